Background: an optimization exercise with open tools, aiming at small area. Do not read the settings as production practice.
Only simulation tests tie the RTL to the original design; equivalence was not proved.
Order is by start time. A run may have started before the one above it ended, and the first run may already hold edits.
Not every run is shown, and edits may drop behaviour that the tests do not exercise.
The flow treats the clock pin as an ideal source, which a real chip does not have.

`flow/design.v`:
```
module quantizer #(
    parameter Q_BITS = 3         
) (
    input logic [7:0] noisy_in,   
    output logic [Q_BITS-1:0] q_out   
);
    always_comb begin
        if (noisy_in[7]) begin   
            if (noisy_in < 8'hA0)       q_out = 3'd0;   
            else if (noisy_in < 8'hC0)  q_out = 3'd1;   
            else if (noisy_in < 8'hE0)  q_out = 3'd2;   
            else                        q_out = 3'd3;   
        end else begin           
            if (noisy_in < 8'h20)       q_out = 3'd4;   
            else if (noisy_in < 8'h40)  q_out = 3'd5;   
            else if (noisy_in < 8'h60)  q_out = 3'd6;   
            else                        q_out = 3'd7;   
        end
    end
endmodule
module bmc #(
    parameter Q_BITS = 3,        
    parameter BM_WIDTH = 4       
) (
    input logic [Q_BITS-1:0] q0,   
    input logic [Q_BITS-1:0] q1,   
    output logic [8*BM_WIDTH-1:0] bm   
);
    logic [BM_WIDTH-1:0] metric_0_q0, metric_1_q0, metric_0_q1, metric_1_q1;
    assign metric_0_q0 = {1'b0, q0};
    assign metric_1_q0 = 4'd7 - {1'b0, q0};
    assign metric_0_q1 = {1'b0, q1};
    assign metric_1_q1 = 4'd7 - {1'b0, q1};
    assign bm[BM_WIDTH*0 +: BM_WIDTH] = metric_0_q0 + metric_0_q1;   
    assign bm[BM_WIDTH*1 +: BM_WIDTH] = metric_1_q0 + metric_1_q1;   
    assign bm[BM_WIDTH*2 +: BM_WIDTH] = metric_1_q0 + metric_1_q1;   
    assign bm[BM_WIDTH*3 +: BM_WIDTH] = metric_0_q0 + metric_0_q1;   
    assign bm[BM_WIDTH*4 +: BM_WIDTH] = metric_1_q0 + metric_0_q1;   
    assign bm[BM_WIDTH*5 +: BM_WIDTH] = metric_0_q0 + metric_1_q1;   
    assign bm[BM_WIDTH*6 +: BM_WIDTH] = metric_0_q0 + metric_1_q1;   
    assign bm[BM_WIDTH*7 +: BM_WIDTH] = metric_1_q0 + metric_0_q1;   
endmodule
module acs #(
    parameter BM_WIDTH = 4,      
    parameter PM_WIDTH = 10      
) (
    input logic [4*PM_WIDTH-1:0] pm,       
    input logic [8*BM_WIDTH-1:0] bm,       
    output logic [4*PM_WIDTH-1:0] new_pm,  
    output logic [7:0] decisions           
);
    logic [PM_WIDTH-1:0] pm0, pm1, pm2, pm3;
    logic [PM_WIDTH-1:0] bm0, bm1, bm2, bm3, bm4, bm5, bm6, bm7;
    assign pm0 = pm[PM_WIDTH*0 +: PM_WIDTH];
    assign pm1 = pm[PM_WIDTH*1 +: PM_WIDTH];
    assign pm2 = pm[PM_WIDTH*2 +: PM_WIDTH];
    assign pm3 = pm[PM_WIDTH*3 +: PM_WIDTH];
    assign bm0 = {{(PM_WIDTH-BM_WIDTH){1'b0}}, bm[BM_WIDTH*0 +: BM_WIDTH]};
    assign bm1 = {{(PM_WIDTH-BM_WIDTH){1'b0}}, bm[BM_WIDTH*1 +: BM_WIDTH]};
    assign bm2 = {{(PM_WIDTH-BM_WIDTH){1'b0}}, bm[BM_WIDTH*2 +: BM_WIDTH]};
    assign bm3 = {{(PM_WIDTH-BM_WIDTH){1'b0}}, bm[BM_WIDTH*3 +: BM_WIDTH]};
    assign bm4 = {{(PM_WIDTH-BM_WIDTH){1'b0}}, bm[BM_WIDTH*4 +: BM_WIDTH]};
    assign bm5 = {{(PM_WIDTH-BM_WIDTH){1'b0}}, bm[BM_WIDTH*5 +: BM_WIDTH]};
    assign bm6 = {{(PM_WIDTH-BM_WIDTH){1'b0}}, bm[BM_WIDTH*6 +: BM_WIDTH]};
    assign bm7 = {{(PM_WIDTH-BM_WIDTH){1'b0}}, bm[BM_WIDTH*7 +: BM_WIDTH]};
    logic [PM_WIDTH-1:0] pm_00_to_00, pm_01_to_00;
    assign pm_00_to_00 = pm0 + bm0;
    assign pm_01_to_00 = pm1 + bm1;
    assign new_pm[PM_WIDTH*0 +: PM_WIDTH] = (pm_00_to_00 < pm_01_to_00) ? pm_00_to_00 : pm_01_to_00;
    assign decisions[1:0] = (pm_00_to_00 < pm_01_to_00) ? 2'd0 : 2'd1;
    logic [PM_WIDTH-1:0] pm_00_to_10, pm_01_to_10;
    assign pm_00_to_10 = pm0 + bm2;
    assign pm_01_to_10 = pm1 + bm3;
    assign new_pm[PM_WIDTH*2 +: PM_WIDTH] = (pm_00_to_10 < pm_01_to_10) ? pm_00_to_10 : pm_01_to_10;
    assign decisions[5:4] = (pm_00_to_10 < pm_01_to_10) ? 2'd0 : 2'd1;
    logic [PM_WIDTH-1:0] pm_10_to_01, pm_11_to_01;
    assign pm_10_to_01 = pm2 + bm4;
    assign pm_11_to_01 = pm3 + bm5;
    assign new_pm[PM_WIDTH*1 +: PM_WIDTH] = (pm_10_to_01 < pm_11_to_01) ? pm_10_to_01 : pm_11_to_01;
    assign decisions[3:2] = (pm_10_to_01 < pm_11_to_01) ? 2'd2 : 2'd3;
    logic [PM_WIDTH-1:0] pm_10_to_11, pm_11_to_11;
    assign pm_10_to_11 = pm2 + bm6;
    assign pm_11_to_11 = pm3 + bm7;
    assign new_pm[PM_WIDTH*3 +: PM_WIDTH] = (pm_10_to_11 < pm_11_to_11) ? pm_10_to_11 : pm_11_to_11;
    assign decisions[7:6] = (pm_10_to_11 < pm_11_to_11) ? 2'd2 : 2'd3;
endmodule
module viterbi_decoder #(
    parameter STATES = 4,
    parameter N = 32,            
    parameter PM_WIDTH = 10      
) (
    input logic clk,
    input logic rst,
    input logic enable,
    output logic done,
    input logic [2*STATES-1:0] decisions,           
    input logic [STATES*PM_WIDTH-1:0] new_pm,
    output logic [STATES*N-1:0] survivor_paths,     
    output logic [STATES*PM_WIDTH-1:0] path_metrics,
    output logic [$clog2(N)-1:0] t
);
	 always_ff @(posedge clk or posedge rst) begin
		 if (rst) begin
			  for (int s = 0; s < STATES; s++) begin
					survivor_paths[N*s +: N] <= 0;
					path_metrics[PM_WIDTH*s +: PM_WIDTH] <= (s == 0) ? 0 : 255;   
			  end
			  t <= 0;
			  done <= 0;
		 end else if (enable && t < N) begin
			  path_metrics <= new_pm;
			  for (int s = 0; s < STATES; s++) begin
					logic bit_to_append;
					logic [1:0] d;
					bit_to_append = (s >= 2) ? 1'b1 : 1'b0;
					d = decisions[2*s +: 2];
					survivor_paths[N*s +: N] <= {survivor_paths[N*d +: N-1], bit_to_append};
			  end
			  t <= t + 1;
			  if (t == N-1) done <= 1;
			  else done <= 0;
		 end else begin
			  done <= (t >= N);
		 end
	end
endmodule
module viterbi_top (
    input  logic        clk,
    input  logic        rst,         
    input  logic        in_valid,    
    input  logic [7:0]  in0,         
    input  logic [7:0]  in1,         
    output logic        out_valid,   
    output logic [31:0] out_bits     
);
    localparam N = 32;
    localparam STATES = 4;
    localparam Q_BITS = 3;
    localparam BM_WIDTH = 4;
    localparam PM_WIDTH = 10;
    logic [Q_BITS-1:0] q0, q1;
    logic [8*BM_WIDTH-1:0] bm;
    logic [STATES*PM_WIDTH-1:0] pm_in, new_pm, path_metrics;
    logic [2*STATES-1:0] decisions;
    logic [STATES*N-1:0] survivor_paths;
    logic [$clog2(N)-1:0] t;
    quantizer #(.Q_BITS(Q_BITS)) quant0 (.noisy_in(in0), .q_out(q0));
    quantizer #(.Q_BITS(Q_BITS)) quant1 (.noisy_in(in1), .q_out(q1));
    bmc #(.Q_BITS(Q_BITS), .BM_WIDTH(BM_WIDTH)) bmc_inst (.q0(q0), .q1(q1), .bm(bm));
    assign pm_in = (t == 0) ? {10'd255, 10'd255, 10'd255, 10'd0} : path_metrics;
    acs #(.BM_WIDTH(BM_WIDTH), .PM_WIDTH(PM_WIDTH)) acs_inst (
        .pm(pm_in), .bm(bm), .new_pm(new_pm), .decisions(decisions)
    );
    viterbi_decoder #(.STATES(STATES), .N(N), .PM_WIDTH(PM_WIDTH)) dec (
        .clk(clk), .rst(rst), .enable(in_valid), .done(out_valid),
        .decisions(decisions), .new_pm(new_pm),
        .survivor_paths(survivor_paths), .path_metrics(path_metrics), .t(t)
    );
    always_comb begin
        logic [1:0] min_state;
        logic [PM_WIDTH-1:0] min_pm;
        min_state = 2'd0;
        min_pm = path_metrics[0 +: PM_WIDTH];
        for (int s = 1; s < STATES; s++) begin
            if (path_metrics[PM_WIDTH*s +: PM_WIDTH] < min_pm) begin
                min_pm = path_metrics[PM_WIDTH*s +: PM_WIDTH];
                min_state = s[1:0];
            end
        end
        out_bits = survivor_paths[N*min_state +: N];
    end
endmodule
```
`flow/run.sh`:
```
#!/bin/bash
# synth_recipe.tcl (not shown) runs the flow's synth.tcl, then flattens the netlist and writes it again
# the make line also repeats each setting of config.mk as NAME=value (left out here)
make -C /OpenROAD-flow-scripts/flow DESIGN_CONFIG=/design/flow/config.mk WORK_HOME=/design/flow/orfs CLKGATE_MAP_FILE= SYNTH_SCRIPT=/design/flow/synth_recipe.tcl finish
```
`flow/config.mk`:
```
export PLATFORM = sky130hd
export DESIGN_NAME = viterbi_top
export DESIGN_NICKNAME = viterbi_top
export VERILOG_FILES = /design/flow/design.v
export SDC_FILE = /design/flow/constraint.sdc
export NUM_CORES = 4
export LEC_CHECK = 0
export CAP_MARGIN = 20
export CORE_MARGIN = 2
export CORE_UTILIZATION = 40
export SLEW_MARGIN = 20
```
`flow/constraint.sdc`:
```
create_clock -name core_clock -period 10.0 [get_ports {clk}]
set_input_delay 2.0000 -clock core_clock [delete_from_list [all_inputs] [get_ports {clk}]]
set_output_delay 2.0000 -clock core_clock [all_outputs]
set_load 0.01 [all_outputs]
```
==> results of run 1 <==
==> worst max-delay path, stage by stage, from the launching register on <==
cell and delay (ns):
dfrtp_1 0.48, inv_1 0.10, ha_1 0.32, a21oi_1 0.12, o21ai_0 0.14, a31o_2 0.27
nor2_4 0.26, buf_4 0.59, mux2i_1 0.33, ha_1 0.29, and2_1 0.20, a211oi_1 0.20
a21bo_2 0.29, buf_4 0.33, nand3_1 0.18, o21ai_1 0.08, ha_1 0.31, nand4_1 0.10
or3_1 0.40, nor2b_1 0.20, a311oi_4 0.14, and2_4 0.33, o31ai_1 0.55, clkdlybuf4s50_1 0.64
==> cells in the mapped netlist, types with 10 or more instances <==
| library cell | count | area, um2 |
|---|---|---|
| a21o_1 | 33 | 248 |
| a21oi_1 | 206 | 1030 |
| a31oi_1 | 17 | 106 |
| and3_1 | 31 | 194 |
| buf_2 | 21 | 105 |
| buf_6 | 11 | 124 |
| clkbuf_1 | 62 | 233 |
| dfrtp_1 | 144 | 3600 |
| dfstp_2 | 24 | 631 |
| fa_1 | 12 | 240 |
| ha_1 | 106 | 1330 |
| inv_1 | 57 | 214 |
| mux2i_1 | 168 | 1680 |
| nand2_1 | 45 | 169 |
| nand2b_1 | 25 | 156 |
| nand3_1 | 53 | 265 |
| nand4_1 | 12 | 75.1 |
| nor2_1 | 188 | 706 |
| o21a_1 | 11 | 82.6 |
| o21ai_0 | 17 | 85.1 |
| o21ai_1 | 21 | 105 |
| o22ai_1 | 14 | 87.6 |
| o31ai_1 | 39 | 293 |
| xnor2_1 | 35 | 307 |
| xor2_1 | 10 | 87.6 |
==> per-layer routing <==
layer / vias to the layer above / GRT usage [%] / share of wire (%)
li1: 5182 / - / -
met1: 5022 / 27.2 / 48
met2: 175 / 33.4 / 47
met3: 32 / 2.43 / 3.2
met4: 0 / 4.96 / 1.4
met5: - / 0 / 0
==> registers in the layout (all words and copies together), names as in the netlist <==
register	cells
dec.done	1
dec.path_metrics	40
dec.survivor_paths	122
dec.t	5
==> per-stage QoR <==
step                area [um2]  setup WS (ns)  cells  utilization, %  hold slack (ns)
finish                   14200          0.674   1894            44.1            0.497
floorplan                13000           2.79   1466               -            0.448
CTS                      14200          0.739   1894            44.1            0.490
detailed placement       13600           1.22   1862            42.2            0.473
global placement         13600           1.28   1862            42.2            0.468
global route             14200          0.316   1894            44.1            0.514
==> worst paths after layout <==
path                                               end  cells after the start                    from  slack [ns]
worst max-delay path                      out_bits[28]                     23     dec.path_metrics[7]        0.67
worst min-delay path            dec.survivor_paths[96]                      1  dec.survivor_paths[96]        0.50
worst max register to register  dec.survivor_paths[99]                     19                dec.t[0]        4.20
worst min register to register  dec.survivor_paths[96]                      1  dec.survivor_paths[96]        0.50
max in group asynchronous         dec.path_metrics[19]                      3                     rst        6.36
min in group asynchronous       dec.survivor_paths[25]                      2                     rst        2.13
==> logic make-up after synthesis <==
kind of cell | count (synthesis) | synth area share, %
muxes | 177 | 13.7
adders and majority gates | 118 | 12.0
DFF | 168 | 32.5
AOI/OAI and AO/OA | 392 | 18.3
buffers and inverters | 159 | 5.57
xor gates and xnor gates | 45 | 3.03
and+or+nand+nor | 407 | 14.8
==> layout make-up <==
class / count / area, um2 / share of cell area [%]
repair buffers: 56 / 528 / 3.71
clock buffers: 18 / 439 / 3.08
flip-flops and latches: 168 / 4230 / 29.7
well taps: 442 / 553 / 3.88
clock inverters: 14 / 175 / 1.23
multi-input cells: 1139 / 8100 / 56.8
inverters: 57 / 219 / 1.54
==> placed cells by master, fill, tap and decap left out, types with 7 or more instances in the layout <==
cell             instances
o22ai_1                 14
nand3_1                 53
buf_4                   15
o21ai_0                 17
and3_1                  31
o31ai_1                 39
dfstp_2                 24
clkbuf_16               17
xor2_1                  10
a31oi_1                 17
mux2i_1                168
a21o_1                  32
ha_1                   106
and2_1                   9
nand2b_1                25
o21a_1                  11
o21ai_1                 19
inv_1                   56
xnor2_1                 35
nor2_1                 188
or2_1                    7
dfrtp_1                144
clkdlybuf4s50_1         40
nand2_1                 45
fa_1                    12
nand4_1                 12
a21oi_1                206
==> flow_summary_export.csv, run 1 <==
group,metric,value,unit
status,status,"finished clean",
floorplanning,rows,66,
timing,hold_viol,0,
floorplanning,die-area,34000,um2
timing,clock_skew,0.0180,ns
synthesis,synth_cell_type_count,64,
clock_network,cts_made_buffers,17,
synthesis,syn-num-nets,1603,
timing,period_share,93.3,%
drt,drtIter0Drc,673,
floorplanning,io_pins,52,
final_layout,layout-drive-gt1-share,6.82,%
drt,routed_wl,32400,um
global_routing,grt_antenna_before_repair,0,
worst_setup_path,cp.required,8.00,ns
drt,firstDrtPassIters,5,
worst_setup_path,cp-end-kind,"output port",
synthesis,synth-edff-count,0,
clock_network,cts_setup_buffers,0,
floorplanning,die_h,184,um
drt,routedWlPerCell,17.1,um
global_routing,grt_pass1_wl,54500,um
synthesis,netlist_area,13000,um2
timing,worst_pin_slew,1.02,ns
final_layout,n_antenna_cell,0,
synthesis,ys_ff_latch,168,
timing,fmax,107,MHz
synthesis,async_flop_share,100,%
synthesis,syn_inst,1466,
place,dp_hpwl,21600,um
floorplanning,floorplan.initialDensity,40.3,%
global_routing,overflow,0,
synthesis,ys.flop_type,"dfrtp_1",
floorplanning,core,32300,um2
drt,vias,10411,
clock_network,htreeDepth,4,
drt,via_per_inst,5.50,
clock_network,cts_root_buf,"clkbuf_16",
final_layout,fill_cells,3196,
final_layout,syn_to_final_growth,9.48,%
worst_setup_path,crit_fanout,65,
worst_setup_path,arrival,7.33,ns
drt,drt.antenna.violating_nets,0,
global_routing,first_global_vias,10489,
clock_network,clk_pin_slew_worst_paths,0.08,ns
timing,rsz0062_at_grt,"no",
synthesis,avgSynthCellArea,8.88,um2
place,gp_congestion,0.857,
timing,slew_headroom,32.3,%
timing,drv_slew,0,
timing,tns,0,ns
final_layout,nNetsFinal,1576,
global_routing,grt_usage,19.9,%
timing,min_period,9.33,ns
clock_network,cts_tree,"done",
synthesis,yosysSeqAreaShare,32.5,%
clock_network,clock_latency,0.44,ns
clock_network,cts_sinks,168,
clock_network,cts_resized,0,
worst_setup_path,timing_worst_setup_path_type,"register to output port",
place,port_buffers,41,
clock_network,hold_buffers,0,
global_routing,grt_max_degree,184,
floorplanning,die_w,184,um
drt,drc,0,
clock_network,clk_path_buf_depth,2,
min_path,hold_class,"register to register",
timing,setup_viol,0,
flow_run,drv_cap,0,
worst_setup_path,startpoint_type,"register",
synthesis,yosysWarnings,3,
Power of run 1 is not shown: default switching activity piles up to over one toggle a cycle in this logic, so the estimate is an artifact.
==> inputs of run 2 (changes only) <==
==> flow/design.v (replaced) <==
module sel2_row #(
    parameter W = 29
) (
    input  logic         clk,
    input  logic         sa,
    input  logic         sb,
    input  logic         hold,
    input  logic [W-1:0] a,
    input  logic [W-1:0] b,
    output logic [W-1:0] q
);
    always_ff @(posedge clk)
        q <= ({W{sa}} & a) | ({W{sb}} & b) | ({W{hold}} & q);
endmodule
module sel4_row #(
    parameter W = 29
) (
    input  logic         clk,
    input  logic [3:0]   s,
    input  logic         hold,
    input  logic [W-1:0] a0,
    input  logic [W-1:0] a1,
    input  logic [W-1:0] a2,
    input  logic [W-1:0] a3,
    output logic [W-1:0] q
);
    always_ff @(posedge clk)
        q <= ({W{s[0]}} & a0) | ({W{s[1]}} & a1) | ({W{s[2]}} & a2) | ({W{s[3]}} & a3)
           | ({W{hold}} & q);
endmodule
module viterbi_top (
    input  logic        clk,
    input  logic        rst,         
    input  logic        in_valid,    
    input  logic [7:0]  in0,         
    input  logic [7:0]  in1,         
    output logic        out_valid,   
    output logic [31:0] out_bits     
);
    logic [4:0]  t;                  
    logic [5:0]  pm [4];             
    logic [28:0] sv [4];             
    logic [3:0]  sd;                 
    logic [1:0]  best_r;
    function automatic logic [5:0] add6(input logic [5:0] x, input logic [5:0] y,
                                        input logic ci);
        logic c;
        c = ci;
        for (int i = 0; i < 6; i++) begin
            add6[i] = x[i] ^ y[i] ^ c;
            c = (x[i] & y[i]) | (x[i] & c) | (y[i] & c);
        end
    endfunction
    function automatic logic lt6(input logic [5:0] x, input logic [5:0] y);
        logic c;
        c = 1'b1;
        for (int i = 0; i < 5; i++)
            c = (x[i] & ~y[i]) | (x[i] & c) | (~y[i] & c);
        lt6 = x[5] ^ ~y[5] ^ c;
    endfunction
    logic [2:0] p0, p1;
    assign p0 = ~in0[7:5];
    assign p1 = ~in1[7:5];
    logic [5:0] pp, k, r0, r1;
    assign pp = add6({{3{p0[2]}}, p0}, {{3{p1[2]}}, p1}, 1'b1);     
    assign k  = {pp[4:0], 1'b0};
    assign r0 = {{2{p0[2]}}, p0, 1'b1};
    assign r1 = {{2{p1[2]}}, p1, 1'b1};
    logic [5:0] d01, d23, h01, h23, npp, dq, ndq;
    assign d01 = add6(pm[0], ~pm[1], 1'b1);
    assign d23 = add6(pm[2], ~pm[3], 1'b1);
    assign h01 = {d01[5], d01[5:1]};
    assign h23 = {d23[5], d23[5:1]};
    assign npp = add6(~pp, 6'd0, 1'b1);
    assign dq  = add6({{3{p1[2]}}, p1}, ~{{3{p0[2]}}, p0}, 1'b1);
    assign ndq = add6({{3{p0[2]}}, p0}, ~{{3{p1[2]}}, p1}, 1'b1);
    logic init;
    logic [3:0] dec;
    assign init = (t[4:1] == 4'd0);
    assign dec[0] = !init && !lt6(h01, pp);
    assign dec[2] = !init && !lt6(h01, npp);
    assign dec[1] = !init && !lt6(h23, dq);
    assign dec[3] = !init && !lt6(h23, ndq);
    logic [5:0] npm [4];
    assign npm[0] = dec[0] ? add6(pm[1], k, 1'b0) : pm[0];
    assign npm[2] = dec[2] ? pm[1] : add6(pm[0], k, 1'b0);
    assign npm[1] = dec[1] ? add6(pm[3], r1, 1'b0) : add6(pm[2], r0, 1'b0);
    assign npm[3] = dec[3] ? add6(pm[3], r0, 1'b0) : add6(pm[2], r1, 1'b0);
    logic c10, c32, cx;
    logic [5:0] m01, m23;
    logic [1:0] best;
    assign c10 = lt6(npm[1], npm[0]);
    assign c32 = lt6(npm[3], npm[2]);
    assign m01 = c10 ? npm[1] : npm[0];
    assign m23 = c32 ? npm[3] : npm[2];
    assign cx  = lt6(m23, m01);
    assign best = cx ? {1'b1, c32} : {1'b0, c10};
    logic last, fin, hold;
    assign last = (t == 5'd31);
    assign fin  = in_valid && last;
    assign hold = !in_valid;
    logic dbest;
    logic [1:0] bpred;
    logic [3:0] sa, sb, s0;
    assign dbest = dec[best];
    assign bpred = {best[0], dbest};
    for (genvar i = 0; i < 4; i++) begin : g_sel
        assign sa[i] = in_valid && !dec[i];
        assign sb[i] = in_valid &&  dec[i];
    end
    assign s0[0] = fin ? (bpred == 2'd0) : sa[0];
    assign s0[1] = fin ? (bpred == 2'd1) : sb[0];
    assign s0[2] = fin && (bpred == 2'd2);
    assign s0[3] = fin && (bpred == 2'd3);
    sel4_row #(.W(29)) u_sv0 (.clk(clk), .s(s0), .hold(hold),
        .a0({sv[0][27:0], sd[0]}), .a1({sv[1][27:0], sd[1]}),
        .a2({sv[2][27:0], sd[2]}), .a3({sv[3][27:0], sd[3]}), .q(sv[0]));
    sel2_row #(.W(29)) u_sv2 (.clk(clk), .sa(sa[2]), .sb(sb[2]), .hold(hold),
        .a({sv[0][27:0], sd[0]}), .b({sv[1][27:0], sd[1]}), .q(sv[2]));
    sel2_row #(.W(29)) u_sv1 (.clk(clk), .sa(sa[1]), .sb(sb[1]), .hold(hold),
        .a({sv[2][27:0], sd[2]}), .b({sv[3][27:0], sd[3]}), .q(sv[1]));
    sel2_row #(.W(29)) u_sv3 (.clk(clk), .sa(sa[3]), .sb(sb[3]), .hold(hold),
        .a({sv[2][27:0], sd[2]}), .b({sv[3][27:0], sd[3]}), .q(sv[3]));
    always_ff @(posedge clk) begin
        if (in_valid) begin
            for (int i = 0; i < 4; i++) pm[i] <= npm[i];
            sd[0] <= last ? dbest : dec[0];
            for (int i = 1; i < 4; i++) sd[i] <= dec[i];
            if (last) best_r <= best;
        end
    end
    always_ff @(posedge clk or posedge rst) begin
        if (rst) begin
            t <= 5'd0;
            out_valid <= 1'b0;
        end else begin
            if (in_valid) t <= add6({1'b0, t}, 6'd0, 1'b1);
            out_valid <= fin;
        end
    end
    assign out_bits = {sv[0], sd[0], best_r[0], best_r[1]};
endmodule
--- a/flow/config.mk
+++ b/flow/config.mk
@@ -9,3 +9,4 @@
 export CORE_MARGIN = 2
 export CORE_UTILIZATION = 40
 export SLEW_MARGIN = 20
+export SYNTH_HIERARCHICAL = 1
==> run 2 against run 1 <==
Net effect:
- still clean on timing, DRC and antenna
- final cell count decreased by 40%
- fmax increased by 1.5%
- worst hold slack got worse by 0.017 ns
- clock skew decreased by 0.0087 ns
- synthesized cell count decreased by 44%
- count of clock-buffer cells in the layout decreased by 1
- critical path type is now primary input to register
==> flow_summary_export.csv, run 2 <==
group,metric,value,unit
clock_network,clk_path_buf_depth,2,
timing,hold_viol,0,
place,gp_congestion,0.822,
floorplanning,core,21000,um2
global_routing,grt_max_degree,116,
drt,via_per_inst,5.82,
final_layout,max_flop_register,"u_sv0.q",
worst_setup_path,startpoint_type,"primary input",
final_layout,syn_to_final_growth,14.5,%
clock_network,cts_root_buf,"clkbuf_16",
global_routing,grt_pass1_wl,34400,um
floorplanning,die_h,150,um
worst_setup_path,arrival,9.55,ns
worst_setup_path,critPathTopFamily,"adder cells",
clock_network,cts_tree,"done",
worst_setup_path,max_stage_delay,0.66,ns
global_routing,overflow,0,
worst_setup_path,cp.required,10.36,ns
timing,clock_skew,0.00931,ns
synthesis,syn-num-nets,900,
worst_setup_path,crit_top_cell,"fa_1",
final_layout,final_cell_mix,"inv_1 (136), a222oi_1 (113), dfxtp_1 (113)",
final_layout,n_antenna_cell,0,
drt,drt.antenna.violating_nets,0,
synthesis,yosysWarnings,14,
timing,rsz0062_at_grt,"no",
global_routing,grt_usage,19.6,%
global_routing,first_global_vias,6423,
place,dp_hpwl,13800,um
floorplanning,die_w,150,um
drt,drtIter0Drc,1076,
synthesis,avgSynthCellArea,10.4,um2
final_layout,ff_latch_area,3310,um2
final_layout,largest_register_ffs,29,
drt,firstDrtPassIters,12,
synthesis,netlist_area,8510,um2
worst_setup_path,cp-end-kind,"register",
flow_run,drv_cap,0,
drt,routed_wl,21200,um
place,port_buffers,41,
clock_network,cts_made_buffers,17,
clock_network,cts_resized,0,
final_layout,nNetsFinal,935,
clock_network,htreeDepth,4,
timing,drv_slew,0,
global_routing,grt_antenna_before_repair,0,
worst_setup_path,r2r_slack,2.49,ns
final_layout,layout-drive-gt1-share,11.3,%
floorplanning,floorplan.initialDensity,40.6,%
timing,slew_headroom,42.8,%
synthesis,syn_inst,820,
timing,setup_viol,0,
min_path,hold_class,"register to register",
timing,min_period,9.19,ns
status,status,"finished clean",
clock_network,clock_latency,0.43,ns
clock_network,hold_buffers,0,
worst_setup_path,cp_num_buf_inv,4,
worst_setup_path,crit_fanout,17,
clock_network,cts_sinks,149,
floorplanning,rows,53,
timing,fmax,109,MHz
clock_network,clk_pin_slew_worst_paths,0.06,ns
drt,routedWlPerCell,18.5,um
timing,period_share,91.9,%
floorplanning,io_pins,52,
worst_setup_path,timing_worst_setup_path_type,"primary input to register",
drt,vias,6655,
final_layout,fill_cells,1969,
final_layout,multi_input_area,4350,um2
final_layout,final_common_cell,"inv_1",
drt,drc,0,
timing,worst_pin_slew,0.859,ns
clock_network,cts_setup_buffers,0,
floorplanning,die-area,22500,um2
timing,tns,0,ns
worst_setup_path,slowest_stage,"clkdlybuf4s50_1",
==> run 2: stage by stage <==
stage	instance area, um2	instances	hold slack (ns)	utilization (%)	setup WS [ns]
final	9750	1143	0.480	46.5	0.812
after global routing	9750	1143	0.505	46.5	0.310
after CTS	9740	1143	0.488	46.5	0.737
after detailed placement	9110	1111	0.478	43.5	0.317
after global placement	9110	1111	0.471	43.5	0.411
after floorplan	8510	820	0.442	-	1.73
==> run 2: layout make-up <==
type,instances,area share (%)
Sequential cell,149,34.0
Clock buffer,17,4.37
Inverter,139,5.37
Multi-Input combinational cell,484,44.6
Tap cell,275,3.53
Clock inverter,15,2.14
Timing Repair Buffer,64,5.97
==> run 2: final timing paths <==
kind,depth (start not counted),end,start
worst min register to register,2,u_sv0.q[28],u_sv0.q[28]
max in group asynchronous,2,t[0],rst
worst max register to register,26,u_sv0.q[15],pm[3][0]
worst min-delay path,2,u_sv0.q[28],u_sv0.q[28]
worst max-delay path,27,u_sv0.q[15],in1[5]
min in group asynchronous,2,out_valid,rst
==> run 2: per-layer routing <==
layer	up-vias	track usage, %	wire length [um]
li1	3125	-	-
met1	3280	28.3	9830
met2	234	29.9	9720
met3	16	4.30	1430
met4	0	4.58	185
met5	-	0	0
==> run 2: tightest hold or removal path: stages, from the launching register on <==
cell and delay, ns:
dfxtp_1 0.32, a222oi_1 0.07, nand2_1 0.06
Power of run 2 is left out for the same reason.
==> inputs of run 3 (changes only) <==
==> flow/design.v (replaced) <==
module sel2_row #(
    parameter W = 29
) (
    input  logic         clk,
    input  logic         sa,
    input  logic         sb,
    input  logic         hold,
    input  logic [W-1:0] a,
    input  logic [W-1:0] b,
    output logic [W-1:0] q
);
    always_ff @(posedge clk)
        q <= ({W{sa}} & a) | ({W{sb}} & b) | ({W{hold}} & q);
endmodule
module pick4 #(
    parameter W = 29
) (
    input  logic [3:0]   s,
    input  logic [W-1:0] a0,
    input  logic [W-1:0] a1,
    input  logic [W-1:0] a2,
    input  logic [W-1:0] a3,
    output logic [W-1:0] y
);
    assign y = ({W{s[0]}} & a0) | ({W{s[1]}} & a1) | ({W{s[2]}} & a2) | ({W{s[3]}} & a3);
endmodule
module viterbi_top (
    input  logic        clk,
    input  logic        rst,         
    input  logic        in_valid,    
    input  logic [7:0]  in0,         
    input  logic [7:0]  in1,         
    output logic        out_valid,   
    output logic [31:0] out_bits     
);
    logic [4:0]  t;                  
    logic [5:0]  pm [4];             
    logic [28:0] sv [4];             
    logic [3:0]  sd;                 
    function automatic logic [5:0] add6(input logic [5:0] x, input logic [5:0] y,
                                        input logic ci);
        logic c;
        c = ci;
        for (int i = 0; i < 6; i++) begin
            add6[i] = x[i] ^ y[i] ^ c;
            c = (x[i] & y[i]) | (x[i] & c) | (y[i] & c);
        end
    endfunction
    function automatic logic lt6(input logic [5:0] x, input logic [5:0] y);
        logic c;
        c = 1'b1;
        for (int i = 0; i < 5; i++)
            c = (x[i] & ~y[i]) | (x[i] & c) | (~y[i] & c);
        lt6 = x[5] ^ ~y[5] ^ c;
    endfunction
    logic [2:0] p0, p1;
    assign p0 = ~in0[7:5];
    assign p1 = ~in1[7:5];
    logic [5:0] pp, k, r0, r1;
    assign pp = add6({{3{p0[2]}}, p0}, {{3{p1[2]}}, p1}, 1'b1);     
    assign k  = {pp[4:0], 1'b0};
    assign r0 = {{2{p0[2]}}, p0, 1'b1};
    assign r1 = {{2{p1[2]}}, p1, 1'b1};
    logic [5:0] d01, d23, h01, h23, npp, dq, ndq;
    assign d01 = add6(pm[0], ~pm[1], 1'b1);
    assign d23 = add6(pm[2], ~pm[3], 1'b1);
    assign h01 = {d01[5], d01[5:1]};
    assign h23 = {d23[5], d23[5:1]};
    assign npp = add6(~pp, 6'd0, 1'b1);
    assign dq  = add6({{3{p1[2]}}, p1}, ~{{3{p0[2]}}, p0}, 1'b1);
    assign ndq = add6({{3{p0[2]}}, p0}, ~{{3{p1[2]}}, p1}, 1'b1);
    logic init;
    logic [3:0] dec;
    assign init = (t[4:1] == 4'd0);
    assign dec[0] = !init && !lt6(h01, pp);
    assign dec[2] = !init && !lt6(h01, npp);
    assign dec[1] = !init && !lt6(h23, dq);
    assign dec[3] = !init && !lt6(h23, ndq);
    logic [5:0] c0b, c2a, c1a, c1b, c3a, c3b;      
    assign c0b = add6(pm[1], k, 1'b0);
    assign c2a = add6(pm[0], k, 1'b0);
    assign c1a = add6(pm[2], r0, 1'b0);
    assign c1b = add6(pm[3], r1, 1'b0);
    assign c3a = add6(pm[2], r1, 1'b0);
    assign c3b = add6(pm[3], r0, 1'b0);
    logic last, fin, hold;
    logic [3:0] sa, sb;
    assign last = (t == 5'd31);
    assign fin  = in_valid && last;
    assign hold = !in_valid;
    for (genvar i = 0; i < 4; i++) begin : g_sel
        assign sa[i] = in_valid && !dec[i];
        assign sb[i] = in_valid &&  dec[i];
    end
    sel2_row #(.W(29)) u_sv0 (.clk(clk), .sa(sa[0]), .sb(sb[0]), .hold(hold),
        .a({sv[0][27:0], sd[0]}), .b({sv[1][27:0], sd[1]}), .q(sv[0]));
    sel2_row #(.W(29)) u_sv2 (.clk(clk), .sa(sa[2]), .sb(sb[2]), .hold(hold),
        .a({sv[0][27:0], sd[0]}), .b({sv[1][27:0], sd[1]}), .q(sv[2]));
    sel2_row #(.W(29)) u_sv1 (.clk(clk), .sa(sa[1]), .sb(sb[1]), .hold(hold),
        .a({sv[2][27:0], sd[2]}), .b({sv[3][27:0], sd[3]}), .q(sv[1]));
    sel2_row #(.W(29)) u_sv3 (.clk(clk), .sa(sa[3]), .sb(sb[3]), .hold(hold),
        .a({sv[2][27:0], sd[2]}), .b({sv[3][27:0], sd[3]}), .q(sv[3]));
    sel2_row #(.W(6)) u_pm2 (.clk(clk), .sa(sa[2]), .sb(sb[2]), .hold(hold),
        .a(c2a), .b(pm[1]), .q(pm[2]));
    sel2_row #(.W(6)) u_pm1 (.clk(clk), .sa(sa[1]), .sb(sb[1]), .hold(hold),
        .a(c1a), .b(c1b), .q(pm[1]));
    sel2_row #(.W(6)) u_pm3 (.clk(clk), .sa(sa[3]), .sb(sb[3]), .hold(hold),
        .a(c3a), .b(c3b), .q(pm[3]));
    always_ff @(posedge clk) begin
        if (sb[0]) pm[0] <= c0b;
        if (in_valid) sd <= dec;
    end
    always_ff @(posedge clk or posedge rst) begin
        if (rst) begin
            t <= 5'd0;
            out_valid <= 1'b0;
        end else begin
            if (in_valid) t <= add6({1'b0, t}, 6'd0, 1'b1);
            out_valid <= fin;
        end
    end
    logic c10, c32, cx;
    logic [5:0] m01, m23;
    logic [1:0] best;
    logic [3:0] bsel;
    assign c10 = !d01[5] && (d01 != 6'd0);       
    assign c32 = !d23[5] && (d23 != 6'd0);       
    assign m01 = c10 ? pm[1] : pm[0];
    assign m23 = c32 ? pm[3] : pm[2];
    assign cx  = lt6(m23, m01);
    assign best = cx ? {1'b1, c32} : {1'b0, c10};
    for (genvar i = 0; i < 4; i++) begin : g_bsel
        assign bsel[i] = (best == i);
    end
    logic [28:0] bsv;
    pick4 #(.W(29)) u_out (.s(bsel), .a0(sv[0]), .a1(sv[1]), .a2(sv[2]), .a3(sv[3]), .y(bsv));
    assign out_bits = {bsv, sd[best], best[0], best[1]};
endmodule
--- a/flow/config.mk
+++ b/flow/config.mk
@@ -7,6 +7,6 @@
 export LEC_CHECK = 0
 export CAP_MARGIN = 20
 export CORE_MARGIN = 2
-export CORE_UTILIZATION = 40
+export CORE_UTILIZATION = 30
 export SLEW_MARGIN = 20
 export SYNTH_HIERARCHICAL = 1
==> run 3 against run 2 <==
Net effect:
- still clean
- clock skew grew 0.0018 ns
- register-to-register slack gained 2.7 ns
- fmax grew 5.8%
- global-route usage shrank 4.9 points
- die area grew 31%
- sequential share of layout area shrank 1.7 points
- first-iteration DRC count grew 16%
- critical path depth shrank 8
- utilization shrank 12 points
- count of clock-buffer cells in the layout grew 5
- critical path type is now register to output port
- largest cell class unchanged
==> flow_summary_export.csv, run 3 <==
group,metric,value,unit
clock_network,clock_latency,0.42,ns
final_layout,nNetsFinal,919,
synthesis,synth_top_area_cell,"dfxtp_1",
final_layout,fin_util,35.0,%
clock_network,cts_root_buf,"clkbuf_16",
drt,drt.antenna.violating_nets,0,
worst_setup_path,reg2regPathDepth,15,
clock_network,cts_setup_buffers,0,
clock_network,clk_pin_slew_worst_paths,0.06,ns
final_layout,fill_cells,2789,
drt,drc,0,
drt,via_per_inst,5.31,
global_routing,grt_antenna_before_repair,0,
timing,drv_slew,0,
global_routing,first_global_vias,6434,
timing,fmax,115,MHz
clock_network,cts_tree,"done",
worst_setup_path,timing_worst_setup_path_type,"register to output port",
final_layout,final_cell_mix,"inv_1 (200), a222oi_1 (134), dfxtp_1 (134)",
synthesis,synth_common_cells,"inv_1 (200), a222oi_1 (134), dfxtp_1 (134)",
status,status,"finished clean",
timing,period_share,86.8,%
drt,firstDrtPassIters,9,
synthesis,avgSynthCellArea,10.4,um2
synthesis,yosysMostFrequentCell,"inv_1",
floorplanning,io_pins,52,
drt,drtIter0Drc,1249,
min_path,hold_class,"register to register",
floorplanning,floorplan.initialDensity,30.4,%
synthesis,async_flop_share,4.00,%
worst_setup_path,r2r_slack,5.22,ns
timing,worst_slack,1.32,ns
timing,tns,0,ns
worst_setup_path,arrival,6.68,ns
synthesis,yosysSeqAreaShare,37.2,%
timing,hold_viol,0,
global_routing,grt_pass1_wl,34300,um
clock_network,cts_resized,0,
drt,routedWlPerCell,17.2,um
clock_network,clk_path_buf_depth,2,
final_layout,final_common_cell,"inv_1",
flow_run,drv_cap,0,
synthesis,syn_inst,812,
clock_network,htreeDepth,4,
synthesis,yosysWarnings,15,
timing,rsz0062_at_grt,"no",
clock_network,hold_buffers,0,
global_routing,grt_max_degree,92,
clock_network,cts_made_buffers,17,
synthesis,netlist_top_cells_area,"dfxtp_1 (32%), a222oi_1 (16%), fa_1 (12%), inv_1 (8.9%), a22oi_2 (4.6%)",
timing,min_period,8.68,ns
drt,routed_wl,21100,um
synthesis,ys_ff_latch,150,
clock_network,cts_sinks,150,
timing,fin_hold_ws,0.470,ns
floorplanning,rows,61,
place,dp_slack,1.78,ns
final_layout,n_antenna_cell,0,
worst_setup_path,startpoint_type,"register",
timing,slew_headroom,27.2,%
synthesis,ys.flop_type,"dfxtp_1",
synthesis,synth_cell_type_count,44,
worst_setup_path,cp.required,8.00,ns
worst_setup_path,crit_path_end,"out_bits[27]",
worst_setup_path,crit_fanout,18,
global_routing,grt_usage,14.6,%
timing,clock_skew,0.0111,ns
timing,worst_pin_slew,1.09,ns
worst_setup_path,r2r_end,"u_sv3.q[0]",
final_layout,syn_to_final_growth,14.9,%
worst_setup_path,startpoint,"pm[0][0]",
floorplanning,die-area,29500,um2
place,gp_congestion,0.808,
worst_setup_path,regToRegStartpoint,"u_pm3.q[0]",
synthesis,syn-num-nets,894,
place,dp_hpwl,13400,um
worst_setup_path,cp-end-kind,"output port",
final_layout,layout-drive-gt1-share,12.4,%
drt,vias,6516,
floorplanning,die_w,172,um
global_routing,overflow,0,
synthesis,post-synth-top-area-fraction,31.8,%
timing,setup_viol,0,
synthesis,synth-edff-count,10,
place,port_buffers,41,
synthesis,netlist_area,8430,um2
floorplanning,core,27700,um2
floorplanning,die_h,172,um
[run 3: metal layers]
layer	wire length [um]	track usage (%)	part of all wire, %	up-vias
met5	0	0	0	-
met4	217	4.09	1.0	0
met3	1130	2.25	5.4	16
met2	10100	24.3	48	227
met1	9560	19.7	45	3260
li1	-	-	-	3013
[run 3: cell type report]
class	count	area (um2)	share of cell area, %
multi-input cells	409	4160	42.9
flip-flops and latches	150	3130	32.3
inverters	201	757	7.81
repair buffers	58	533	5.50
clock buffers	22	497	5.13
well taps	378	473	4.88
clock inverters	9	138	1.42
[run 3: worst min-delay path by stage]
stage	from	end	slack [ns]	cells after the start
after floorplan	u_pm3.q[3]	u_pm3.q[3]	0.43	2
after detailed placement	u_pm3.q[3]	u_pm3.q[3]	0.46	2
final	t[0]	t[0]	0.47	1
after global routing	t[0]	t[0]	0.50	1
after CTS	t[0]	t[0]	0.47	1
after global placement	u_sv0.q[28]	u_sv0.q[28]	0.45	2
[run 3: critical path, stage by stage (launching register included)]
cell and delay, ns:
edfxtp_1 0.43, inv_1 0.08, ha_1 0.14, inv_1 0.05
fa_1 0.37, fa_1 0.39, fa_1 0.52, or3_1 0.39
o21bai_4 0.35, mux2_2 0.40, a22oi_2 0.15, o31ai_1 0.12
maj3_2 0.37, o21ai_4 0.20, xor2_1 0.38, and2_1 0.86
buf_4 0.31, a22oi_2 0.09, nand2_1 0.12, clkdlybuf4s50_1 0.55
[run 3: kinds of logic (layout without fill, tap and decap cells)]
kind of cell             Yosys count  after routing  synth area share [%]
multiplexers                      17             17                  2.17
AND/OR/NAND/NOR                   82             82                  4.02
XOR/XNOR                          25             25                  2.97
flip-flops                       150            150                  37.2
buffers and inverters            253            290                  14.1
adder cells (fa/ha/maj)           72             72                  14.8
AO/OA/AOI/OAI                    213            213                  24.7
[run 3: stage by stage]
step	area, um2	cells
after floorplan	8430	812
after global placement	9050	1196
after detailed placement	9050	1196
after CTS	9690	1227
after global routing	9690	1227
final	9690	1227
Power of run 3 is left out for the same reason.
==> inputs of run 4 (changes only) <==
--- a/flow/design.v
+++ b/flow/design.v
@@ -12,17 +12,33 @@
     always_ff @(posedge clk)
         q <= ({W{sa}} & a) | ({W{sb}} & b) | ({W{hold}} & q);
 endmodule
+module sel2_row_n #(
+    parameter W = 29
+) (
+    input  logic         clk,
+    input  logic         sa,
+    input  logic         sb,
+    input  logic         hold,
+    input  logic [W-1:0] a,
+    input  logic [W-1:0] b,
+    output logic [W-1:0] q
+);
+    always_ff @(posedge clk)
+        q <= ~(({W{sa}} & a) | ({W{sb}} & b) | ({W{hold}} & q));
+endmodule
 module pick4 #(
     parameter W = 29
 ) (
     input  logic [3:0]   s,
+    input  logic         inv,
     input  logic [W-1:0] a0,
     input  logic [W-1:0] a1,
     input  logic [W-1:0] a2,
     input  logic [W-1:0] a3,
     output logic [W-1:0] y
 );
-    assign y = ({W{s[0]}} & a0) | ({W{s[1]}} & a1) | ({W{s[2]}} & a2) | ({W{s[3]}} & a3);
+    assign y = (({W{s[0]}} & a0) | ({W{s[1]}} & a1) | ({W{s[2]}} & a2) | ({W{s[3]}} & a3))
+             ^ {W{inv}};
 endmodule
 module viterbi_top (
     input  logic        clk,
@@ -37,6 +53,7 @@
     logic [5:0]  pm [4];             
     logic [28:0] sv [4];             
     logic [3:0]  sd;                 
+    logic        ph;                 
     function automatic logic [5:0] add6(input logic [5:0] x, input logic [5:0] y,
                                         input logic ci);
         logic c;
@@ -92,13 +109,13 @@
         assign sa[i] = in_valid && !dec[i];
         assign sb[i] = in_valid &&  dec[i];
     end
-    sel2_row #(.W(29)) u_sv0 (.clk(clk), .sa(sa[0]), .sb(sb[0]), .hold(hold),
+    sel2_row_n #(.W(29)) u_sv0 (.clk(clk), .sa(sa[0]), .sb(sb[0]), .hold(hold),
         .a({sv[0][27:0], sd[0]}), .b({sv[1][27:0], sd[1]}), .q(sv[0]));
-    sel2_row #(.W(29)) u_sv2 (.clk(clk), .sa(sa[2]), .sb(sb[2]), .hold(hold),
+    sel2_row_n #(.W(29)) u_sv2 (.clk(clk), .sa(sa[2]), .sb(sb[2]), .hold(hold),
         .a({sv[0][27:0], sd[0]}), .b({sv[1][27:0], sd[1]}), .q(sv[2]));
-    sel2_row #(.W(29)) u_sv1 (.clk(clk), .sa(sa[1]), .sb(sb[1]), .hold(hold),
+    sel2_row_n #(.W(29)) u_sv1 (.clk(clk), .sa(sa[1]), .sb(sb[1]), .hold(hold),
         .a({sv[2][27:0], sd[2]}), .b({sv[3][27:0], sd[3]}), .q(sv[1]));
-    sel2_row #(.W(29)) u_sv3 (.clk(clk), .sa(sa[3]), .sb(sb[3]), .hold(hold),
+    sel2_row_n #(.W(29)) u_sv3 (.clk(clk), .sa(sa[3]), .sb(sb[3]), .hold(hold),
         .a({sv[2][27:0], sd[2]}), .b({sv[3][27:0], sd[3]}), .q(sv[3]));
     sel2_row #(.W(6)) u_pm2 (.clk(clk), .sa(sa[2]), .sb(sb[2]), .hold(hold),
         .a(c2a), .b(pm[1]), .q(pm[2]));
@@ -108,15 +125,17 @@
         .a(c3a), .b(c3b), .q(pm[3]));
     always_ff @(posedge clk) begin
         if (sb[0]) pm[0] <= c0b;
-        if (in_valid) sd <= dec;
+        sd <= ~(in_valid ? dec ^ {4{ph}} : sd);
     end
     always_ff @(posedge clk or posedge rst) begin
         if (rst) begin
             t <= 5'd0;
             out_valid <= 1'b0;
+            ph <= 1'b0;
         end else begin
             if (in_valid) t <= add6({1'b0, t}, 6'd0, 1'b1);
             out_valid <= fin;
+            ph <= ~ph;
         end
     end
     logic c10, c32, cx;
@@ -133,6 +152,6 @@
         assign bsel[i] = (best == i);
     end
     logic [28:0] bsv;
-    pick4 #(.W(29)) u_out (.s(bsel), .a0(sv[0]), .a1(sv[1]), .a2(sv[2]), .a3(sv[3]), .y(bsv));
-    assign out_bits = {bsv, sd[best], best[0], best[1]};
+    pick4 #(.W(29)) u_out (.s(bsel), .inv(ph), .a0(sv[0]), .a1(sv[1]), .a2(sv[2]), .a3(sv[3]), .y(bsv));
+    assign out_bits = {bsv, sd[best] ^ ph, best[0], best[1]};
 endmodule
--- a/flow/config.mk
+++ b/flow/config.mk
@@ -6,7 +6,9 @@
 export NUM_CORES = 4
 export LEC_CHECK = 0
 export CAP_MARGIN = 20
+export CELL_PAD_IN_SITES_DETAIL_PLACEMENT = 1
 export CORE_MARGIN = 2
 export CORE_UTILIZATION = 30
+export PLACE_DENSITY = 0.5
 export SLEW_MARGIN = 20
 export SYNTH_HIERARCHICAL = 1
==> run 4 against run 3 <==
Net effect:
- still clean
- critical path depth rose by 1
- cell area fell by 1.4%
- routed wire length rose by 6.3%
- global-route usage rose by 1.2 points
- non-clock buffer count fell by 2
- highest routed layer unchanged
==> flow_summary_export.csv, run 4 <==
group,metric,value,unit
clock_network,clk_pin_slew_worst_paths,0.06,ns
drt,routed_wl,22400,um
synthesis,ys_ff_latch,151,
synthesis,netlist_top_cells_area,"dfxtp_1 (33%), a222oi_1 (16%), fa_1 (12%), xnor2_1 (5.3%), a221oi_2 (5.2%)",
final_layout,final_cell_mix,"dfxtp_1 (138), a222oi_1 (134), inv_1 (84)",
clock_network,cts_resized,0,
clock_network,clock_latency,0.42,ns
clock_network,cts_tree,"done",
flow_run,drv_cap,0,
synthesis,synth-edff-count,6,
timing,period_share,91.4,%
synthesis,synth_top_area_cell,"dfxtp_1",
clock_network,hold_buffers,0,
timing,min_period,9.14,ns
clock_network,htreeDepth,4,
timing,tns,0,ns
clock_network,cts_root_buf,"clkbuf_16",
timing,fmax,109,MHz
timing,setup_viol,0,
place,dp_hpwl,14100,um
global_routing,first_global_vias,6409,
place,gp_congestion,0.796,
floorplanning,die-area,29300,um2
synthesis,syn-num-nets,792,
final_layout,nNetsFinal,813,
floorplanning,die_w,171,um
synthesis,ys.flop_type,"dfxtp_1",
drt,drt.antenna.violating_nets,0,
drt,drc,0,
status,status,"finished clean",
drt,drtIter0Drc,1052,
worst_setup_path,cp-end-kind,"output port",
worst_setup_path,timing.critical_path.cells,"inv_1 -> ha_1 -> inv_1 -> fa_1 -> fa_1 -> fa_1 -> inv_1 -> fa_1 -> nor2b_1 -> a21oi_4 -> mux2i_1 -> nand2b_1 -> a2111oi_4 -> o221ai_1 -> or4_1 -> nor2b_4 -> buf_4 -> a221oi_2 -> xnor2_1 -> clkdlybuf4s50_1",
drt,firstDrtPassIters,9,
global_routing,grt_usage,15.9,%
timing,slew_headroom,28.1,%
final_layout,final_common_cell,"dfxtp_1",
global_routing,grt_antenna_before_repair,0,
synthesis,yosysMostFrequentCell,"dfxtp_1",
synthesis,yosysSeqAreaShare,37.2,%
worst_setup_path,critPathTopFamily,"adder cells",
worst_setup_path,cp_num_buf_inv,5,
floorplanning,floorplan.initialDensity,30.3,%
worst_setup_path,cp.required,8.00,ns
global_routing,overflow,0,
clock_network,cts_setup_buffers,0,
drt,via_per_inst,5.58,
worst_setup_path,crit_fanout,18,
min_path,hold_class,"register to register",
drt,vias,6257,
timing,rsz0062_at_grt,"no",
clock_network,cts_made_buffers,17,
synthesis,avgSynthCellArea,11.8,um2
synthesis,post-synth-top-area-fraction,33.0,%
floorplanning,die_h,171,um
synthesis,syn_inst,710,
final_layout,n_antenna_cell,0,
synthesis,yosysWarnings,15,
timing,worst_pin_slew,1.08,ns
global_routing,grt_pass1_wl,36600,um
timing,drv_slew,0,
floorplanning,rows,61,
synthesis,netlist_area,8370,um2
floorplanning,io_pins,52,
timing,clock_skew,0.0109,ns
final_layout,syn_to_final_growth,14.1,%
worst_setup_path,startpoint_type,"register",
final_layout,fill_cells,3025,
worst_setup_path,arrival,7.14,ns
global_routing,grt_max_degree,103,
synthesis,async_flop_share,4.64,%
clock_network,cts_sinks,151,
timing,hold_viol,0,
worst_setup_path,timing_worst_setup_path_type,"register to output port",
floorplanning,core,27600,um2
final_layout,layout-drive-gt1-share,13.4,%
clock_network,clk_path_buf_depth,2,
drt,routedWlPerCell,19.9,um
synthesis,synth_cell_type_count,47,
worst_setup_path,slowest_stage,"nor2b_4",
place,port_buffers,41,
worst_setup_path,max_stage_delay,0.72,ns
synthesis,synth_common_cells,"dfxtp_1 (138), a222oi_1 (134), inv_1 (85)",
worst_setup_path,crit_top_cell,"fa_1",
==> run 4: cell count changes after synthesis, moves of 5 or more <==
cell	delta
a22oi_1	-28
buf_6	-8
nand2_1	-32
a22o_1	+29
inv_1	-115
o21ai_0	-5
mux2i_1	+12
nor2b_1	+6
a221oi_2	+29
a22oi_2	-31
xnor2_1	+33
nor3_1	-6
==> run 4: logic make-up after synthesis <==
kind of cell | count (synthesis) | share of synthesized area [%]
flip-flops | 151 | 37.2
AND/OR/NAND/NOR | 57 | 3.36
buffers and inverters | 140 | 9.01
adder cells (fa/ha/maj) | 72 | 14.9
multiplexers | 26 | 3.17
AO/OA/AOI/OAI | 207 | 26.0
XOR/XNOR | 57 | 6.33
==> run 4: area by class of cell <==
type	count	area (um2)	share of cell area, %
well taps	378	473	4.95
clock buffers	18	439	4.60
multi-input cells	419	4540	47.6
clock inverters	14	130	1.36
repair buffers	56	523	5.47
flip-flops and latches	151	3120	32.6
inverters	86	325	3.40
==> run 4: through the flow <==
stage / instance area [um2] / hold WS (ns) / worst slack, ns / cells / util (%)
floorplan: 8370 / 0.418 / 2.81 / 710 / -
global placement: 8980 / 0.430 / 1.32 / 1090 / 32.5
detailed placement: 8980 / 0.440 / 1.24 / 1090 / 32.5
CTS: 9550 / 0.449 / 0.773 / 1122 / 34.6
global route: 9550 / 0.478 / 0.461 / 1122 / 34.6
finish: 9550 / 0.445 / 0.857 / 1122 / 34.6
==> run 4: metal layers <==
layer | up-vias | global-route usage (%) | wire [um]
met5 | - | 0 | 0
met4 | 0 | 4.27 | 214
met3 | 14 | 2.06 | 944
met2 | 167 | 26.0 | 10600
met1 | 3244 | 22.0 | 10600
li1 | 2832 | - | -
==> run 4: final timing paths <==
| path | cells past startpoint | to | from | slack (ns) |
|---|---|---|---|---|
| worst max-delay path | 20 | out_bits[10] | u_pm2.q[0] | 0.86 |
| worst min-delay path | 1 | u_sv3.q[28] | u_sv3.q[28] | 0.45 |
| worst max register to register | 15 | u_sv3.q[26] | u_pm2.q[0] | 4.96 |
| worst min register to register | 1 | u_sv3.q[28] | u_sv3.q[28] | 0.45 |
| max in group asynchronous | 2 | ph | rst | 7.94 |
| min in group asynchronous | 2 | out_valid | rst | 1.82 |
Power of run 4 is left out for the same reason.
==> inputs of run 5 (changes only) <==
--- a/flow/design.v
+++ b/flow/design.v
@@ -70,6 +70,13 @@
             c = (x[i] & ~y[i]) | (x[i] & c) | (~y[i] & c);
         lt6 = x[5] ^ ~y[5] ^ c;
     endfunction
+    function automatic logic neg6(input logic [5:0] x, input logic [5:0] y);
+        logic c;
+        c = 1'b0;
+        for (int i = 0; i < 5; i++)
+            c = (x[i] & y[i]) | (x[i] & c) | (y[i] & c);
+        neg6 = x[5] ^ y[5] ^ c;
+    endfunction
     logic [2:0] p0, p1;
     assign p0 = ~in0[7:5];
     assign p1 = ~in1[7:5];
@@ -78,21 +85,19 @@
     assign k  = {pp[4:0], 1'b0};
     assign r0 = {{2{p0[2]}}, p0, 1'b1};
     assign r1 = {{2{p1[2]}}, p1, 1'b1};
-    logic [5:0] d01, d23, h01, h23, npp, dq, ndq;
+    logic [5:0] d01, d23, h01, h23, dq;
     assign d01 = add6(pm[0], ~pm[1], 1'b1);
     assign d23 = add6(pm[2], ~pm[3], 1'b1);
     assign h01 = {d01[5], d01[5:1]};
     assign h23 = {d23[5], d23[5:1]};
-    assign npp = add6(~pp, 6'd0, 1'b1);
     assign dq  = add6({{3{p1[2]}}, p1}, ~{{3{p0[2]}}, p0}, 1'b1);
-    assign ndq = add6({{3{p0[2]}}, p0}, ~{{3{p1[2]}}, p1}, 1'b1);
     logic init;
     logic [3:0] dec;
     assign init = (t[4:1] == 4'd0);
     assign dec[0] = !init && !lt6(h01, pp);
-    assign dec[2] = !init && !lt6(h01, npp);
+    assign dec[2] = !init && !neg6(h01, pp);
     assign dec[1] = !init && !lt6(h23, dq);
-    assign dec[3] = !init && !lt6(h23, ndq);
+    assign dec[3] = !init && !neg6(h23, dq);
     logic [5:0] c0b, c2a, c1a, c1b, c3a, c3b;      
     assign c0b = add6(pm[1], k, 1'b0);
     assign c2a = add6(pm[0], k, 1'b0);
==> flow/flow/run.sh (new file) <==
#!/bin/bash
# The standard layout (standard.sh, standard synthesis unchanged) with
# three changes that only affect buffering and sizing:
#  - every port gets a buffer, the smallest one (buf_1);
#  - the clock tree is built from clkbuf_8 cells, without dummy loads;
#  - after global routing, cells on paths with positive slack are sized down.
# The make output goes to standard.log; ORFS's per-step logs stay under orfs/logs.
set -euo pipefail
export BUFFER_PORTS_ARGS="-buffer_cell sky130_fd_sc_hd__buf_1"
export CTS_ARGS="-sink_clustering_enable -repair_clock_nets -buf_list sky130_fd_sc_hd__clkbuf_8 -dont_use_dummy_load"
export RECOVER_POWER=100
bash standard.sh finish > standard.log 2>&1
==> flow/standard.sh (new file) <==
#!/bin/bash
# synth_recipe.tcl (not shown) runs the flow's synth.tcl, then flattens the netlist and writes it again
# the make line also repeats each setting of config.mk as NAME=value (left out here)
make -C /OpenROAD-flow-scripts/flow DESIGN_CONFIG=/design/flow/config.mk WORK_HOME=/design/flow/orfs CLKGATE_MAP_FILE= SYNTH_SCRIPT=/design/flow/synth_recipe.tcl "${@:-finish}"
removed: flow/run.sh
==> run 5 against run 4 <==
Net effect:
- utilization shrank 2.7 points
- non-clock buffer count grew 4
- global-route usage is essentially flat
- now fails the layout checks on max-capacitance violations, max-slew violations
- register-to-register slack lost 0.64 ns
- sequential share of layout area grew 3.8 points
- synthesized cell count shrank 1.8%
- flip-flop and latch count is the same
- routed wire length shrank 0.38%
- worst hold slack gained 0.0016 ns
==> flow_summary_export.csv, run 5 <==
group,metric,value,unit
status,status,"finished with violations",
status,check.faults,"max-capacitance violations, max-slew violations",
timing,setup_viol,0,
place,port_buffers,41,
final_layout,fin_area,8570,um2
clock_network,clk_path_buf_depth,2,
floorplanning,die-area,28600,um2
timing,min_period,9.30,ns
synthesis,netlist_area,8180,um2
global_routing,overflow,0,
worst_setup_path,regToRegStartpoint,"u_pm3.q[0]",
final_layout,n_antenna_cell,0,
global_routing,grt_pass1_wl,35900,um
synthesis,syn_inst,697,
clock_network,cts_resized,0,
drt,routed_wl,22300,um
worst_setup_path,timing_worst_setup_path_type,"register to output port",
floorplanning,floorplan.initialDensity,30.4,%
drt,drc,0,
final_layout,nNetsFinal,790,
synthesis,muxShareOfSynthArea,3.41,%
min_path,hold_start,"u_sv3.q[28]",
drt,drt.antenna.violating_nets,0,
timing,worst_pin_slew,2.74,ns
global_routing,grt_max_degree,103,
place,placed_area,8510,um2
clock_network,clk_pin_slew_worst_paths,0.08,ns
floorplanning,core,26900,um2
place,dp_hpwl,13900,um
timing,period_share,93.0,%
floorplanning,io_pins,52,
floorplanning,die_h,169,um
clock_network,cts_tree,"done",
synthesis,synth_top_area_cell,"dfxtp_1",
worst_setup_path,cp.required,8.00,ns
synthesis,synth_common_cells,"dfxtp_1 (138), a222oi_1 (134), inv_1 (81)",
synthesis,post-synth-top-area-fraction,33.8,%
clock_network,htreeDepth,4,
final_layout,fill_cells,3039,
timing,slew_headroom,-82.7,%
min_path,min_delay_worst_endpoint,"u_sv3.q[28]",
clock_network,cts_setup_buffers,0,
global_routing,first_global_vias,6308,
clock_network,cts_root_buf,"clkbuf_8",
synthesis,netlist_top_cells_area,"dfxtp_1 (34%), a222oi_1 (16%), fa_1 (10%), a221oi_2 (5.3%), xnor2_1 (5.2%)",
synthesis,synth_top_family_by_area,"compound AO/OA/AOI/OAI gates",
synthesis,async_flop_share,4.64,%
timing,tns,0,ns
synthesis,avgSynthCellArea,11.7,um2
timing,fmax,108,MHz
clock_network,clock_latency,0.47,ns
min_path,hold_depth,1,
worst_setup_path,arrival,7.30,ns
synthesis,synth-compound-area-share,26.2,%
timing,rsz0062_at_grt,"no",
drt,vias,6126,
synthesis,ys.flop_type,"dfxtp_1",
place,gp_congestion,0.762,
worst_setup_path,cp-end-kind,"output port",
place,dpl.cell_count,1042,
worst_setup_path,startpoint_type,"register",
worst_setup_path,crit_fanout,17,
final_layout,final_cell_mix,"dfxtp_1 (138), a222oi_1 (134), inv_1 (80)",
worst_setup_path,reg2regPathDepth,13,
synthesis,synth_cell_type_count,48,
drt,drtIter0Drc,934,
global_routing,grt_antenna_before_repair,0,
global_routing,grt_usage,15.9,%
synthesis,syn-num-nets,767,
final_layout,syn_to_final_growth,4.74,%
worst_setup_path,r2r_end,"u_sv3.q[7]",
final_layout,final_cells,1059,
synthesis,yosysSeqAreaShare,38.1,%
timing,hold_viol,0,
worst_setup_path,r2r_slack,4.32,ns
synthesis,ys_ff_latch,151,
clock_network,cts_made_buffers,17,
synthesis,synth-xor-area-share,6.46,%
synthesis,synth-simple-area-share,3.53,%
floorplanning,die_w,169,um
synthesis,synthAdderAreaFrac,13.2,%
final_layout,final_common_cell,"dfxtp_1",
synthesis,synth-edff-count,6,
synthesis,yosysMostFrequentCell,"dfxtp_1",
clock_network,hold_buffers,0,
final_layout,layout-drive-gt1-share,7.80,%
drt,via_per_inst,5.78,
floorplanning,rows,60,
synthesis,yosysWarnings,15,
drt,firstDrtPassIters,10,
flow_run,drv_cap,4,
timing,drv_slew,139,
clock_network,cts_sinks,151,
min_path,hold_class,"register to register",
timing,clock_skew,0.0392,ns
drt,routedWlPerCell,21.0,um
==> run 5: changes by cell type after synthesis, sizes merged, moves of 3 or more <==
cell   delta
nor2      -8
fa        -7
nor2b     +6
ha        -5
inv       -5
mux2      +5
mux2i     -5
and2      -3
maj3      +3
nand2     +3
==> run 5: cell families (layout without fill, tap and decap cells) <==
kind of cell             count (synthesis)  after routing
flip-flops                             151            151
buffers and inverters                  137            158
multiplexers                            26             26
XOR/XNOR                                55             55
AO/OA/AOI/OAI                          208            208
adder cells (fa/ha/maj)                 63             63
AND/OR/NAND/NOR                         57             57
==> run 5: stage by stage <==
stage / hold slack, ns / util (%) / setup slack (ns)
after floorplan: 0.418 / - / 2.97
after global placement: 0.435 / 31.7 / 1.50
after detailed placement: 0.436 / 31.7 / 1.46
after CTS: 0.447 / 32.5 / 0.942
after global routing: 0.480 / 31.9 / 0.255
final: 0.447 / 31.9 / 0.704
==> run 5: critical path, cell delays in order (launching register included) <==
cell	delay [ns]
dfxtp_1	0.49
ha_1	0.21
inv_1	0.05
fa_1	0.37
fa_1	0.39
fa_1	0.38
inv_1	0.08
fa_1	0.42
nor4b_1	0.19
a21boi_2	0.62
mux2i_1	0.24
a32oi_1	0.25
a31oi_1	0.11
maj3_1	0.36
maj3_1	0.54
xnor2_4	0.37
nor2b_2	0.83
buf_4	0.30
a22o_1	0.14
a221oi_1	0.07
xnor2_1	0.19
buf_1	0.22
==> run 5: worst max-delay path by stage <==
stage / from / endpoint / slack [ns] / cells after the start
2_1_floorplan: pm[0][0] / out_bits[30] / 2.97 / 22
3_3_place_gp: u_pm3.q[0] / out_bits[3] / 1.50 / 21
3_5_place_dp: u_pm3.q[0] / out_bits[3] / 1.46 / 21
4_1_cts: u_pm3.q[0] / out_bits[3] / 0.94 / 21
5_1_grt: u_pm3.q[0] / out_bits[3] / 0.26 / 21
6_report: u_pm3.q[0] / out_bits[3] / 0.70 / 21
==> run 5: per-layer routing <==
metal  vias up  GRT usage (%)  part of all wire, %
met3        15           2.64                  4.1
met1      3160           21.5                   47
met2       166           26.6                   48
met5         -              0                    0
met4         0           3.94                 0.93
li1       2785              -                    -
==> run 5: final cells by class <==
| type | instances | area, um2 | share of cell area, % |
|---|---|---|---|
| clock buffers | 17 | 234 | 2.73 |
| well taps | 341 | 427 | 4.98 |
| flip-flops and latches | 151 | 3120 | 36.4 |
| repair buffers | 60 | 274 | 3.20 |
| multi-input cells | 409 | 4210 | 49.1 |
| inverters | 81 | 307 | 3.58 |
Power of run 5 is left out for the same reason.
==> inputs of run 6 (changes only) <==
==> flow/flow/run.sh (replaced) <==
#!/bin/bash
# The standard layout (standard.sh, standard synthesis unchanged) with
# three changes that only affect buffering and sizing:
#  - every port gets a buffer, the smallest one (buf_1);
#  - the clock tree is built from clkbuf_8 cells, without dummy loads;
#  - before the placement-stage repair, cells on paths with positive slack
#    are sized down (flow/pre_resize.tcl).
# The make output goes to standard.log; ORFS's per-step logs stay under orfs/logs.
set -euo pipefail
export BUFFER_PORTS_ARGS="-buffer_cell sky130_fd_sc_hd__buf_1"
export CTS_ARGS="-sink_clustering_enable -repair_clock_nets -buf_list sky130_fd_sc_hd__clkbuf_8 -dont_use_dummy_load"
export PRE_RESIZE_TCL="$(pwd)/flow/pre_resize.tcl"
bash standard.sh finish > standard.log 2>&1
==> flow/flow/pre_resize.tcl (new file) <==
# Before the placement-stage repair_design: size down cells on paths with
# positive slack. repair_design, which follows, then fixes any slew or
# capacitance limit this breaks.
estimate_parasitics -placement
repair_timing -recover_power 100 -verbose
==> run 6 against run 5 <==
Net effect:
- the run now finishes clean
- register-to-register slack improved by 0.51 ns
- synthesized cell count did not move
- first-iteration DRC count fell by 6.6%
- utilization rose by 0.30 points
- synthesized area did not move
- final cell count rose by 0.38%
- routed wire length fell by 0.85%
- largest cell class unchanged
==> flow_summary_export.csv, run 6 <==
group,metric,value,unit
worst_setup_path,r2r_end,"u_sv3.q[26]",
final_layout,nNetsFinal,793,
worst_setup_path,startpoint_type,"register",
clock_network,cts_made_buffers,17,
worst_setup_path,r2r_slack,4.83,ns
clock_network,hold_buffers,0,
final_layout,layout-drive-gt1-share,8.88,%
clock_network,cts_sinks,151,
clock_network,cts_setup_buffers,0,
synthesis,ys_ff_latch,151,
synthesis,yosysMostFrequentCell,"dfxtp_1",
drt,drtIter0Drc,872,
synthesis,synth_common_cells,"dfxtp_1 (138), a222oi_1 (134), inv_1 (81)",
timing,fmax,106,MHz
synthesis,netlist_area,8180,um2
worst_setup_path,timing_worst_setup_path_type,"register to output port",
worst_setup_path,timing.critical_path.cells,"ha_1 -> inv_1 -> fa_1 -> fa_1 -> fa_1 -> inv_1 -> fa_1 -> nor4b_1 -> a21boi_2 -> mux2i_1 -> a32oi_1 -> a31oi_1 -> maj3_1 -> maj3_1 -> xnor2_1 -> and2_2 -> clkbuf_1 -> a22o_1 -> a221oi_1 -> xnor2_1 -> buf_1",
global_routing,grt_max_degree,103,
min_path,hold_start,"u_sv0.q[28]",
min_path,hold_class,"register to register",
timing,worst_pin_slew,1.08,ns
synthesis,yosysSeqAreaShare,38.1,%
worst_setup_path,crit_top_cell,"fa_1",
worst_setup_path,crit_fanout,18,
timing,slew_headroom,28.2,%
drt,routed_wl,22100,um
global_routing,grt_pass1_wl,36100,um
floorplanning,die_w,169,um
final_layout,syn_to_final_growth,5.74,%
synthesis,syn_inst,697,
status,status,"finished clean",
floorplanning,rows,60,
synthesis,synth_top_family_by_area,"compound AO/OA/AOI/OAI gates",
worst_setup_path,cp.required,8.00,ns
floorplanning,die-area,28600,um2
min_path,min_delay_worst_endpoint,"u_sv0.q[28]",
worst_setup_path,max_stage_delay,0.79,ns
clock_network,clock_latency,0.47,ns
synthesis,synth_cell_type_count,48,
synthesis,synth-simple-area-share,3.53,%
timing,clock_skew,0.0434,ns
synthesis,ys.flop_type,"dfxtp_1",
drt,firstDrtPassIters,13,
final_layout,final_common_cell,"dfxtp_1",
timing,hold_viol,0,
global_routing,first_global_vias,6332,
global_routing,grt_antenna_before_repair,0,
clock_network,clk_pin_slew_worst_paths,0.08,ns
floorplanning,io_pins,52,
min_path,hold_depth,1,
worst_setup_path,cp-end-kind,"output port",
floorplanning,core,26900,um2
floorplanning,floorplan.initialDensity,30.4,%
timing,setup_viol,0,
timing,min_period,9.39,ns
clock_network,cts_root_buf,"clkbuf_8",
clock_network,cts_tree,"done",
synthesis,synth-xor-area-share,6.46,%
floorplanning,die_h,169,um
timing,drv_slew,0,
synthesis,netlist_top_cells_area,"dfxtp_1 (34%), a222oi_1 (16%), fa_1 (10%), a221oi_2 (5.3%), xnor2_1 (5.2%)",
synthesis,post-synth-top-area-fraction,33.8,%
worst_setup_path,slowest_stage,"xnor2_1",
global_routing,overflow,0,
place,gp_congestion,0.762,
drt,vias,6153,
worst_setup_path,arrival,7.39,ns
synthesis,avgSynthCellArea,11.7,um2
drt,routedWlPerCell,20.8,um
synthesis,yosysWarnings,15,
drt,drc,0,
global_routing,grt_usage,15.9,%
worst_setup_path,reg2regPathDepth,13,
synthesis,synthAdderAreaFrac,13.2,%
synthesis,async_flop_share,4.64,%
synthesis,syn-num-nets,767,
clock_network,clk_path_buf_depth,2,
worst_setup_path,regToRegStartpoint,"u_pm3.q[0]",
clock_network,htreeDepth,4,
timing,period_share,93.9,%
drt,via_per_inst,5.79,
timing,rsz0062_at_grt,"no",
place,dp_hpwl,14200,um
synthesis,synth-compound-area-share,26.2,%
synthesis,synth-edff-count,6,
synthesis,muxShareOfSynthArea,3.41,%
final_layout,final_cell_mix,"dfxtp_1 (138), a222oi_1 (134), inv_1 (80)",
flow_run,drv_cap,0,
drt,drt.antenna.violating_nets,0,
place,port_buffers,41,
synthesis,synth_top_area_cell,"dfxtp_1",
timing,tns,0,ns
## run 6: area by class of cell
cell class | instances | area [um2]
clock buffer | 17 | 234
multi-input combinational | 409 | 4190
tap | 341 | 427
timing repair buffer | 63 | 365
sequential | 151 | 3120
antenna | 1 | 2.50
fill | 2989 | 18200
inverter | 81 | 307
## run 6: per-stage QoR
step	utilization [%]	worst slack, ns	instance area [um2]	hold WS (ns)	instances
floorplan	-	2.97	8180	0.418	697
global placement	31.7	1.50	8510	0.435	1042
detailed placement	31.3	0.747	8410	0.438	1045
CTS	32.1	0.245	8640	0.451	1062
global route	32.2	0.0167	8650	0.479	1062
finish	32.2	0.609	8650	0.450	1063
## run 6: cells by family (layout without fill, tap and decap cells)
group | after synthesis | after routing
compound gates | 208 | 208
flops | 151 | 151
buf+inv | 137 | 161
fa+ha+maj | 63 | 63
simple gates | 57 | 57
xor+xnor | 55 | 55
mux | 26 | 26
other cells | 0 | 1
## run 6: worst max-delay path, delay by kind of cell (launching register included)
kind	cells	cell delay (ns)
flip-flops	1	0.50
adder cells (fa/ha/maj)	7	2.60
AO/OA/AOI/OAI	5	1.28
XOR/XNOR	2	0.94
AND/OR/NAND/NOR	2	0.76
buffers and inverters	4	0.62
multiplexers	1	0.22
## run 6: worst max path at each step
| stage | startpoint | endpoint | cells past startpoint |
|---|---|---|---|
| 2_1_floorplan | pm[0][0] | out_bits[30] | 22 |
| 3_5_place_dp | u_pm3.q[0] | out_bits[3] | 21 |
| 4_1_cts | u_pm2.q[0] | out_bits[3] | 22 |
| 3_3_place_gp | u_pm3.q[0] | out_bits[3] | 21 |
| 6_report | u_pm3.q[0] | out_bits[18] | 21 |
| 5_1_grt | u_pm3.q[0] | out_bits[19] | 21 |
## run 6: repair_timing
action | 4_1_cts | 5_1_grt
setup endpoints to repair | 0 | 27
gates resized for setup | 0 | 2
endpoints found under the hold margin | 0 | 0
## run 6: routing by layer
layer | global-route usage [%] | part of all wire (%) | wire length (um)
met5 | 0 | 0 | 0
met4 | 3.86 | 0.86 | 191
met3 | 2.81 | 4.2 | 926
met2 | 26.7 | 48 | 10600
met1 | 21.4 | 47 | 10400
Power of run 6 is left out for the same reason.
==> inputs of run 7 (changes only) <==
--- a/flow/config.mk
+++ b/flow/config.mk
@@ -8,7 +8,7 @@
 export CAP_MARGIN = 20
 export CELL_PAD_IN_SITES_DETAIL_PLACEMENT = 1
 export CORE_MARGIN = 2
-export CORE_UTILIZATION = 30
-export PLACE_DENSITY = 0.5
+export CORE_UTILIZATION = 45
+export PLACE_DENSITY = 0.6
 export SLEW_MARGIN = 20
 export SYNTH_HIERARCHICAL = 1
==> run 7 against run 6 <==
Net effect:
- still clean
- global-route usage is 6.3 points higher
- cell area is 1.4% lower
- non-clock buffer count is 3 lower
- critical path depth stayed put
- register-to-register slack better by 0.59 ns
- fmax is 0.65% higher
- via count is 1.6% higher
- flip-flop and latch count stayed put
- sequential share of layout area is 0.53 points higher
- routed wire length is 3.9% lower
- critical path type unchanged
- highest routed layer unchanged
==> flow_summary_export.csv, run 7 <==
group,metric,value,unit
status,status,"finished clean",
timing,drv_slew,0,
clock_network,cts_root_buf,"clkbuf_8",
final_layout,syn_to_final_growth,4.21,%
synthesis,netlist_area,8180,um2
worst_setup_path,cp-end-kind,"output port",
global_routing,grt_usage,22.2,%
floorplanning,die_h,139,um
synthesis,async_flop_share,4.64,%
global_routing,busiest_layer,"met2",
synthesis,synth_cell_type_count,48,
worst_setup_path,regToRegStartpoint,"u_pm3.q[0]",
min_path,hold_depth,1,
floorplanning,floorplan.initialDensity,45.7,%
clock_network,cts_made_buffers,17,
drt,routed_wl,21200,um
timing,clock_skew,0.0349,ns
place,dp_hpwl,14100,um
clock_network,cts_setup_buffers,0,
clock_network,cts_sinks,151,
drt,drtIter0Drc,958,
timing,min_period,9.33,ns
final_layout,fill_cells,1944,
drt,drt.antenna.violating_nets,0,
final_layout,n_antenna_cell,0,
synthesis,avgSynthCellArea,11.7,um2
floorplanning,die_w,139,um
floorplanning,rows,49,
clock_network,cts_tree,"done",
clock_network,htreeDepth,4,
synthesis,syn_inst,697,
worst_setup_path,r2r_slack,5.42,ns
global_routing,grt_antenna_before_repair,0,
synthesis,yosysWarnings,15,
final_layout,final_common_cell,"dfxtp_1",
clock_network,clock_latency,0.45,ns
synthesis,ys.flop_type,"dfxtp_1",
final_layout,nNetsFinal,790,
final_layout,layout-drive-gt1-share,8.91,%
timing,setup_viol,0,
timing,tns,0,ns
worst_setup_path,reg2regPathDepth,14,
clock_network,clk_pin_slew_worst_paths,0.07,ns
drt,routedWlPerCell,22.4,um
timing,period_share,93.3,%
final_layout,multi_input_area,4190,um2
global_routing,overflow,0,
global_routing,first_global_vias,6592,
flow_run,drv_cap,0,
synthesis,ys_ff_latch,151,
final_layout,ff_latch_area,3120,um2
synthesis,synth_top_area_cell,"dfxtp_1",
global_routing,use_met1,28.2,%
min_path,min_delay_worst_endpoint,"u_sv3.q[28]",
floorplanning,die-area,19300,um2
drt,vias,6253,
clock_network,hold_buffers,0,
worst_setup_path,timing_worst_setup_path_type,"register to output port",
synthesis,post-synth-top-area-fraction,33.8,%
worst_setup_path,r2r_end,"u_pm1.q[2]",
place,port_buffers,41,
min_path,hold_start,"u_sv3.q[28]",
timing,fmax,107,MHz
clock_network,clk_path_buf_depth,2,
drt,firstDrtPassIters,10,
timing,rsz0062_at_grt,"no",
global_routing,grt_pass1_wl,34900,um
worst_setup_path,startpoint_type,"register",
synthesis,netlist_top_cells_area,"dfxtp_1 (34%), a222oi_1 (16%), fa_1 (10%), a221oi_2 (5.3%), xnor2_1 (5.2%)",
synthesis,syn-num-nets,767,
clock_network,cts_resized,0,
timing,hold_viol,0,
global_routing,grt_max_degree,117,
timing,worst_pin_slew,0.891,ns
worst_setup_path,crit_fanout,17,
synthesis,yosysSeqAreaShare,38.1,%
worst_setup_path,arrival,7.33,ns
place,gp_congestion,0.802,
min_path,hold_class,"register to register",
drt,via_per_inst,6.60,
floorplanning,core,17900,um2
timing,slew_headroom,40.6,%
global_routing,grt_util_met2,38.6,%
synthesis,yosysMostFrequentCell,"dfxtp_1",
drt,drc,0,
synthesis,synth-edff-count,6,
floorplanning,io_pins,52,
synthesis,synth_common_cells,"dfxtp_1 (138), a222oi_1 (134), inv_1 (81)",
global_routing,grt.met3_usage,4.73,%
final_layout,final_cell_mix,"dfxtp_1 (138), a222oi_1 (134), inv_1 (80)",
worst_setup_path,cp.required,8.00,ns
-- run 7: layer usage --
| metal | wire, um | vias up |
|---|---|---|
| met4 | 245 | 0 |
| li1 | - | 2791 |
| met1 | 8830 | 3222 |
| met2 | 10800 | 225 |
| met5 | 0 | - |
| met3 | 1390 | 15 |
-- run 7: kinds of logic (layout without fill, tap and decap cells) --
family / Yosys count / count (layout) / share of synthesized area (%)
buf+inv: 137 / 158 / 9.12
xor+xnor: 55 / 55 / 6.46
mux: 26 / 26 / 3.41
compound gates: 208 / 208 / 26.2
fa+ha+maj: 63 / 63 / 13.2
simple gates: 57 / 57 / 3.53
flops: 151 / 151 / 38.1
-- run 7: area by class of cell --
class                   count  area share, %
clock buffers              17           2.75
inverters                  81           3.60
multi-input cells         409           49.2
flip-flops and latches    151           36.6
well taps                 229           3.36
repair buffers             60           4.49
-- run 7: how the worst max path moves through the flow --
| stage | from | to | slack (ns) |
|---|---|---|---|
| 4_1_cts | u_pm3.q[0] | out_bits[28] | 0.22 |
| 3_3_place_gp | u_pm2.q[0] | out_bits[9] | 1.58 |
| 2_1_floorplan | pm[0][0] | out_bits[30] | 2.97 |
| 3_5_place_dp | u_pm2.q[0] | out_bits[28] | 0.74 |
| 6_report | u_pm3.q[0] | out_bits[31] | 0.67 |
| 5_1_grt | u_pm3.q[0] | out_bits[31] | 0.22 |
-- run 7: worst max-delay path, stage by stage (launching register included) --
cell      delay [ns]
dfxtp_1         0.51
ha_1            0.21
inv_1           0.05
fa_1            0.40
fa_1            0.39
fa_1            0.36
inv_1           0.08
fa_1            0.41
nor4b_1         0.18
a21boi_2        0.63
mux2i_1         0.22
a32oi_1         0.25
a31oi_1         0.13
maj3_1          0.35
maj3_1          0.51
xnor2_2         0.45
and2_1          0.66
buf_4           0.35
a22o_1          0.15
a221oi_1        0.06
xnor2_1         0.32
buf_1           0.19
-- run 7: metrics by stage --
step | setup WS (ns) | utilization (%) | instance area [um2] | hold WS, ns | std cells
finish | 0.670 | 47.6 | 8520 | 0.444 | 947
global route | 0.215 | 47.6 | 8520 | 0.478 | 947
detailed placement | 0.742 | 46.2 | 8270 | 0.438 | 930
floorplan | 2.97 | - | 8180 | 0.418 | 697
global placement | 1.58 | 46.5 | 8330 | 0.432 | 925
CTS | 0.217 | 47.5 | 8510 | 0.447 | 947
Power of run 7 is left out for the same reason.
==> inputs of run 8 (changes only) <==
==> flow/flow/run.sh (replaced) <==
#!/bin/bash
# The standard layout (standard.sh, standard synthesis unchanged) with
# changes that only affect buffering and sizing:
#  - every port gets a buffer, the smallest one (buf_1);
#  - the clock tree is built from clkbuf_8 cells, without dummy loads, and
#    then each of its buffers is sized down to clkbuf_4 where the clock slew
#    at every flip-flop stays at most 120 ps (flow/post_cts.tcl);
#  - before the placement-stage repair, cells on paths with positive slack
#    are sized down (flow/pre_resize.tcl).
# The make output goes to standard.log; ORFS's per-step logs stay under orfs/logs.
set -euo pipefail
export BUFFER_PORTS_ARGS="-buffer_cell sky130_fd_sc_hd__buf_1"
export CTS_ARGS="-sink_clustering_enable -repair_clock_nets -buf_list sky130_fd_sc_hd__clkbuf_8 -dont_use_dummy_load"
export PRE_RESIZE_TCL="$(pwd)/flow/pre_resize.tcl"
export POST_CTS_TCL="$(pwd)/flow/post_cts.tcl"
bash standard.sh finish > standard.log 2>&1
==> flow/flow/post_cts.tcl (new file) <==
proc my_clk_pin_slew_ps {} {
  set w 0
  foreach pin [all_registers -clock_pins -edge_triggered] {
    foreach e {rise fall} {
      set ps [expr {[sta::time_ui_sta [get_property $pin slew_max_$e]] * 1e12}]
      if {$ps > $w} { set w $ps }
    }
  }
  return $w
}
estimate_parasitics -placement
set_propagated_clock [all_clocks]
set small [get_lib_cells */sky130_fd_sc_hd__clkbuf_4]
set big [get_lib_cells */sky130_fd_sc_hd__clkbuf_8]
set n 0
foreach inst [get_cells *] {
  if {[get_property $inst ref_name] ne "sky130_fd_sc_hd__clkbuf_8"} { continue }
  replace_cell $inst $small
  estimate_parasitics -placement
  if {[my_clk_pin_slew_ps] > 120.0} {
    replace_cell $inst $big
    estimate_parasitics -placement
  } else {
    incr n
  }
}
puts "post_cts: sized $n clock buffers down, worst clock pin slew [my_clk_pin_slew_ps] ps"
--- a/flow/config.mk
+++ b/flow/config.mk
@@ -8,7 +8,7 @@
 export CAP_MARGIN = 20
 export CELL_PAD_IN_SITES_DETAIL_PLACEMENT = 1
 export CORE_MARGIN = 2
-export CORE_UTILIZATION = 45
-export PLACE_DENSITY = 0.6
+export CORE_UTILIZATION = 30
+export PLACE_DENSITY = 0.5
 export SLEW_MARGIN = 20
 export SYNTH_HIERARCHICAL = 1
==> run 8 against run 7 <==
Net effect:
- still clean on timing, DRC and antenna
- die area grew 48%
- fmax grew 1.2%
- synthesized cell count is the same
- global-route usage decreased by 6.3 points
- first-iteration DRC count is 0.31% higher
- setup slack improved by 0.11 ns
- critical endpoint is now out_bits[18]
- highest routed layer unchanged
==> flow_summary_export.csv, run 8 <==
group,metric,value,unit
timing,worst_pin_slew,1.06,ns
clock_network,cts_tree,"done",
drt,drt.antenna.violating_nets,0,
synthesis,yosysSeqAreaShare,38.1,%
global_routing,grt_antenna_before_repair,1,
timing,setup_viol,0,
timing,rsz0062_at_grt,"no",
worst_setup_path,regToRegStartpoint,"u_pm3.q[0]",
floorplanning,io_pins,52,
worst_setup_path,timing.critical_path.cells,"ha_1 -> inv_1 -> fa_1 -> fa_1 -> fa_1 -> inv_1 -> fa_1 -> nor4b_1 -> a21boi_2 -> mux2i_1 -> a32oi_1 -> a31oi_1 -> maj3_1 -> maj3_1 -> xnor2_2 -> and2_2 -> clkbuf_1 -> a22o_1 -> a221oi_1 -> xnor2_1 -> buf_1",
synthesis,async_flop_share,4.64,%
worst_setup_path,r2r_end,"u_sv3.q[1]",
synthesis,netlist_top_cells_area,"dfxtp_1 (34%), a222oi_1 (16%), fa_1 (10%), a221oi_2 (5.3%), xnor2_1 (5.2%)",
clock_network,clk_pin_slew_worst_paths,0.11,ns
clock_network,clock_latency,0.57,ns
global_routing,grt_pass1_wl,36100,um
floorplanning,die_w,169,um
status,status,"finished clean",
final_layout,nNetsFinal,793,
min_path,hold_class,"register to register",
min_path,hold_start,"u_sv0.q[28]",
synthesis,synth-edff-count,6,
worst_setup_path,slowest_stage,"a21boi_2",
worst_setup_path,arrival,7.22,ns
clock_network,cts_sinks,151,
synthesis,synth_cell_type_count,48,
worst_setup_path,cp.required,8.00,ns
worst_setup_path,startpoint_type,"register",
worst_setup_path,r2r_slack,4.82,ns
synthesis,syn-num-nets,767,
synthesis,ys_ff_latch,151,
floorplanning,floorplan.initialDensity,30.4,%
floorplanning,rows,60,
floorplanning,core,26900,um2
final_layout,ff_latch_area,3120,um2
synthesis,synth_top_area_cell,"dfxtp_1",
global_routing,first_global_vias,6324,
final_layout,final_common_cell,"dfxtp_1",
synthesis,post-synth-top-area-fraction,33.8,%
timing,tns,0,ns
synthesis,synth_common_cells,"dfxtp_1 (138), a222oi_1 (134), inv_1 (81)",
global_routing,grt_max_degree,103,
synthesis,ys.flop_type,"dfxtp_1",
min_path,hold_depth,1,
synthesis,avgSynthCellArea,11.7,um2
drt,vias,6174,
place,port_buffers,41,
global_routing,overflow,0,
timing,min_period,9.22,ns
drt,drtIter0Drc,961,
drt,via_per_inst,5.79,
timing,fmax,108,MHz
synthesis,netlist_area,8180,um2
worst_setup_path,critPathTopFamily,"adder cells",
timing,period_share,92.2,%
floorplanning,die-area,28600,um2
synthesis,yosysWarnings,15,
worst_setup_path,cp-end-kind,"output port",
worst_setup_path,timing_worst_setup_path_type,"register to output port",
synthesis,syn_inst,697,
drt,drc,0,
drt,routed_wl,22100,um
global_routing,grt_usage,15.9,%
place,dp_hpwl,14200,um
min_path,min_delay_worst_endpoint,"u_sv0.q[28]",
final_layout,syn_to_final_growth,5.03,%
flow_run,drv_cap,0,
timing,slew_headroom,29.1,%
drt,routedWlPerCell,20.7,um
final_layout,fill_cells,3006,
timing,hold_viol,0,
floorplanning,die_h,169,um
final_layout,final_cell_mix,"dfxtp_1 (138), a222oi_1 (134), inv_1 (80)",
synthesis,yosysMostFrequentCell,"dfxtp_1",
worst_setup_path,cp_num_buf_inv,4,
worst_setup_path,crit_fanout,18,
drt,firstDrtPassIters,10,
worst_setup_path,max_stage_delay,0.62,ns
final_layout,layout-drive-gt1-share,9.02,%
place,gp_congestion,0.762,
worst_setup_path,crit_top_cell,"fa_1",
timing,drv_slew,0,
timing,clock_skew,0.0369,ns
final_layout,multi_input_area,4200,um2
worst_setup_path,reg2regPathDepth,13,
run 8: stage by stage:
stage               setup WS [ns]  instances  instance area, um2  hold WS (ns)  util (%)
finish                      0.778       1067                8590         0.456      32.0
global route                0.175       1066                8590         0.479      32.0
detailed placement          0.747       1045                8410         0.438      31.3
global placement             1.50       1042                8510         0.435      31.7
floorplan                    2.97        697                8180         0.418         -
run 8: worst max path at each step:
stage	startpoint	to	slack, ns	cells past startpoint
final	u_pm3.q[0]	out_bits[18]	0.78	21
after global routing	u_pm3.q[0]	out_bits[19]	0.17	21
after detailed placement	u_pm3.q[0]	out_bits[3]	0.75	21
after global placement	u_pm3.q[0]	out_bits[3]	1.50	21
after floorplan	pm[0][0]	out_bits[30]	2.97	22
run 8: cells by family (layout without fill, tap and decap cells):
group | after synthesis | in the layout | synth area share [%]
compound gates | 208 | 208 | 26.2
flops | 151 | 151 | 38.1
mux | 26 | 26 | 3.41
fa+ha+maj | 63 | 63 | 13.2
other cells | 0 | 5 | 0
simple gates | 57 | 57 | 3.53
xor+xnor | 55 | 55 | 6.46
buf+inv | 137 | 161 | 9.12
run 8: final cells by class:
| type | count | share of cell area, % |
|---|---|---|
| Antenna cell | 5 | 0.146 |
| Clock buffer | 17 | 1.85 |
| Inverter | 81 | 3.57 |
| Multi-Input combinational cell | 409 | 48.9 |
| Sequential cell | 151 | 36.3 |
| Tap cell | 341 | 4.97 |
| Timing Repair Buffer | 63 | 4.25 |
run 8: routing by layer:
layer / routed length (um) / part of all wire (%) / global-route usage [%]
met5: 0 / 0 / 0
met3: 830 / 3.8 / 2.81
met4: 143 / 0.65 / 3.86
met1: 10600 / 48 / 21.4
met2: 10600 / 48 / 26.6
Power of run 8 is left out for the same reason.
==> inputs of run 9 (changes only) <==
==> flow/config.mk (replaced) <==
export PLATFORM = sky130hd
export DESIGN_NAME = viterbi_top
export DESIGN_NICKNAME = viterbi_top
export VERILOG_FILES = /design/flow/design.v
export SDC_FILE = /design/flow/constraint.sdc
export NUM_CORES = 4
export LEC_CHECK = 0
export CAP_MARGIN = 0
export CELL_PAD_IN_SITES_DETAIL_PLACEMENT = 1
export CORE_MARGIN = 2
export CORE_UTILIZATION = 45
export PLACE_DENSITY = 0.6
export SLEW_MARGIN = 0
export SYNTH_HIERARCHICAL = 1
==> run 9 against run 8 <==
Net effect:
- utilization up 15 points
- worst hold slack worse by 0.0036 ns
- clock skew down 0.0011 ns
- critical path type unchanged
- via count down 0.84%
- non-clock buffer count down 6
- global-route usage up 6.3 points
- die area down 33%
- highest routed layer unchanged
- flip-flop and latch count unchanged
- synthesized area unchanged
==> flow_summary_export.csv, run 9 <==
group,metric,value,unit
status,status,"finished clean",
worst_setup_path,slowest_stage,"and2_1",
floorplanning,io_pins,52,
timing,clock_skew,0.0358,ns
flow_run,drv_cap,0,
timing,tns,0,ns
timing,drv_slew,0,
drt,drc,0,
drt,vias,6122,
timing,worst_pin_slew,1.20,ns
worst_setup_path,timing_worst_setup_path_type,"register to output port",
timing,period_share,94.1,%
synthesis,yosysMostFrequentCell,"dfxtp_1",
final_layout,final_common_cell,"dfxtp_1",
synthesis,netlist_top_cells_area,"dfxtp_1 (34%), a222oi_1 (16%), fa_1 (10%), a221oi_2 (5.3%), xnor2_1 (5.2%)",
synthesis,synth_top_area_cell,"dfxtp_1",
place,dp_hpwl,13600,um
timing,rsz0062_at_grt,"no",
worst_setup_path,cp.required,8.00,ns
timing,slew_headroom,20.2,%
final_layout,layout-drive-gt1-share,8.53,%
synthesis,synth_common_cells,"dfxtp_1 (138), a222oi_1 (134), inv_1 (81)",
min_path,hold_class,"register to register",
synthesis,synth-edff-count,6,
synthesis,yosysSeqAreaShare,38.1,%
drt,routedWlPerCell,22.3,um
synthesis,ys_ff_latch,151,
worst_setup_path,max_stage_delay,0.66,ns
timing,fmax,106,MHz
synthesis,async_flop_share,4.64,%
global_routing,grt_antenna_before_repair,0,
final_layout,syn_to_final_growth,2.14,%
synthesis,syn-num-nets,767,
clock_network,cts_sinks,151,
clock_network,cts_tree,"done",
worst_setup_path,crit_top_cell,"fa_1",
worst_setup_path,timing.critical_path.cells,"ha_1 -> inv_1 -> fa_1 -> fa_1 -> fa_1 -> inv_1 -> fa_1 -> nor4b_1 -> a21boi_2 -> mux2i_1 -> a32oi_1 -> a31oi_1 -> maj3_1 -> maj3_1 -> xnor2_2 -> and2_1 -> buf_4 -> a22o_1 -> a221oi_1 -> xnor2_1 -> buf_1",
worst_setup_path,arrival,7.41,ns
synthesis,avgSynthCellArea,11.7,um2
timing,min_period,9.41,ns
drt,drtIter0Drc,892,
final_layout,final_cell_mix,"dfxtp_1 (138), a222oi_1 (134), inv_1 (80)",
worst_setup_path,cp_num_buf_inv,4,
global_routing,grt_pass1_wl,35000,um
final_layout,nNetsFinal,787,
drt,via_per_inst,6.49,
synthesis,ys.flop_type,"dfxtp_1",
floorplanning,core,17900,um2
final_layout,n_antenna_cell,0,
timing,hold_viol,0,
worst_setup_path,critPathTopFamily,"adder cells",
clock_network,clk_pin_slew_worst_paths,0.10,ns
floorplanning,floorplan.initialDensity,45.7,%
final_layout,fin_util,46.7,%
worst_setup_path,cp-end-kind,"output port",
worst_setup_path,crit_fanout,17,
drt,routed_wl,21000,um
drt,drt.antenna.violating_nets,0,
global_routing,first_global_vias,6644,
global_routing,grt_usage,22.2,%
floorplanning,die_h,139,um
floorplanning,die-area,19300,um2
worst_setup_path,startpoint_type,"register",
place,port_buffers,41,
synthesis,syn_inst,697,
global_routing,overflow,0,
synthesis,post-synth-top-area-fraction,33.8,%
global_routing,grt_max_degree,117,
drt,firstDrtPassIters,10,
place,gp_congestion,0.802,
synthesis,netlist_area,8180,um2
clock_network,clock_latency,0.55,ns
timing,setup_viol,0,
synthesis,yosysWarnings,15,
floorplanning,die_w,139,um
floorplanning,rows,49,
synthesis,synth_cell_type_count,48,
## run 9: cell counts after synthesis
No cell type changed its count.
## run 9: final cells by class
class,count,area [um2]
inverter,81,307
sequential,151,3120
tap,229,287
timing repair buffer,57,289
clock buffer,17,159
fill,1961,9550
multi-input combinational,409,4190
## run 9: worst paths after layout
| path | end | start | slack, ns | cells after the start |
|---|---|---|---|---|
| max | out_bits[28] | u_pm3.q[0] | 0.59 | 21 |
| min | u_sv0.q[28] | u_sv0.q[28] | 0.45 | 1 |
| max reg2reg | u_sv1.q[25] | u_pm3.q[0] | 5.22 | 12 |
| min reg2reg | u_sv0.q[28] | u_sv0.q[28] | 0.45 | 1 |
| max in group asynchronous | ph | rst | 8.45 | 2 |
| min in group asynchronous | t[4] | rst | 1.33 | 2 |
## run 9: worst register-to-register path: cells and delay by family (launching register included)
family	cells	cell delay [ns]
compound gates	1	0.25
xor+xnor	1	0.42
fa+ha+maj	6	2.22
buf+inv	2	0.77
flops	1	0.52
mux	1	0.15
simple gates	1	0.23
## run 9: metrics by stage
step	cell area (um2)	setup WS [ns]	hold slack, ns	instances
3_5_place_dp	8180	0.754	0.438	927
6_report	8350	0.587	0.452	944
3_3_place_gp	8330	1.58	0.432	925
2_1_floorplan	8180	2.97	0.418	697
5_1_grt	8350	0.0687	0.484	944
## run 9: cell families after synthesis
family,Yosys count,synth area share [%]
xor+xnor,55,6.46
simple gates,57,3.53
flops,151,38.1
buf+inv,137,9.12
compound gates,208,26.2
fa+ha+maj,63,13.2
mux,26,3.41
## run 9: routing by layer
metal,global-route usage [%],vias up,wire length [um]
met2,38.9,190,10700
met4,5.32,0,228
li1,-,2785,-
met5,0,-,0
met3,4.11,16,1140
met1,28.4,3131,8950
Power of run 9 is left out for the same reason.
==> inputs of run 10 (changes only) <==
--- a/flow/config.mk
+++ b/flow/config.mk
@@ -8,7 +8,7 @@
 export CAP_MARGIN = 0
 export CELL_PAD_IN_SITES_DETAIL_PLACEMENT = 1
 export CORE_MARGIN = 2
-export CORE_UTILIZATION = 45
-export PLACE_DENSITY = 0.6
+export CORE_UTILIZATION = 55
+export PLACE_DENSITY = 0.7
 export SLEW_MARGIN = 0
 export SYNTH_HIERARCHICAL = 1
==> run 10 against run 9 <==
Net effect:
- worst hold slack gained 0.00071 ns
- count of clock-buffer cells in the layout is the same
- fmax grew 1.1%
- highest routed layer unchanged
- critical path depth is the same
- sequential share of layout area grew 0.49 points
- flip-flop and latch count is the same
- final cell count shrank 5.0%
==> flow_summary_export.csv, run 10 <==
group,metric,value,unit
timing,worst_slack,0.685,ns
synthesis,yosysWarnings,15,
final_layout,final_cells,897,
final_layout,final_cell_mix,"dfxtp_1 (138), a222oi_1 (134), inv_1 (80)",
status,status,"finished clean",
timing,setup_viol,0,
timing,hold_viol,0,
timing,clock_skew,0.0482,ns
final_layout,layout-drive-gt1-share,7.43,%
worst_setup_path,crit_fanout,18,
floorplanning,die_w,126,um
synthesis,synth_top_area_cell,"dfxtp_1",
drt,routed_wl,21700,um
final_layout,fin_area,8250,um2
worst_setup_path,r2r_slack,4.33,ns
floorplanning,io_pins,52,
drt,drc,0,
worst_setup_path,timing.critical_path.cells,"ha_1 -> inv_1 -> fa_1 -> fa_1 -> fa_1 -> inv_1 -> fa_1 -> nor4b_1 -> a21boi_2 -> mux2i_1 -> a32oi_1 -> a31oi_1 -> maj3_1 -> maj3_1 -> xnor2_2 -> nor2b_4 -> buf_4 -> a22o_1 -> a221oi_1 -> xnor2_1 -> buf_1",
global_routing,grt_max_degree,117,
synthesis,yosysSeqAreaShare,38.1,%
synthesis,avgSynthCellArea,11.7,um2
synthesis,ys_ff_latch,151,
timing,fmax,107,MHz
synthesis,synth_common_cells,"dfxtp_1 (138), a222oi_1 (134), inv_1 (81)",
global_routing,grt_pass1_wl,35700,um
clock_network,cts_sinks,151,
place,gp_congestion,0.847,
drt,drtIter0Drc,1310,
place,dp_hpwl,13900,um
place,port_buffers,41,
timing,slew_headroom,5.66,%
synthesis,syn-num-nets,767,
final_layout,syn_to_final_growth,0.826,%
place,dpl.cell_count,880,
synthesis,ys.flop_type,"dfxtp_1",
drt,vias,6279,
worst_setup_path,startpoint_type,"register",
worst_setup_path,timing_worst_setup_path_type,"register to output port",
floorplanning,rows,44,
worst_setup_path,max_stage_delay,0.62,ns
timing,worst_pin_slew,1.42,ns
global_routing,first_global_vias,6646,
flow_run,drv_cap,0,
global_routing,grt_antenna_before_repair,0,
final_layout,final_common_cell,"dfxtp_1",
worst_setup_path,arrival,7.31,ns
floorplanning,die_h,126,um
synthesis,yosysMostFrequentCell,"dfxtp_1",
place,placed_area,8080,um2
final_layout,nNetsFinal,785,
floorplanning,die-area,15900,um2
global_routing,grt_usage,28.0,%
worst_setup_path,cp_num_buf_inv,4,
timing,rsz0062_at_grt,"no",
worst_setup_path,crit_top_cell,"fa_1",
clock_network,clk_pin_slew_worst_paths,0.10,ns
worst_setup_path,cp-end-kind,"output port",
drt,routedWlPerCell,24.1,um
floorplanning,core,14500,um2
min_path,hold_class,"register to register",
synthesis,synth-edff-count,6,
synthesis,synth_cell_type_count,48,
timing,tns,0,ns
worst_setup_path,critPathTopFamily,"adder cells",
final_layout,fill_cells,1539,
synthesis,netlist_top_cells_area,"dfxtp_1 (34%), a222oi_1 (16%), fa_1 (10%), a221oi_2 (5.3%), xnor2_1 (5.2%)",
timing,period_share,93.1,%
global_routing,overflow,0,
drt,drt.antenna.violating_nets,0,
place,dp_slack,0.751,ns
clock_network,clock_latency,0.60,ns
synthesis,async_flop_share,4.64,%
timing,min_period,9.31,ns
final_layout,n_antenna_cell,0,
clock_network,cts_tree,"done",
drt,firstDrtPassIters,9,
synthesis,post-synth-top-area-fraction,33.8,%
timing,drv_slew,0,
synthesis,netlist_area,8180,um2
synthesis,syn_inst,697,
floorplanning,floorplan.initialDensity,56.3,%
worst_setup_path,slowest_stage,"a21boi_2",
drt,via_per_inst,7.00,
worst_setup_path,cp.required,8.00,ns
## run 10: cell counts after synthesis
No cell type changed its count.
## run 10: final timing paths
kind | depth (start not counted) | from | end
worst max-delay path | 21 | u_pm3.q[0] | out_bits[3]
worst min register to register | 1 | u_sv1.q[28] | u_sv1.q[28]
max in group asynchronous | 2 | rst | ph
worst min-delay path | 1 | u_sv1.q[28] | u_sv1.q[28]
worst max register to register | 13 | pm[0][0] | u_sv2.q[5]
min in group asynchronous | 2 | rst | t[0]
## run 10: worst register-to-register path, cell delays in order, from the launching register on
cell      delay [ns]
edfxtp_1        0.45
inv_1           0.09
ha_1            0.15
inv_1           0.05
fa_1            0.38
fa_1            0.40
fa_1            0.50
maj3_1          0.37
maj3_1          0.39
mux2i_1         0.15
xnor2_1         0.28
nor2b_1         0.91
clkbuf_1        1.11
a222oi_1        0.25
## run 10: metrics by stage
| step | utilization, % | hold slack, ns |
|---|---|---|
| floorplan | - | 0.418 |
| global placement | 56.9 | 0.430 |
| detailed placement | 55.6 | 0.438 |
| global route | 56.7 | 0.470 |
| finish | 56.7 | 0.453 |
## run 10: per-layer routing
| metal | routed length (um) | global-route usage [%] |
|---|---|---|
| met2 | 10900 | 47.3 |
| met1 | 8990 | 35.9 |
| met3 | 1470 | 5.65 |
| met4 | 314 | 9.63 |
| met5 | 0 | 0 |
## run 10: layout make-up
type | instances | area [um2] | share of cell area, %
clock buffer | 17 | 153 | 1.85
inverter | 81 | 307 | 3.72
sequential | 151 | 3120 | 37.8
multi-input combinational | 409 | 4180 | 50.7
tap | 184 | 230 | 2.79
timing repair buffer | 55 | 259 | 3.14
## run 10: logic make-up after synthesis
| logic type | synth area share (%) |
|---|---|
| buf+inv | 9.12 |
| flops | 38.1 |
| simple gates | 3.53 |
| compound gates | 26.2 |
| xor+xnor | 6.46 |
| fa+ha+maj | 13.2 |
| mux | 3.41 |
Power of run 10 is left out for the same reason.
==> inputs of run 11 (changes only) <==
--- a/flow/flow/run.sh
+++ b/flow/flow/run.sh
@@ -3,8 +3,9 @@
 # changes that only affect buffering and sizing:
 #  - every port gets a buffer, the smallest one (buf_1);
 #  - the clock tree is built from clkbuf_8 cells, without dummy loads, and
-#    then each of its buffers is sized down to clkbuf_4 where the clock slew
-#    at every flip-flop stays at most 120 ps (flow/post_cts.tcl);
+#    then (flow/post_cts.tcl) cells on paths with positive slack are sized down
+#    again, and each clock buffer is sized down to clkbuf_4 where the clock slew
+#    at every flip-flop stays at most 120 ps;
 #  - before the placement-stage repair, cells on paths with positive slack
 #    are sized down (flow/pre_resize.tcl).
 # The make output goes to standard.log; ORFS's per-step logs stay under orfs/logs.
--- a/flow/flow/post_cts.tcl
+++ b/flow/flow/post_cts.tcl
@@ -10,6 +10,11 @@
 }
 estimate_parasitics -placement
 set_propagated_clock [all_clocks]
+# Size down cells on paths with positive slack once more, then fix any slew
+# or capacitance limit that breaks.
+repair_timing -recover_power 100 -verbose
+repair_design -cap_margin $::env(CAP_MARGIN) -slew_margin $::env(SLEW_MARGIN) -verbose
+estimate_parasitics -placement
 set small [get_lib_cells */sky130_fd_sc_hd__clkbuf_4]
 set big [get_lib_cells */sky130_fd_sc_hd__clkbuf_8]
 set n 0
==> run 11 against run 10 <==
Net effect:
- final cell count grew 0.11%
- worst hold slack worse by 0.0046 ns
- count of clock-buffer cells in the layout unchanged
- via count grew 1.0%
- still clean on timing, DRC and antenna
- sequential share of layout area is essentially flat
- critical path depth stayed put
- largest cell class unchanged
- global-route usage about the same
==> flow_summary_export.csv, run 11 <==
group,metric,value,unit
status,status,"finished clean",
final_layout,final_common_cell,"dfxtp_1",
floorplanning,floorplan.initialDensity,56.3,%
timing,drv_slew,0,
final_layout,final_cells,898,
synthesis,synth_top_area_cell,"dfxtp_1",
timing,clock_skew,0.0504,ns
drt,drt-met1-wl,8760,um
final_layout,syn_to_final_growth,0.719,%
synthesis,synth-edff-count,6,
drt,top_layer,"met4",
timing,rsz0062_at_grt,"no",
synthesis,yosysWarnings,15,
synthesis,synth_cell_type_count,48,
place,placed_area,8080,um2
timing,worst_pin_slew,1.41,ns
synthesis,avgSynthCellArea,11.7,um2
synthesis,syn-num-nets,767,
drt,routedWlPerCell,24.1,um
floorplanning,core,14500,um2
floorplanning,rows,44,
timing,setup_viol,0,
worst_setup_path,critPathTopFamily,"adder cells",
drt,met3_length,1580,um
synthesis,syn_inst,697,
drt,drc,0,
place,gp_congestion,0.847,
place,port_buffers,41,
synthesis,async_flop_share,4.64,%
synthesis,netlist_top_cells_area,"dfxtp_1 (34%), a222oi_1 (16%), fa_1 (10%), a221oi_2 (5.3%), xnor2_1 (5.2%)",
worst_setup_path,cp.depth,21,
synthesis,post-synth-top-area-fraction,33.8,%
worst_setup_path,cp_num_buf_inv,4,
timing,min_period,9.44,ns
timing,fmax,106,MHz
worst_setup_path,crit_top_cell,"fa_1",
drt,routed_wl,21600,um
global_routing,first_global_vias,6648,
final_layout,nNetsFinal,786,
worst_setup_path,slowest_stage,"a21boi_2",
place,dpl.cell_count,880,
worst_setup_path,max_stage_delay,0.61,ns
synthesis,ys.flop_type,"dfxtp_1",
drt,vias,6342,
drt,firstDrtPassIters,12,
worst_setup_path,reg2regPathDepth,12,
worst_setup_path,timing_worst_setup_path_type,"register to output port",
worst_setup_path,cp.required,8.00,ns
floorplanning,die_w,126,um
worst_setup_path,cp-end-kind,"output port",
worst_setup_path,arrival,7.44,ns
clock_network,clock_latency,0.60,ns
final_layout,n_antenna_cell,0,
worst_setup_path,timing.critical_path.cells,"ha_1 -> inv_1 -> fa_1 -> fa_1 -> fa_1 -> inv_1 -> fa_1 -> nor4b_1 -> a21boi_2 -> mux2i_1 -> a32oi_1 -> a31oi_1 -> maj3_1 -> maj3_1 -> xnor2_2 -> nor2b_4 -> clkbuf_2 -> a22o_1 -> a221oi_1 -> xnor2_1 -> buf_1",
global_routing,grt_antenna_before_repair,0,
clock_network,cts_sinks,151,
flow_run,drv_cap,0,
drt,via_per_inst,7.06,
timing,tns,0,ns
global_routing,overflow,0,
synthesis,yosysMostFrequentCell,"dfxtp_1",
final_layout,layout-drive-gt1-share,7.14,%
floorplanning,die-area,15900,um2
floorplanning,io_pins,52,
global_routing,grt_usage,27.9,%
timing,hold_viol,0,
timing,fin_hold_ws,0.448,ns
drt,drt.antenna.violating_nets,0,
synthesis,netlist_area,8180,um2
floorplanning,die_h,126,um
worst_setup_path,crit_fanout,18,
place,dp_hpwl,13900,um
drt,drtIter0Drc,1307,
synthesis,ys_ff_latch,151,
worst_setup_path,startpoint_type,"register",
final_layout,final_cell_mix,"dfxtp_1 (138), a222oi_1 (134), inv_1 (80)",
drt,dr_wl_met2,10900,um
timing,period_share,94.4,%
synthesis,yosysSeqAreaShare,38.1,%
min_path,hold_depth,1,
global_routing,grt_max_degree,117,
clock_network,cts_tree,"done",
synthesis,synth_common_cells,"dfxtp_1 (138), a222oi_1 (134), inv_1 (81)",
timing,slew_headroom,6.04,%
clock_network,clk_pin_slew_worst_paths,0.10,ns
final_layout,fin_area,8240,um2
min_path,hold_class,"register to register",
global_routing,grt_pass1_wl,35700,um
[run 11: cell count changes in the layout (fill, tap and decap cells not counted), sizes merged]
cell,change
clkbuf,+2
buf,-1
[run 11: final timing paths]
path	startpoint	to	slack [ns]
hold reg to reg	u_sv1.q[28]	u_sv1.q[28]	0.45
min in group asynchronous	rst	t[0]	1.29
hold / removal	u_sv1.q[28]	u_sv1.q[28]	0.45
max in group asynchronous	rst	ph	8.47
setup / recovery	u_pm3.q[0]	out_bits[3]	0.56
setup reg to reg	u_pm1.q[0]	u_sv2.q[1]	4.31
[run 11: cells by family (layout without fill, tap and decap cells)]
group / after synthesis / after routing / synth area share (%)
DFF: 151 / 151 / 38.1
buffers and inverters: 137 / 154 / 9.12
muxes: 26 / 26 / 3.41
adders and majority gates: 63 / 63 / 13.2
xor gates and xnor gates: 55 / 55 / 6.46
and+or+nand+nor: 57 / 57 / 3.53
AOI/OAI and AO/OA: 208 / 208 / 26.2
[run 11: layer usage]
metal | vias to the layer above | track usage (%)
li1 | 2779 | -
met1 | 3232 | 36.0
met2 | 305 | 47.3
met3 | 26 | 5.31
met4 | 0 | 9.70
met5 | - | 0
[run 11: layout make-up]
type / instances / area (um2)
Fill cell: 1544 / 6300
Inverter: 81 / 307
Sequential cell: 151 / 3120
Timing Repair Buffer: 56 / 269
Tap cell: 184 / 230
Clock buffer: 17 / 153
Multi-Input combinational cell: 409 / 4160
[run 11: worst reg2reg max path, stage by stage (launching register included)]
cell	delay [ns]
dfxtp_1	0.47
ha_1	0.20
inv_1	0.05
fa_1	0.38
fa_1	0.40
fa_1	0.50
maj3_1	0.37
maj3_1	0.39
mux2i_1	0.15
xnor2_1	0.28
nor2b_1	0.94
clkbuf_1	1.11
a222oi_1	0.25
[run 11: through the flow]
| step | util, % | setup slack (ns) |
|---|---|---|
| after floorplan | - | 2.97 |
| after global placement | 56.9 | 1.55 |
| after detailed placement | 55.6 | 0.751 |
| after global routing | 56.7 | 0.165 |
| final | 56.7 | 0.563 |
Power of run 11 is left out for the same reason.

-- separate check: timing with driven ports --
No port has a modelled driver above. Below, the same layouts with a new extraction and two added sets of constraints.
Step 1: set_driving_cell puts a clkbuf_16 on clk and a buf_2 on each other input, an assumption about the parent block.
Step 2 times the ports against the registers' clock, not the clock port: input delays grow and output delays shrink by t, the midpoint of the rising clock arrivals with the driver on.
Three values: ideal, step 1, step 2; two values: the first two.
run	t (ns)	setup slack, ns	worst setup path at the end	latest minus earliest clock arrival (ns)
run 1	0.488	0.674 / 0.620 / 1.108	register to output	0.018 / 0.018
run 2	0.468	0.812 / 0.835 / 0.368	input to register	0.011 / 0.011
run 3	0.462	1.318 / 1.273 / 1.735	register to output	0.012 / 0.012
run 4	0.468	0.857 / 0.809 / 1.277	register to output	0.014 / 0.014
run 5	0.488	0.704 / 0.661 / 1.149	register to output	0.039 / 0.040
run 6	0.493	0.609 / 0.563 / 1.056	register to output	0.044 / 0.044
run 7	0.476	0.670 / 0.631 / 1.107	register to output	0.034 / 0.035
run 8	0.594	0.778 / 0.730 / 1.324	register to output	0.038 / 0.038
run 9	0.570	0.587 / 0.550 / 1.119	register to output	0.036 / 0.037
run 10	0.610	0.685 / 0.649 / 1.259	register to output	0.048 / 0.048
run 11	0.610	0.563 / 0.525 / 1.135	register to output	0.050 / 0.050
The setup slack of run 2, which loses most, moves by +0.023 ns with the drivers and by -0.444 ns with both steps.
